Source: an optimization exercise on an open RTL-to-GDS flow (aim: small area). Production flows keep margins and buffers that such runs may drop. The RTL was checked by simulation tests, not by an equivalence proof against the original design. Order is by start time. A run may have started before the one above it ended, and the first run may already hold edits. Some runs may be left out. An edit can pass the tests and still lose a function that they never use. No driver is modelled on the clock port, so clocking that relies on it looks cheaper here than on a real chip. Power is estimated from default activity; no workload was simulated.

$ cat flow/config.mk
export PLATFORM = sky130hd
export DESIGN_NAME = ecc_hamming_secded_faulty_memory
export DESIGN_NICKNAME = ecc_hamming_secded_faulty_memory
export VERILOG_FILES = /design/flow/design.v
export SDC_FILE = /design/flow/constraint.sdc
export NUM_CORES = 4
export LEC_CHECK = 0
export CAP_MARGIN = 20
export CORE_MARGIN = 2
export CORE_UTILIZATION = 40
export SLEW_MARGIN = 20
$ cat flow/constraint.sdc
create_clock -name core_clock -period 8.0 [get_ports {clk}]
set_input_delay 1.6000 -clock core_clock [delete_from_list [all_inputs] [get_ports {clk}]]
set_output_delay 1.6000 -clock core_clock [all_outputs]
set_load 0.01 [all_outputs]
$ cat flow/design.v
module hamming_secded_encoder;
endmodule
module mem_secded (
    input        clk,
    input        rst,
    input        wr_en,
    input  [3:0] addr,
    input  [7:0] data_in,
    output [7:0] data_out
);
    reg [7:0]  mem [0:15];
    reg [15:0] valid;
    wire [3:0] lo = 4'd1 << addr[1:0];
    wire [3:0] hi = 4'd1 << addr[3:2];
    integer i;
    reg [7:0] rd;
    reg [15:0] wsel;
    always @(*) begin
        rd = 8'd0;
        for (i = 0; i < 16; i = i + 1) begin
            wsel[i] = wr_en & hi[i/4] & lo[i%4];
            rd = rd | ({8{valid[i] & hi[i/4] & lo[i%4]}} & mem[i]);
        end
    end
    always @(posedge clk) begin
        for (i = 0; i < 16; i = i + 1)
            if (wsel[i])
                mem[i] <= data_in;
    end
    always @(posedge clk or posedge rst) begin
        if (rst)
            valid <= 16'd0;
        else
            valid <= valid | wsel;
    end
    assign data_out = rd;
endmodule
module two_bit_fault_injector
(
    input  [3:0] fault_bit_addr1,
    input  [3:0] fault_bit_addr2,
    input        fault_en,
    input        is_two_bit_fault,
    output [7:0] data_flip,
    output       single_error_corrected,
    output       double_error_detected
);
    wire v1 = fault_en && (fault_bit_addr1 <= 4'd12);
    wire v2 = fault_en && is_two_bit_fault && (fault_bit_addr2 <= 4'd12);
    wire two = v1 && v2 && (fault_bit_addr1 != fault_bit_addr2);
    assign double_error_detected  = two;
    assign single_error_corrected = (v1 || v2) && !two;
    wire [15:0] sel1 = 16'd1 << fault_bit_addr1;
    wire [15:0] sel2 = 16'd1 << fault_bit_addr2;
    wire [15:0] hit  = (sel1 | sel2) & {16{two}};
    assign data_flip = {hit[12], hit[11], hit[10], hit[9],
                        hit[7],  hit[6],  hit[5],  hit[3]};
endmodule
module hamming_secded_decoder(
    input  [7:0] in_data,
    input  [7:0] data_flip,
    output [7:0] out_data
);
    assign out_data = in_data ^ data_flip;
endmodule
module ecc_hamming_secded_faulty_memory(
    input clk,
    input rst,
    input [7:0] input_data,
    input [3:0] input_addr,
    input wr_en,
    input [3:0] fault_addr1,
    input [3:0] fault_addr2,
    input fault_enable,
    input two_bit_fault_enable,
    output [7:0] output_data,
    output single_bit_error_corrected,
    output double_bit_error_detected
);
    wire [7:0] word;
    wire [7:0] flip;
    mem_secded memory(
        .clk(clk),
        .rst(rst),
        .wr_en(wr_en),
        .addr(input_addr),
        .data_in(input_data),
        .data_out(word)
    );
    two_bit_fault_injector injector (
        .fault_bit_addr1(fault_addr1),
        .fault_bit_addr2(fault_addr2),
        .fault_en(fault_enable),
        .is_two_bit_fault(two_bit_fault_enable),
        .data_flip(flip),
        .single_error_corrected(single_bit_error_corrected),
        .double_error_detected(double_bit_error_detected)
    );
    hamming_secded_decoder decoder (
        .in_data(word),
        .data_flip(flip),
        .out_data(output_data)
    );
endmodule
$ cat flow/run.sh
#!/bin/bash
# synth_recipe.tcl (not shown) runs the flow's synth.tcl, then flattens the netlist and writes it again
# the make line also repeats each setting of config.mk as NAME=value (left out here)
make -C /OpenROAD-flow-scripts/flow DESIGN_CONFIG=/design/flow/config.mk WORK_HOME=/design/flow/orfs CLKGATE_MAP_FILE= SYNTH_SCRIPT=/design/flow/synth_recipe.tcl finish
==> impl_metrics.tcl, run 1 <==
set metrics [dict create \
    status "timing/DRC/antenna clean" \
    finalCriticalPeriod_ns 5.827 \
    utilization 0.4936 \
    dr.pass1.iters 5 \
    synth_warnings 2 \
    setup-violations-final 0 \
    ys_types 34 \
    numPortBuffers 34 \
    ir_drop_uv 152.6 \
    hp-start "memory.valid[0]" \
    synth_area_leaders "edfxtp_1 (67%), dfrtp_1 (7.0%), a22o_1 (3.8%)" \
    pwr-share-seq 0.453 \
    die_h_microns 124.0 \
    wirelength_met1_mm 5.572 \
    skew_ns 0 \
    syn_avg_cell_area_sq_um 16.00 \
    io_pins 35 \
    grt_pass1_vias 3372 \
    pwr-share-comb 0.067 \
    syn_nets 385 \
    slew_headroom 0.2573 \
    start_kind "input port" \
    synth_top_family_by_area "compound AO/OA/AOI/OAI gates" \
    hold_path_end "memory.valid[0]" \
    core_sq_um 13990 \
    gr-total-overflow 0 \
    end_kind "output port" \
    synth-simple-area-share 0.1073 \
    synth_cells 360 \
    required_ns 6.40 \
    p_per_area_nw_per_um2 274.7 \
    ctsHoldBuffers 0 \
    r2r_cells 1 \
    dieArea_sq_um 15380 \
    cts_made_buffers 17 \
    drt-total-wl_mm 13.26 \
    fillers 1174 \
    htree_levels 4 \
    criticalPathCategory "in -> out" \
    routed_via_density 5.576 \
    finalCritPeriodShare 0.7284 \
    cts_root_buf "clkbuf_16" \
    r2r_end "memory.valid[1]" \
    multi_input_area_sq_um 1403 \
    postCtsSetupBuffers 0 \
    p_leak_nw 2.285 \
    cts_tree "yes" \
    power_frac_clock 0.481 \
    nNetsFinal 422 \
    p_sw_frac 0.1976 \
    post_cts_resized 0 \
    met2_wirelength_mm 6.601 \
    yosysTopAreaCell "edfxtp_1" \
    routabilityCongestion 0.8605 \
    clock.fmax_mhz 171.6 \
    power.switching_w 0.0003749 \
    synth_fa_ha_area_frac 0 \
    holdPathStages 1 \
    syn-cell-area_sq_um 5761 \
    synth_compound_area_frac 0.1179 \
    maxUsedRoutingLayer "met4" \
    cp_max_fo 8 \
    synth.top_cell.area_share 0.6672 \
    drcViolationCount 0 \
    drt_first_iter_violations 239 \
    finalSetupTns_ns 0 \
    core.rowCount 43 \
    seqCellArea_sq_um 4244 \
    reg2reg_from "memory.valid[1]" \
    vias 3290 \
    hold_viol_final 0 \
    drive_gt1_frac 0.1659 \
    hp-class "reg -> reg" \
    initial_core_util 0.4118 \
    ys_seq_elements 144 \
    antenna_left 0 \
    worstSkewPairLatency_ns 0.41 \
    worst_slew_pin_slew_ns 1.110 \
    grt_pass1_wl_mm 19.84 \
    drv_cap 0 \
    holdWs_ns 0.4582 \
    antenna_found_initial 0 \
    rsz0062_at_grt "no" \
    wire_per_inst_microns 22.47 \
    arrival_ns 4.23 \
    met3WireLength_microns 813 \
    hpwl_mm 9.155 \
    n_antenna_cell 0 \
    ys_seq_area_frac 0.7368 \
    cts_buffer_depth 2 \
    finalMaxSlewViolations 0 \
    area_growth_syn_to_layout_pct 19.87 \
    track_usage 0.1854 \
    internal_power_w 0.001522 \
    reg2reg_slack_ns 7.20 \
    path_clk_slew_ns 0.06 \
    synth_xor_area_frac 0.01825 \
    cts.sink_count 144 \
    synthMuxAreaShare 0 \
    die_x_microns 124.0 \
    grt_max_degree 17 \
]
worst max-delay path, cell delays in order:
cell and delay (ns):
clkdlybuf4s50_1 0.53, nor2b_1 0.22, and3_1 0.34, a22oi_1 0.35
nand4_1 0.14, nor2_1 0.32, xor2_1 0.17, clkdlybuf4s50_1 0.55
cells in the final DEF (no fill, tap or decap), drive strengths merged:
| cell | instances |
|---|---|
| a21oi | 1 |
| clkbuf | 18 |
| dfrtp | 16 |
| nor2b | 4 |
| o22ai | 6 |
| nor4 | 2 |
| clkinv | 3 |
| a22o | 25 |
| clkinvlp | 2 |
| nand2b | 9 |
| edfxtp | 128 |
| a22oi | 24 |
| nand2 | 19 |
| nor2 | 28 |
| xnor2 | 5 |
| nand4 | 9 |
| and3 | 16 |
| bufinv | 7 |
| and2 | 2 |
| clkdlybuf4s50 | 34 |
| xor2 | 7 |
| a221oi | 15 |
| or2 | 17 |
| o21ai | 3 |
| or2b | 1 |
| nor3 | 5 |
| inv | 3 |
| o211ai | 1 |
cell families (layout without fill, tap and decap cells):
| logic type | after synthesis | after routing |
|---|---|---|
| buf+inv | 17 | 67 |
| simple gates | 112 | 112 |
| flops | 144 | 144 |
| compound gates | 75 | 75 |
| xor+xnor | 12 | 12 |
worst max path at each step:
stage                  startpoint        endpoint  slack (ns)  cells after the start
floorplan           input_addr[2]  output_data[2]        3.57                      7
global placement    input_addr[0]  output_data[3]        2.25                      8
detailed placement  input_addr[0]  output_data[3]        2.19                      8
CTS                 input_addr[0]  output_data[3]        2.18                      8
global route        input_addr[0]  output_data[0]        2.11                      8
finish              input_addr[0]  output_data[7]        2.17                      8
synth_stat cells:
| cell type | n |
|---|---|
| a221oi_1 | 4 |
| and3_1 | 13 |
| or2_2 | 17 |
| o21ai_0 | 3 |
| buf_6 | 5 |
| a221oi_2 | 11 |
| nor3_1 | 4 |
| nand2_2 | 1 |
| inv_1 | 1 |
| and2_1 | 1 |
| and2_4 | 1 |
| xnor2_1 | 5 |
| edfxtp_1 | 128 |
| nand2b_1 | 9 |
| nor4_4 | 1 |
| or2b_1 | 1 |
| dfrtp_1 | 16 |
| a22oi_2 | 3 |
| clkbuf_1 | 3 |
| a22oi_1 | 21 |
| o211ai_1 | 1 |
| nand4_1 | 9 |
| buf_4 | 1 |
| o22ai_1 | 6 |
| nor2_1 | 28 |
| buf_2 | 7 |
| nor4_1 | 1 |
| a22o_1 | 25 |
| nor3_2 | 1 |
| nand2_1 | 18 |
| a21oi_1 | 1 |
| xor2_1 | 7 |
| nor2b_1 | 4 |
| and3_4 | 3 |
sequential cells by signal, summed over array words and instances (netlist names):
signal / count
memory.valid: 16
memory.mem: 128
metal layers:
layer  track usage  vias up
li1              -     1493
met1        0.2380     1646
met2        0.3098      127
met3       0.04533       24
met4       0.06180        0
met5             0        -
power groups by stage:
stage	registers [W]	clock network [W]	logic (W)
after global routing	0.000862	0.000954	0.000136
after floorplan	0.000869	0	0.0000676
after global placement	0.000875	0	0.000125
after CTS	0.000859	0.000919	0.000127
after detailed placement	0.000875	0	0.000127
final	0.000859	0.000912	0.000126
area by class of cell:
class	count	share of cell area
Clock buffer	18	0.06215
Clock inverter	14	0.03769
Inverter	1	0.0005436
Multi-Input combinational cell	199	0.2031
Sequential cell	144	0.6146
Tap cell	180	0.03261
Timing Repair Buffer	34	0.04928
per-stage QoR:
| stage | total power, W | cell area (sq um) | worst slack [ns] | instances |
|---|---|---|---|---|
| floorplan | 0.0009369 | 5761 | 3.567 | 360 |
| global placement | 0.001000 | 6216 | 2.247 | 558 |
| detailed placement | 0.001001 | 6216 | 2.189 | 558 |
| CTS | 0.001906 | 6905 | 2.177 | 590 |
| global route | 0.001952 | 6905 | 2.109 | 590 |
| finish | 0.001897 | 6905 | 2.173 | 590 |
==> inputs of run 2 (changes only) <==
==> flow/flow/run.sh (new file) <==
#!/bin/bash
# Standard ORFS layout (standard.sh, standard synthesis) with:
#  - port buffers of the smallest buffer cell,
#  - a clock tree of small clock buffers and no dummy loads.
set -euo pipefail
cd "$(dirname "$0")/.."
bash standard.sh \
  "BUFFER_PORTS_ARGS=-buffer_cell sky130_fd_sc_hd__buf_1" \
  "CTS_ARGS=-sink_clustering_enable -repair_clock_nets -dont_use_dummy_load -buf_list {sky130_fd_sc_hd__clkbuf_2 sky130_fd_sc_hd__clkbuf_4 sky130_fd_sc_hd__clkbuf_8}" \
  finish > make_finish.log 2>&1
==> flow/standard.sh (new file) <==
#!/bin/bash
# synth_recipe.tcl (not shown) runs the flow's synth.tcl, then flattens the netlist and writes it again
# the make line also repeats each setting of config.mk as NAME=value (left out here)
make -C /OpenROAD-flow-scripts/flow DESIGN_CONFIG=/design/flow/config.mk WORK_HOME=/design/flow/orfs CLKGATE_MAP_FILE= SYNTH_SCRIPT=/design/flow/synth_recipe.tcl "${@:-finish}"
removed: flow/run.sh
==> run 2 against run 1 <==
Still clean. Maximum frequency increased by 17%. Area after synthesis unchanged. Combinational power decreased by 15%. Flip-flop and latch count unchanged. Cell area decreased by 9.7%. Critical path type unchanged. Critical endpoint unchanged. Largest cell class unchanged. Largest power group is now sequential cells. Highest routed layer unchanged.
==> impl_metrics.tcl, run 2 <==
set metrics [dict create \
    status "timing/DRC/antenna clean" \
    pwr-share-comb 0.078 \
    p_leak_nw 1.988 \
    drive_gt1_frac 0.1392 \
    cts_root_buf "clkbuf_8" \
    yosysTopAreaCell "edfxtp_1" \
    area_growth_syn_to_layout_pct 8.275 \
    hpwl_mm 9.232 \
    async_flop_share 0.1111 \
    cts.sink_count 144 \
    pre_cts_ws_ns 2.937 \
    core_sq_um 13990 \
    cts_made_buffers 17 \
    synth_xor_area_frac 0.01825 \
    hp-class "reg -> reg" \
    fillers 1268 \
    yosysMostFrequentCell "edfxtp_1" \
    synth_top_family_by_area "compound AO/OA/AOI/OAI gates" \
    ys_seq_area_frac 0.7368 \
    synth-simple-area-share 0.1073 \
    die_x_microns 124.0 \
    die_h_microns 124.0 \
    arrival_ns 3.40 \
    synth_compound_area_frac 0.1179 \
    syn_nets 385 \
    track_usage 0.1847 \
    dieArea_sq_um 15380 \
    use_met3 0.03755 \
    antenna_left 0 \
    power_frac_clock 0.295 \
    layout_commonest_cell "edfxtp_1" \
    n_antenna_cell 0 \
    utilization 0.4459 \
    ys_seq_elements 144 \
    largest_register_ffs 128 \
    criticalPathCategory "in -> out" \
    synth_area_leaders "edfxtp_1 (67%), dfrtp_1 (7.0%), a22o_1 (3.8%)" \
    finalMaxSlewViolations 0 \
    grt_use_met1 0.2393 \
    start_kind "input port" \
    gr-max-usage-layer "met2" \
    fin_cells 575 \
    finalCriticalPeriod_ns 5.000 \
    skew_ns 0 \
    cp_max_fo 8 \
    drcViolationCount 0 \
    p_sw_frac 0.2167 \
    cts_tree "yes" \
    cts_buffer_depth 2 \
    ir_drop_uv 101.2 \
    ys_types 34 \
    hold_viol_final 0 \
    io_pins 35 \
    drt-total-wl_mm 13.07 \
    finalSetupTns_ns 0 \
    dr.pass1.iters 5 \
    synth-edff-count 128 \
    synth_warnings 2 \
    synth_cells 360 \
    worst_slew_pin_slew_ns 1.075 \
    routed_via_density 5.656 \
    met2_usage 0.3049 \
    grt_pass1_wl_mm 19.55 \
    synth_fa_ha_area_frac 0 \
    routabilityCongestion 0.8145 \
    worstSkewPairLatency_ns 0.43 \
    initial_core_util 0.4118 \
    dp.cells 558 \
    pwr-share-seq 0.626 \
    vias 3252 \
    end_kind "output port" \
    wire_per_inst_microns 22.74 \
    rsz0062_at_grt "no" \
    regMostFlops "memory.mem" \
    synth.top_cell.area_share 0.6672 \
    final_cell_mix "edfxtp_1 (128), buf_1 (34), nor2_1 (28)" \
    ys.flop_type "edfxtp_1" \
    postCtsSetupBuffers 0 \
    core.rowCount 43 \
    gr-total-overflow 0 \
    p_per_area_nw_per_um2 219.7 \
    synthMuxAreaShare 0 \
    path_clk_slew_ns 0.06 \
    worst_slack_ns 3.000 \
    largestRegisters "memory.mem x128, memory.valid x16" \
    grt_pass1_vias 3267 \
    drt_first_iter_violations 297 \
    internal_power_w 0.001074 \
    drv_cap 0 \
    required_ns 6.40 \
    antenna_found_initial 0 \
    slew_headroom 0.2809 \
    clock.fmax_mhz 200.0 \
    synthTopCellsByCount "edfxtp_1 (128), nor2_1 (28), a22o_1 (25)" \
    syn_avg_cell_area_sq_um 16.00 \
    grt_max_degree 17 \
    setup-violations-final 0 \
    htree_levels 4 \
    post_cts_resized 0 \
    holdWs_ns 0.4588 \
    syn-cell-area_sq_um 5761 \
    finalCritPeriodShare 0.6250 \
    numPortBuffers 34 \
    reg2reg_slack_ns 7.19 \
    power.switching_w 0.0002969 \
    ctsHoldBuffers 0 \
    nNetsFinal 422 \
]
==> run 2: logic make-up (layout without fill, tap and decap cells) <==
logic type	Yosys count	after routing
and+or+nand+nor	112	112
xor gates and xnor gates	12	12
AOI/OAI and AO/OA	75	75
DFF	144	144
buffers and inverters	17	52
==> run 2: path summary, 6_finish.rpt <==
| kind | startpoint | endpoint | depth (start not counted) |
|---|---|---|---|
| worst min register to register | memory.valid[0] | memory.valid[0] | 1 |
| max in group asynchronous | rst | memory.valid[5] | 2 |
| worst max register to register | memory.valid[14] | memory.valid[14] | 1 |
| worst min-delay path | memory.valid[0] | memory.valid[0] | 1 |
| worst max-delay path | input_addr[0] | output_data[7] | 8 |
| min in group asynchronous | rst | memory.valid[2] | 2 |
==> run 2: area by class of cell <==
type                       instances  area (sq um)  share of cell area
multi-input combinational        199          1403              0.2249
timing repair buffer              34         127.6             0.02046
tap                              180         225.2             0.03611
clock buffer                      17         234.0             0.03751
sequential                       144          4244              0.6804
inverter                           1         3.754           0.0006018
==> run 2: power groups by stage <==
stage | clock network (W) | logic, W | registers (W)
floorplan | 0 | 0.0000676 | 0.000869
global placement | 0 | 0.000106 | 0.000875
detailed placement | 0 | 0.000109 | 0.000875
CTS | 0.000416 | 0.000109 | 0.000859
global route | 0.000440 | 0.000119 | 0.000861
finish | 0.000404 | 0.000107 | 0.000859
==> run 2: layer usage <==
layer,up-vias,share of wire
met1,1636,0.43
met5,-,0
li1,1479,-
met2,115,0.50
met4,0,0.017
met3,22,0.050
==> run 2: worst max-delay path: stages <==
cell	delay, ns
buf_1	0.21
nor2_1	0.13
and3_1	0.35
a22oi_1	0.31
nand4_1	0.13
nor2_1	0.32
xor2_1	0.17
buf_1	0.16
==> run 2: metrics by stage <==
step,instance area (sq um),total power (W)
floorplan,5761,0.0009369
global placement,6003,0.0009808
detailed placement,6003,0.0009833
CTS,6237,0.001384
global route,6237,0.001421
finish,6237,0.001371
==> inputs of run 3 (changes only) <==
==> flow/flow/run.sh (replaced) <==
#!/bin/bash
# Standard ORFS layout (standard.sh, standard synthesis) with:
#  - every logic cell swapped for its smallest variant after floorplan
#    (timing repair upsizes again where needed),
#  - port buffers of the smallest buffer cell,
#  - a clock tree of small clock buffers and no dummy loads.
set -euo pipefail
W="$(cd "$(dirname "$0")/.." && pwd)"
cd "$W"
bash standard.sh \
  "POST_FLOORPLAN_TCL=$W/flow/downsize.tcl" \
  "BUFFER_PORTS_ARGS=-buffer_cell sky130_fd_sc_hd__buf_1" \
  "CTS_ARGS=-sink_clustering_enable -repair_clock_nets -dont_use_dummy_load -buf_list {sky130_fd_sc_hd__clkbuf_4 sky130_fd_sc_hd__clkbuf_8} " \
  finish > make_finish.log 2>&1
==> flow/flow/downsize.tcl (new file) <==
# Swap every combinational cell and buffer for the smallest-area cell of the
# same function (the _0/_1 variant of its family). Timing repair later in the
# flow upsizes again wherever timing, slew or capacitance needs it.
set db [ord::get_db]
set n 0
foreach inst [[ord::get_db_block] getInsts] {
  set m [[$inst getMaster] getName]
  if {![regexp {^(sky130_fd_sc_hd__[a-z0-9]+)_([0-9]+)$} $m -> base drv]} { continue }
  if {[regexp {df|dl|edf|sdf|tap|fill|decap|conb|clk} $base]} { continue }
  set best ""
  set best_area 1e9
  foreach d {0 1 2} {
    set mm [$db findMaster ${base}_$d]
    if {$mm eq "NULL"} { continue }
    set a [expr {[$mm getWidth] * [$mm getHeight]}]
    if {$a < $best_area} { set best_area $a; set best ${base}_$d }
  }
  set cur [$inst getMaster]
  if {$best ne "" && $best ne $m && $best_area < [$cur getWidth] * [$cur getHeight]} {
    replace_cell [$inst getName] $best
    incr n
  }
}
puts "downsize: replaced $n cells"
==> run 3 against run 2 <==
Still clean on timing, DRC and antenna. Cell area fell by 1.6%. Maximum frequency fell by 3.9%. Worst hold slack got worse by 0.0019 ns. Combinational power barely moved. Power fell by 0.15%. Sequential share of layout area rose by 1.1 points. Largest cell class unchanged.
==> impl_metrics.tcl, run 3 <==
set metrics [dict create \
    criticalPathCategory "in -> out" \
    synth.top_cell.area_share 0.6672 \
    grt_pass1_wl_mm 20.07 \
    yosysMostFrequentCell "edfxtp_1" \
    clock.fmax_mhz 192.2 \
    numPortBuffers 34 \
    met3WireLength_microns 886 \
    finish.instance_area_sq_um 6138 \
    largest_register_ffs 128 \
    internal_power_w 0.001071 \
    hp-class "reg -> reg" \
    synth_cells 360 \
    area_growth_syn_to_layout_pct 6.560 \
    finalMaxSlewViolations 0 \
    slew_headroom 0.3090 \
    initial_core_util 0.4118 \
    io_pins 35 \
    maxUsedRoutingLayer "met4" \
    postCtsSetupBuffers 0 \
    finalCritPeriodShare 0.6503 \
    power.switching_w 0.0002974 \
    core.rowCount 43 \
    start_kind "input port" \
    cts_made_buffers 17 \
    post_cts_resized 0 \
    drt_first_iter_violations 294 \
    n_antenna_cell 0 \
    layout_commonest_cell "edfxtp_1" \
    antenna_found_initial 0 \
    htree_levels 4 \
    grt_max_degree 17 \
    ctsHoldBuffers 0 \
    ys_seq_area_frac 0.7368 \
    setup-violations-final 0 \
    synthTopCellsByCount "edfxtp_1 (128), nor2_1 (28), a22o_1 (25)" \
    regMostFlops "memory.mem" \
    holdWs_ns 0.4568 \
    hpwl_mm 9.199 \
    end_kind "output port" \
    hold_viol_final 0 \
    ys_seq_elements 144 \
    ys.flop_type "edfxtp_1" \
    largestRegisters "memory.mem x128, memory.valid x16" \
    p_leak_nw 1.967 \
    skew_ns 0 \
    rsz0062_at_grt "no" \
    p_sw_frac 0.2173 \
    synth-edff-count 128 \
    grt_pass1_vias 3447 \
    cp_max_fo 8 \
    synth_area_leaders "edfxtp_1 (67%), dfrtp_1 (7.0%), a22o_1 (3.8%)" \
    syn-cell-area_sq_um 5761 \
    ir_drop_uv 111.4 \
    finalCriticalPeriod_ns 5.202 \
    arrival_ns 3.60 \
    nNetsFinal 424 \
    wirelength_met1_mm 5.911 \
    track_usage 0.1869 \
    power_frac_clock 0.296 \
    routed_via_density 5.804 \
    dr.pass1.iters 6 \
    async_flop_share 0.1111 \
    antenna_left 0 \
    placed_cell_area_sq_um 5879 \
    status "timing/DRC/antenna clean" \
    finalSetupTns_ns 0 \
    ys_types 34 \
    drcViolationCount 0 \
    pre_cts_ws_ns 2.802 \
    core_sq_um 13990 \
    wire_per_inst_microns 23.50 \
    drt-total-wl_mm 13.56 \
    drv_cap 0 \
    pwr-share-seq 0.627 \
    utilization 0.4388 \
    worst_slew_pin_slew_ns 1.033 \
    dieArea_sq_um 15380 \
    cts_buffer_depth 2 \
    die_x_microns 124.0 \
    pwr-share-comb 0.076 \
    worstSkewPairLatency_ns 0.42 \
    routabilityCongestion 0.8694 \
    cts_tree "yes" \
    syn_avg_cell_area_sq_um 16.00 \
    final_cell_mix "edfxtp_1 (128), buf_1 (34), nor2_1 (27)" \
    drive_gt1_frac 0.09320 \
    cts_root_buf "clkbuf_8" \
    p_per_area_nw_per_um2 222.9 \
    path_clk_slew_ns 0.05 \
    yosysTopAreaCell "edfxtp_1" \
    syn_nets 385 \
    synth_warnings 2 \
    met2_wirelength_mm 6.480 \
    gr-total-overflow 0 \
    worst_slack_ns 2.798 \
    vias 3349 \
    cts.sink_count 144 \
    die_h_microns 124.0 \
    required_ns 6.40 \
]
run 3: power groups by stage:
| stage | sequential (W) | combinational, W | clock [W] |
|---|---|---|---|
| after floorplan | 0.000869 | 0.0000676 | 0 |
| after global placement | 0.000874 | 0.000102 | 0 |
| after detailed placement | 0.000874 | 0.000104 | 0 |
| after CTS | 0.000858 | 0.000105 | 0.000413 |
| after global routing | 0.000861 | 0.000115 | 0.000435 |
| final | 0.000859 | 0.000105 | 0.000405 |
run 3: cell families (layout without fill, tap and decap cells):
family | Yosys count | after routing | share of synthesized area
compound gates | 75 | 75 | 0.1179
xor+xnor | 12 | 12 | 0.01824
buf+inv | 17 | 54 | 0.01976
flops | 144 | 144 | 0.7368
simple gates | 112 | 112 | 0.1073
run 3: final cells by class:
| class | instances | area, sq um |
|---|---|---|
| clock buffers | 17 | 234.0 |
| fillers | 1287 | 7850 |
| inverters | 1 | 3.754 |
| multi-input cells | 199 | 1281 |
| flip-flops and latches | 144 | 4244 |
| well taps | 180 | 225.2 |
| repair buffers | 36 | 150.1 |
run 3: path summary, 6_finish.rpt:
path                                 start               end  cells past startpoint  slack, ns
hold / removal             memory.valid[4]   memory.valid[4]                      1       0.46
setup / recovery             input_addr[0]    output_data[1]                      8       2.80
min in group asynchronous              rst  memory.valid[15]                      2       1.22
hold reg to reg            memory.valid[4]   memory.valid[4]                      1       0.46
setup reg to reg           memory.valid[5]   memory.valid[5]                      1       7.19
max in group asynchronous              rst  memory.valid[14]                      2       6.35
run 3: per-layer routing:
| metal | vias up | GRT usage |
|---|---|---|
| li1 | 1478 | - |
| met5 | - | 0 |
| met4 | 0 | 0.07444 |
| met2 | 155 | 0.3032 |
| met1 | 1688 | 0.2414 |
| met3 | 28 | 0.04808 |
run 3: through the flow:
stage | total power, W | cells
after floorplan | 0.0009369 | 360
after global placement | 0.0009765 | 558
after detailed placement | 0.0009787 | 558
after CTS | 0.001376 | 575
after global routing | 0.001411 | 577
final | 0.001368 | 577
run 3: critical path, stage by stage:
cell and delay [ns]:
buf_1 0.22, nor2_1 0.15, and3_1 0.34, a22o_1 0.28, a221oi_1 0.36, nand4_1 0.24
xnor2_1 0.23, buf_1 0.18
==> inputs of run 4 (changes only) <==
==> flow/flow/run.sh (replaced) <==
#!/bin/bash
# Layout flow:
#  1. the standard synthesis (standard.sh synth);
#  2. the combinational cells of that netlist re-mapped for area by Yosys/ABC
#     (flow/remap.tcl); the flip-flops are left exactly as synthesis made them;
#  3. the standard ORFS steps from floorplan on (standard.sh finish), with
#     - every logic cell swapped for its smallest variant after floorplan
#       (timing repair upsizes again where needed),
#     - port buffers of the smallest buffer cell,
#     - a clock tree of small clock buffers and no dummy loads, its leaf
#       buffers then sized to the smallest that keeps clock-pin slew in limits.
# Each tool's output goes to a log file in this folder.
set -euo pipefail
W="$(cd "$(dirname "$0")/.." && pwd)"
cd "$W"
RES="$W/orfs/results/sky130hd/ecc_hamming_secded_faulty_memory/base"
PLAT="$FLOW_HOME/platforms/sky130hd"

bash standard.sh synth > make_synth.log 2>&1

cp "$RES/1_2_yosys.v" "$W/standard_synth.v"
YOSYS="$FLOW_HOME/../tools/install/yosys/bin/yosys"
[[ -x "$YOSYS" ]] || YOSYS=yosys
export REMAP_LIB="$PLAT/lib/sky130_fd_sc_hd__tt_025C_1v80.lib"
export REMAP_NETLIST="$RES/1_2_yosys.v"
export DESIGN_NAME="$FLOW_TOP"
export DONT_USE_CELLS="$(sed -n '/^export DONT_USE_CELLS += \\/,/[^\\]$/p' "$PLAT/config.mk" | sed 's/export DONT_USE_CELLS += //; s/\\//g' | tr -s ' \n' ' ')"
export REMAP_FLOPS="$(grep -oE '^\s*sky130_fd_sc_hd__(df|edf|sdf|dl)\w*' "$REMAP_NETLIST" | tr -d ' ' | sort -u | tr '\n' ' ')"
"$YOSYS" -c "$W/flow/remap.tcl" > remap.log 2>&1

bash standard.sh \
  "POST_FLOORPLAN_TCL=$W/flow/downsize.tcl" \
  "POST_CTS_TCL=$W/flow/cts_fix.tcl" \
  "BUFFER_PORTS_ARGS=-buffer_cell sky130_fd_sc_hd__buf_1" \
  "CTS_ARGS=-sink_clustering_enable -repair_clock_nets -dont_use_dummy_load -buf_list {sky130_fd_sc_hd__clkbuf_4}" \
  finish > make_finish.log 2>&1
==> flow/flow/cts_fix.tcl (new file) <==
# Resize the clock tree's leaf buffers: the smallest clock buffer whose
# flip-flop clock pins all see a slew below the target.
proc clk_leaf_slew { inst } {
  set on [[$inst findITerm X] getNet]
  set s 0
  foreach it [$on getITerms] {
    if {[$it getInst] eq $inst} { continue }
    set pn "[[$it getInst] getName]/[[$it getMTerm] getName]"
    set sl [get_property [get_pins $pn] slew_max]
    if {$sl > $s} { set s $sl }
  }
  return $s
}
set target 0.105
set sizes {sky130_fd_sc_hd__clkbuf_2 sky130_fd_sc_hd__clkbuf_4 sky130_fd_sc_hd__clkbuf_8 sky130_fd_sc_hd__clkbuf_16}
estimate_parasitics -placement
foreach inst [[ord::get_db_block] getInsts] {
  set m [[$inst getMaster] getName]
  if {![string match sky130_fd_sc_hd__clkbuf_* $m]} { continue }
  # leaf buffers only: those driving flip-flop clock pins
  set leaf 0
  foreach it [[[$inst findITerm X] getNet] getITerms] {
    if {[[$it getMTerm] getName] eq "CLK"} { set leaf 1 }
  }
  if {!$leaf} { continue }
  foreach c $sizes {
    replace_cell [$inst getName] $c
    estimate_parasitics -placement
    if {[clk_leaf_slew $inst] < $target} { break }
  }
  puts "cts_fix: [$inst getName] $m -> [[$inst getMaster] getName] slew [clk_leaf_slew $inst]"
}
detailed_placement
check_placement -verbose
estimate_parasitics -placement
==> flow/flow/remap.tcl (new file) <==
# Re-map the combinational logic of the standard synthesis netlist for area.
# The flip-flops are kept as they are (same instances, names and cell types);
# every other cell is expanded to its logic function and mapped again by ABC
# with an area-oriented script.
yosys -import
set lib $::env(REMAP_LIB)
set netlist $::env(REMAP_NETLIST)
read_liberty -ignore_miss_func $lib
# flip-flop cells stay black boxes so that flatten keeps them
foreach ff [split $::env(REMAP_FLOPS) " "] {
  if {$ff ne ""} { setattr -mod -set blackbox 1 $ff }
}
read_verilog $netlist
hierarchy -top $::env(DESIGN_NAME)
flatten
hierarchy -top $::env(DESIGN_NAME)
delete t:\$scopeinfo
yosys rename -hide w:_*_.*
opt_clean
set du {}
foreach c $::env(DONT_USE_CELLS) { lappend du -dont_use $c }
abc -liberty $lib {*}$du -script "+&get,-n;&st;&dch,-f;&nf,-R,1000;&put;topo"
read_liberty -lib -overwrite $lib
setundef -zero
splitnets
opt_clean -purge
hilomap -singleton -hicell sky130_fd_sc_hd__conb_1 HI -locell sky130_fd_sc_hd__conb_1 LO
insbuf -buf sky130_fd_sc_hd__buf_4 A X
check -assert -mapped
stat -liberty $lib
write_verilog -noattr -nohex -nodec $netlist
==> run 4 against run 3 <==
Critical path type unchanged. Combinational power shrank 5%. Utilization grew 1.1 points. Via count grew 1.4%. Highest routed layer unchanged. Routed wire length grew 2.8%. Largest power group unchanged. Die area shrank 5.1%.
==> impl_metrics.tcl, run 4 <==
set metrics [dict create \
    arrival_ns 3.71 \
    hp-class "reg -> reg" \
    die_x_microns 120.8 \
    path_clk_slew_ns 0.07 \
    drt-total-wl_mm 13.93 \
    hold_path_end "memory.valid[5]" \
    cp_common_cell "buf_1" \
    initial_core_util 0.4104 \
    finalCriticalPeriod_ns 5.314 \
    reg2reg_slack_ns 7.25 \
    p_per_area_nw_per_um2 213.1 \
    reg2reg_from "memory.valid[14]" \
    slowest_stage "a222oi_1" \
    syn_avg_cell_area_sq_um 16.39 \
    pre_cts_ws_ns 2.747 \
    cp_cell_sequence "buf_1 > nor2b_1 > and3_1 > a222oi_1 > nand4_1 > a211oi_1 > xor2_1 > buf_1" \
    finish.instance_area_sq_um 5986 \
    cts.sink_count 144 \
    cts_tree "yes" \
    holdPathStages 1 \
    crit_buf_inv 2 \
    n_antenna_cell 0 \
    placed_cell_area_sq_um 5827 \
    max_stage_delay_ns 0.43 \
    hpwl_mm 9.072 \
    cp_max_fo 8 \
    drcViolationCount 0 \
    finalMaxSlewViolations 0 \
    utilization 0.4502 \
    layout_commonest_cell "edfxtp_1" \
    area_growth_syn_to_layout_pct 9.700 \
    vias 3395 \
    largest_register_ffs 128 \
    rsz0062_at_grt "no" \
    synth_cells 333 \
    gr-total-overflow 0 \
    clock.fmax_mhz 188.2 \
    syn_nets 358 \
    nNetsFinal 415 \
    dieArea_sq_um 14590 \
    regMostFlops "memory.mem" \
    hold_viol_final 0 \
    drt_first_iter_violations 514 \
    setup-violations-final 0 \
    wire_per_inst_microns 24.70 \
    core.rowCount 42 \
    status "timing/DRC/antenna clean" \
    end_kind "output port" \
    worst_slack_ns 2.686 \
    grt_pass1_vias 3413 \
    worst_slew_pin_slew_ns 1.143 \
    routabilityCongestion 0.9572 \
    routed_via_density 6.020 \
    antenna_left 0 \
    required_ns 6.40 \
    antenna_found_initial 1 \
    die_h_microns 120.8 \
    finalPower_w 0.001275 \
    core_sq_um 13300 \
    io_pins 35 \
    crit_family "compound AO/OA/AOI/OAI gates" \
    finalCritPeriodShare 0.6643 \
    r2r_end "memory.valid[14]" \
    start_kind "input port" \
    grt_max_degree 17 \
    drive_gt1_frac 0.05928 \
    hp-start "memory.valid[5]" \
    fillers 1181 \
    worstSkewPairLatency_ns 0.50 \
    p_leak_nw 1.869 \
    criticalPathCategory "in -> out" \
    finalSetupTns_ns 0 \
    numPortBuffers 34 \
    largestRegisters "memory.mem x128, memory.valid x16" \
    dr.pass1.iters 8 \
    drv_cap 0 \
    final_cell_mix "edfxtp_1 (128), buf_1 (34), nand2_1 (23), a22oi_1 (23), a222oi_1 (22)" \
    track_usage 0.2022 \
    ir_drop_uv 122.4 \
    r2r_cells 1 \
    grt_pass1_wl_mm 20.58 \
    syn-cell-area_sq_um 5456 \
    skew_ns 0 \
    synth_warnings 2 \
    slew_headroom 0.2350 \
]
==> run 4: layer usage <==
metal	global-route usage	vias up	routed length, microns
met5	0	-	0
met4	0.08794	0	335
met1	0.2719	1699	5530
met3	0.05991	25	1532
li1	-	1465	-
met2	0.3061	206	6534
==> run 4: how the worst max path moves through the flow <==
stage	to	start	cells past startpoint	slack [ns]
2_1_floorplan	output_data[0]	fault_addr2[0]	5	3.35
3_3_place_gp	output_data[6]	input_addr[0]	8	2.76
5_1_grt	output_data[0]	input_addr[1]	9	2.53
6_report	output_data[5]	input_addr[1]	8	2.69
3_5_place_dp	output_data[0]	input_addr[1]	9	2.75
==> run 4: power breakdown <==
group | leakage (nW) | internal (W) | total [W] | switching (W)
combinational | 0.464 | 0.0000319 | 0.0000994 | 0.0000675
clock | 0.0860 | 0.000113 | 0.000318 | 0.000206
sequential | 1.32 | 0.000846 | 0.000858 | 0.0000114
==> run 4: per-stage QoR <==
| step | instances | hold slack (ns) |
|---|---|---|
| global placement | 545 | 0.4574 |
| finish | 564 | 0.4784 |
| global route | 564 | 0.5014 |
| detailed placement | 546 | 0.4606 |
| floorplan | 333 | 0.4345 |
==> run 4: layout make-up <==
type                       count  area, sq um  area share
clock buffer                  17        146.4     0.02446
multi-input combinational    188         1214      0.2028
timing repair buffer          38        157.7     0.02634
tap                          176        220.2     0.03679
inverter                       1        3.754   0.0006271
sequential                   144         4244      0.7090
==> inputs of run 5 (changes only) <==
==> flow/flow/run.sh (replaced) <==
#!/bin/bash
# Standard ORFS layout (standard.sh, standard synthesis) with:
#  - every logic cell swapped for its smallest variant after floorplan
#    (timing repair upsizes again where needed),
#  - port buffers of the smallest buffer cell,
#  - a clock tree of small clock buffers and no dummy loads, its leaf
#    buffers then sized to the smallest that keeps clock-pin slew in limits.
set -euo pipefail
W="$(cd "$(dirname "$0")/.." && pwd)"
cd "$W"
bash standard.sh \
  "POST_FLOORPLAN_TCL=$W/flow/downsize.tcl" \
  "POST_CTS_TCL=$W/flow/cts_fix.tcl" \
  "BUFFER_PORTS_ARGS=-buffer_cell sky130_fd_sc_hd__buf_1" \
  "CTS_ARGS=-sink_clustering_enable -repair_clock_nets -dont_use_dummy_load -buf_list {sky130_fd_sc_hd__clkbuf_4} " \
  finish > make_finish.log 2>&1
removed: flow/flow/remap.tcl
==> run 5 against run 4 <==
Largest power group unchanged. Clock skew did not move. Non-clock buffer count fell by 2. Cell area rose by 1.2%. Setup slack improved by 0.062 ns. Still clean on timing, DRC and antenna. Highest routed layer unchanged. Sequential share of layout area fell by 0.83 points. Worst hold slack got worse by 0.015 ns.
==> impl_metrics.tcl, run 5 <==
set metrics [dict create \
    clock.fmax_mhz 190.4 \
    fillers 1294 \
    hold_viol_final 0 \
    core.rowCount 43 \
    syn_nets 385 \
    criticalPathCategory "in -> out" \
    initial_core_util 0.4118 \
    slew_headroom 0.2909 \
    drcViolationCount 0 \
    grt_max_degree 17 \
    synthMuxAreaShare 0 \
    antenna_found_initial 0 \
    finalCriticalPeriod_ns 5.252 \
    dr.pass1.iters 5 \
    worst_slew_pin_slew_ns 1.060 \
    fin_cells 577 \
    ys_types 34 \
    cts.sink_count 144 \
    die_x_microns 124.0 \
    antenna_left 0 \
    ir_drop_uv 99.57 \
    drive_gt1_frac 0.09320 \
    status "timing/DRC/antenna clean" \
    cp_cell_sequence "buf_1 > nor2_1 > and3_1 > a22o_1 > a221oi_1 > nand4_1 > xnor2_1 > buf_1" \
    synth_xor_area_frac 0.01825 \
    synth_fa_ha_area_frac 0 \
    vias 3312 \
    start_kind "input port" \
    power.switching_w 0.0002855 \
    syn-cell-area_sq_um 5761 \
    setup-violations-final 0 \
    die_h_microns 124.0 \
    arrival_ns 3.65 \
    nNetsFinal 424 \
    routabilityCongestion 0.8694 \
    slowest_stage "a221oi_1" \
    synth-simple-area-share 0.1073 \
    synth_area_leaders "edfxtp_1 (67%), dfrtp_1 (7.0%), a22o_1 (3.8%)" \
    drv_cap 0 \
    required_ns 6.40 \
    crit_buf_inv 2 \
    dieArea_sq_um 15380 \
    rsz0062_at_grt "no" \
    track_usage 0.1871 \
    p_sw_frac 0.2220 \
    yosysMostFrequentCell "edfxtp_1" \
    ys.flop_type "edfxtp_1" \
    largestRegisters "memory.mem x128, memory.valid x16" \
    core_sq_um 13990 \
    dp.cells 558 \
    synthTopCellsByCount "edfxtp_1 (128), nor2_1 (28), a22o_1 (25)" \
    synth.top_cell.area_share 0.6672 \
    hp-class "reg -> reg" \
    cp_common_cell "buf_1" \
    skew_ns 0 \
    layout_commonest_cell "edfxtp_1" \
    pwr-share-comb 0.081 \
    finalMaxSlewViolations 0 \
    synth_compound_area_frac 0.1179 \
    routed_via_density 5.740 \
    wire_per_inst_microns 23.36 \
    numPortBuffers 34 \
    async_flop_share 0.1111 \
    drt_first_iter_violations 260 \
    gr-total-overflow 0 \
    ys_seq_elements 144 \
    finalSetupTns_ns 0 \
    syn_avg_cell_area_sq_um 16.00 \
    end_kind "output port" \
    finalCritPeriodShare 0.6565 \
    crit_family "simple AND/OR/NAND/NOR gates" \
    cts_tree "yes" \
    n_antenna_cell 0 \
    synth_top_family_by_area "compound AO/OA/AOI/OAI gates" \
    regMostFlops "memory.mem" \
    path_clk_slew_ns 0.07 \
    power_frac_clock 0.252 \
    synth_warnings 2 \
    io_pins 35 \
    grt_pass1_wl_mm 20.07 \
    drt-total-wl_mm 13.48 \
    worstSkewPairLatency_ns 0.48 \
    pwr-share-seq 0.667 \
    grt_pass1_vias 3439 \
    final_cell_mix "edfxtp_1 (128), buf_1 (34), nor2_1 (27)" \
    max_stage_delay_ns 0.42 \
    internal_power_w 0.001001 \
    largest_register_ffs 128 \
    synth_cells 360 \
    hpwl_mm 9.199 \
    p_leak_nw 1.933 \
    yosysTopAreaCell "edfxtp_1" \
    p_per_area_nw_per_um2 212.4 \
    ys_seq_area_frac 0.7368 \
    area_growth_syn_to_layout_pct 5.148 \
    cp_max_fo 8 \
    synth-edff-count 128 \
]
[run 5: cell count changes in the layout (fill, tap and decap cells not counted), moves of 7 or more]
cell | before | now
a221oi_1 | 3 | 15
a222oi_1 | 22 | 0
a22o_1 | 1 | 25
nor2_1 | 20 | 27
or2_0 | 17 | 0
or2_2 | 0 | 17
[run 5: final cells by class]
class	count	area [sq um]	share of cell area
Tap cell	180	225.2	0.03718
Clock buffer	17	152.6	0.02520
Timing Repair Buffer	36	150.1	0.02479
Sequential cell	144	4244	0.7007
Multi-Input combinational cell	199	1281	0.2115
Inverter	1	3.754	0.0006197
[run 5: metrics by stage]
step                      setup slack (ns)  utilization  area, sq um  power (W)  hold slack (ns)
after floorplan                      3.567            -         5761  0.0009369           0.4302
after global placement               2.843       0.4203         5879  0.0009765           0.4491
after detailed placement             2.802       0.4203         5879  0.0009787           0.4465
after global routing                 2.692       0.4330         6057   0.001331           0.4756
final                                2.748       0.4330         6057   0.001286           0.4632
[run 5: path summary, 6_finish.rpt]
check | cells past startpoint | slack, ns | start | endpoint
hold reg to reg | 1 | 0.46 | memory.valid[4] | memory.valid[4]
max in group asynchronous | 2 | 6.43 | rst | memory.valid[8]
hold / removal | 1 | 0.46 | memory.valid[4] | memory.valid[4]
min in group asynchronous | 2 | 1.13 | rst | memory.valid[9]
setup reg to reg | 1 | 7.18 | memory.valid[5] | memory.valid[5]
setup / recovery | 8 | 2.75 | input_addr[0] | output_data[1]
[run 5: logic make-up after synthesis]
logic type | after synthesis
xor+xnor | 12
simple gates | 112
compound gates | 75
buf+inv | 17
flops | 144
[run 5: power by group through the flow]
stage                     combinational (W)  sequential (W)  clock, W
after global placement             0.000102        0.000874         0
after detailed placement           0.000104        0.000874         0
after global routing               0.000115        0.000860  0.000356
after floorplan                   0.0000676        0.000869         0
final                              0.000105        0.000857  0.000324
[run 5: layer usage]
layer / global-route usage / routed length, microns / vias to the layer above
met4: 0.06390 / 215 / 0
met1: 0.2423 / 5783 / 1667
met5: 0 / 0 / -
met2: 0.3053 / 6574 / 149
li1: - / - / 1479
met3: 0.05174 / 902 / 17
==> inputs of run 6 (changes only) <==
==> flow/flow/run.sh (replaced) <==
#!/bin/bash
# Layout flow:
#  1. the standard synthesis (standard.sh synth);
#  2. the combinational cells of that netlist re-mapped for area by Yosys/ABC
#     (flow/remap.tcl); the flip-flops are left exactly as synthesis made them;
#  3. the standard ORFS steps from floorplan on (standard.sh finish), with
#     - every logic cell swapped for its smallest variant after floorplan
#       (timing repair upsizes again where needed),
#     - port buffers of the smallest buffer cell,
#     - a clock tree of small clock buffers and no dummy loads, its leaf
#       buffers then sized to the smallest that keeps clock-pin slew in limits.
# Each tool's output goes to a log file in this folder.
set -euo pipefail
W="$(cd "$(dirname "$0")/.." && pwd)"
cd "$W"
RES="$W/orfs/results/sky130hd/ecc_hamming_secded_faulty_memory/base"
PLAT="$FLOW_HOME/platforms/sky130hd"

bash standard.sh synth > make_synth.log 2>&1

cp "$RES/1_2_yosys.v" "$W/standard_synth.v"
YOSYS="$FLOW_HOME/../tools/install/yosys/bin/yosys"
[[ -x "$YOSYS" ]] || YOSYS=yosys
export REMAP_LIB="$PLAT/lib/sky130_fd_sc_hd__tt_025C_1v80.lib"
export REMAP_NETLIST="$RES/1_2_yosys.v"
export DESIGN_NAME="$FLOW_TOP"
export DONT_USE_CELLS="$(sed -n '/^export DONT_USE_CELLS += \\/,/[^\\]$/p' "$PLAT/config.mk" | sed 's/export DONT_USE_CELLS += //; s/\\//g' | tr -s ' \n' ' ')"
export REMAP_FLOPS="$(grep -oE '^\s*sky130_fd_sc_hd__(df|edf|sdf|dl)\w*' "$REMAP_NETLIST" | tr -d ' ' | sort -u | tr '\n' ' ')"
"$YOSYS" -c "$W/flow/remap.tcl" > remap.log 2>&1

bash standard.sh \
  "POST_FLOORPLAN_TCL=$W/flow/downsize.tcl" \
  "POST_CTS_TCL=$W/flow/cts_fix.tcl" \
  "BUFFER_PORTS_ARGS=-buffer_cell sky130_fd_sc_hd__buf_1" \
  "CTS_ARGS=-sink_clustering_enable -repair_clock_nets -dont_use_dummy_load -buf_list {sky130_fd_sc_hd__clkbuf_4}" \
  finish > make_finish.log 2>&1
==> flow/flow/remap.tcl (new file) <==
# Re-map the combinational logic of the standard synthesis netlist for area.
# The flip-flops are kept as they are (same instances, names and cell types);
# every other cell is expanded to its logic function and mapped again by ABC
# with an area-oriented script.
yosys -import
set lib $::env(REMAP_LIB)
set netlist $::env(REMAP_NETLIST)
read_liberty -ignore_miss_func $lib
# flip-flop cells stay black boxes so that flatten keeps them
foreach ff [split $::env(REMAP_FLOPS) " "] {
  if {$ff ne ""} { setattr -mod -set blackbox 1 $ff }
}
read_verilog $netlist
hierarchy -top $::env(DESIGN_NAME)
flatten
hierarchy -top $::env(DESIGN_NAME)
delete t:\$scopeinfo
yosys rename -hide w:_*_.*
opt_clean
set du {}
foreach c $::env(DONT_USE_CELLS) { lappend du -dont_use $c }
abc -liberty $lib {*}$du -script "+&get,-n;&st;&dch,-f;&nf,-R,1000;&put;topo"
read_liberty -lib -overwrite $lib
setundef -zero
splitnets
opt_clean -purge
hilomap -singleton -hicell sky130_fd_sc_hd__conb_1 HI -locell sky130_fd_sc_hd__conb_1 LO
insbuf -buf sky130_fd_sc_hd__buf_4 A X
check -assert -mapped
stat -liberty $lib
write_verilog -noattr -nohex -nodec $netlist
--- a/flow/config.mk
+++ b/flow/config.mk
@@ -6,6 +6,6 @@
 export NUM_CORES = 4
 export LEC_CHECK = 0
-export CAP_MARGIN = 20
+export CAP_MARGIN = 0
 export CORE_MARGIN = 2
 export CORE_UTILIZATION = 40
-export SLEW_MARGIN = 20
+export SLEW_MARGIN = 0
==> run 6 against run 5 <==
Still clean. Register-to-register slack better by 0.07 ns. Clock skew unchanged. Utilization up 1.7 points. Synthesized cell count down 7.5%. Critical path type unchanged.
==> impl_metrics.tcl, run 6 <==
set metrics [dict create \
    grt_max_degree 17 \
    cp_cell_sequence "buf_1 > nor2_1 > and3_1 > a222oi_1 > nand3_1 > a221oi_1 > nand4_1 > xnor2_1 > buf_1" \
    finalSetupTns_ns 0 \
    die_x_microns 120.8 \
    routabilityCongestion 0.9572 \
    cp_common_cell "buf_1" \
    regMostFlops "memory.mem" \
    slew_headroom 0.1709 \
    area_growth_syn_to_layout_pct 9.562 \
    cts.sink_count 144 \
    drt_first_iter_violations 456 \
    p_leak_nw 1.864 \
    worstSkewPairLatency_ns 0.52 \
    antenna_found_initial 0 \
    reg2reg_from "memory.valid[7]" \
    worst_slew_pin_slew_ns 1.239 \
    r2r_end "memory.valid[7]" \
    holdWs_ns 0.4808 \
    ir_drop_uv 120.8 \
    track_usage 0.2037 \
    hp-class "reg -> reg" \
    cp_max_fo 8 \
    pre_cts_ws_ns 2.731 \
    setup-violations-final 0 \
    maxUsedRoutingLayer "met4" \
    gr-total-overflow 0 \
    worst_slack_ns 2.693 \
    status "timing/DRC/antenna clean" \
    skew_ns 0 \
    final_cell_mix "edfxtp_1 (128), buf_1 (34), nand2_1 (23), a22oi_1 (23)" \
    grt_pass1_wl_mm 20.80 \
    required_ns 6.40 \
    finalMaxSlewViolations 0 \
    largest_register_ffs 128 \
    holdPathStages 1 \
    syn-cell-area_sq_um 5456 \
    slowest_stage "a222oi_1" \
    dieArea_sq_um 14590 \
    met2_wirelength_mm 6.492 \
    synth_cells 333 \
    met3WireLength_mm 1.154 \
    grt_pass1_vias 3425 \
    wire_per_inst_microns 24.78 \
    synth_warnings 2 \
    hp-start "memory.valid[5]" \
    path_clk_slew_ns 0.08 \
    nNetsFinal 413 \
    syn_avg_cell_area_sq_um 16.39 \
    dr.pass1.iters 5 \
    core.rowCount 42 \
    hold_path_end "memory.valid[5]" \
    syn_nets 358 \
    drt-total-wl_mm 13.93 \
    arrival_ns 3.71 \
    crit_family "simple AND/OR/NAND/NOR gates" \
    crit_buf_inv 2 \
    vias 3325 \
    initial_core_util 0.4104 \
    core_sq_um 13300 \
    p_per_area_nw_per_um2 215.1 \
    routed_via_density 5.916 \
    drv_cap 0 \
    numPortBuffers 34 \
    clock.fmax_mhz 188.4 \
    finalCritPeriodShare 0.6634 \
    io_pins 35 \
    criticalPathCategory "in -> out" \
    hpwl_mm 9.089 \
    finalCriticalPeriod_ns 5.307 \
    hold_viol_final 0 \
    drcViolationCount 0 \
    die_h_microns 120.8 \
    max_stage_delay_ns 0.43 \
    antenna_left 0 \
    drive_gt1_frac 0.04922 \
    rsz0062_at_grt "no" \
    reg2reg_slack_ns 7.25 \
    start_kind "input port" \
    largestRegisters "memory.mem x128, memory.valid x16" \
    n_antenna_cell 0 \
    r2r_cells 1 \
    cts_tree "yes" \
    layout_commonest_cell "edfxtp_1" \
    end_kind "output port" \
    wirelength_met1_mm 5.960 \
]
==> run 6: worst max-delay path by stage <==
| stage | cells past startpoint | startpoint | slack (ns) | endpoint |
|---|---|---|---|---|
| after floorplan | 5 | fault_addr2[0] | 3.35 | output_data[0] |
| after global placement | 8 | input_addr[0] | 2.76 | output_data[6] |
| after detailed placement | 9 | input_addr[1] | 2.73 | output_data[0] |
| after global routing | 7 | fault_addr2[1] | 2.55 | output_data[7] |
| final | 9 | input_addr[1] | 2.69 | output_data[0] |
==> run 6: stage by stage <==
| step | instance area (sq um) | total power, W | utilization | std cells |
|---|---|---|---|---|
| 2_1_floorplan | 5456 | 0.0009230 | - | 333 |
| 6_report | 5978 | 0.001286 | 0.4497 | 562 |
| 3_5_place_dp | 5819 | 0.0009729 | 0.4377 | 545 |
| 3_3_place_gp | 5819 | 0.0009706 | 0.4377 | 545 |
| 5_1_grt | 5978 | 0.001339 | 0.4497 | 562 |
==> run 6: layout make-up <==
cell class | count | area, sq um
Timing Repair Buffer | 36 | 142.6
Inverter | 1 | 3.754
Fill cell | 1156 | 7317
Tap cell | 176 | 220.2
Sequential cell | 144 | 4244
Multi-Input combinational cell | 188 | 1209
Clock buffer | 17 | 158.9
==> run 6: layer usage <==
layer	up-vias	GRT usage
met5	-	0
met4	0	0.07558
met3	28	0.06038
met2	158	0.3111
met1	1675	0.2771
li1	1464	-
==> run 6: power by group <==
group	leakage, nW	total, W	internal, W	switching [W]
registers	1.32	0.000858	0.000846	0.0000116
clock network	0.0912	0.000330	0.000123	0.000207
logic	0.453	0.0000980	0.0000317	0.0000664
==> inputs of run 7 (changes only) <==
--- a/flow/config.mk
+++ b/flow/config.mk
@@ -8,4 +8,4 @@
 export CAP_MARGIN = 0
 export CORE_MARGIN = 2
-export CORE_UTILIZATION = 40
+export CORE_UTILIZATION = 60
 export SLEW_MARGIN = 0
==> run 7 against run 6 <==
Still clean. Routed wire length decreased by 6.2%. First-iteration DRC count decreased by 7.0%. Utilization increased by 22 points. Clock-buffer cell count unchanged. Critical path type unchanged. Largest power group unchanged.
==> impl_metrics.tcl, run 7 <==
set metrics [dict create \
    syn_nets 358 \
    routabilityCongestion 0.8811 \
    initial_core_util 0.6226 \
    antenna_found_initial 0 \
    start_kind "input port" \
    grt_max_degree 17 \
    rsz0062_at_grt "no" \
    dieArea_sq_um 9873 \
    syn-cell-area_sq_um 5456 \
    cp_cell_sequence "buf_1 > and2_0 > and3_1 > a222oi_1 > nand3_1 > a221oi_1 > nand4_1 > xnor2_1 > buf_1" \
    gr-total-overflow 0 \
    die_x_microns 99.37 \
    finalCritPeriodShare 0.6694 \
    wire_per_inst_microns 26.55 \
    p_per_area_nw_per_um2 215.5 \
    drive_gt1_frac 0.04427 \
    largest_register_ffs 128 \
    path_clk_slew_ns 0.10 \
    routed_via_density 6.817 \
    finalSetupTns_ns 0 \
    end_kind "output port" \
    largestRegisters "memory.mem x128, memory.valid x16" \
    arrival_ns 3.76 \
    fillers 635 \
    holdWs_ns 0.4846 \
    area_growth_syn_to_layout_pct 7.384 \
    final_cell_mix "edfxtp_1 (128), buf_1 (34), nand2_1 (23), a22oi_1 (23)" \
    finalCriticalPeriod_ns 5.355 \
    vias 3354 \
    ir_drop_uv 140.1 \
    criticalPathCategory "in -> out" \
    clock.fmax_mhz 186.7 \
    skew_ns 0 \
    n_antenna_cell 0 \
    cts.sink_count 144 \
    hp-class "reg -> reg" \
    drcViolationCount 0 \
    crit_buf_inv 2 \
    hold_viol_final 0 \
    p_leak_nw 1.845 \
    setup-violations-final 0 \
    r2r_cells 1 \
    finalPower_w 0.001263 \
    worstSkewPairLatency_ns 0.50 \
    drt-total-wl_mm 13.06 \
    grt_pass1_wl_mm 19.48 \
    core_sq_um 8763 \
    drt_first_iter_violations 424 \
    status "timing/DRC/antenna clean" \
    numPortBuffers 34 \
    slowest_stage "and3_1" \
    worst_slew_pin_slew_ns 1.351 \
    syn_avg_cell_area_sq_um 16.39 \
    slew_headroom 0.09603 \
    cp_max_fo 8 \
    antenna_left 0 \
    hpwl_mm 8.357 \
    holdPathStages 1 \
    required_ns 6.40 \
    nNetsFinal 411 \
    crit_family "simple AND/OR/NAND/NOR gates" \
    track_usage 0.2860 \
    cts_tree "yes" \
    regMostFlops "memory.mem" \
    synth_cells 333 \
    cp_common_cell "buf_1" \
    drv_cap 0 \
    io_pins 35 \
    dr.pass1.iters 6 \
    max_stage_delay_ns 0.40 \
    die_h_microns 99.37 \
    finalMaxSlewViolations 0 \
    core.rowCount 34 \
    grt_pass1_vias 3242 \
    synth_warnings 2 \
    cp.depth 9 \
    layout_commonest_cell "edfxtp_1" \
]
-- run 7: power breakdown --
| group | switching, W | total [W] | internal (W) | leakage, nW |
|---|---|---|---|---|
| clock | 0.000203 | 0.000311 | 0.000108 | 0.0834 |
| sequential | 0.0000107 | 0.000857 | 0.000846 | 1.32 |
| combinational | 0.0000641 | 0.0000956 | 0.0000315 | 0.442 |
-- run 7: metrics by stage --
stage / setup slack (ns) / instance area (sq um) / utilization / cells
floorplan: 3.345 / 5456 / - / 333
detailed placement: 2.704 / 5719 / 0.6526 / 475
global placement: 2.738 / 5719 / 0.6526 / 475
global route: 2.476 / 5859 / 0.6686 / 492
finish: 2.645 / 5859 / 0.6686 / 492
-- run 7: cell type report --
type                       count  area, sq um  share of cell area
timing repair buffer          34        127.6             0.02178
inverter                       1        3.754           0.0006406
multi-input combinational    188         1209              0.2063
sequential                   144         4244              0.7243
tap                          108        135.1             0.02306
clock buffer                  17        140.1             0.02392
-- run 7: path summary, 6_finish.rpt --
check                            startpoint  slack (ns)               end
max                           input_addr[0]        2.64    output_data[0]
min                        memory.valid[11]        0.48  memory.valid[11]
max reg2reg                 memory.valid[4]        7.26   memory.valid[4]
min reg2reg                memory.valid[11]        0.48  memory.valid[11]
max in group asynchronous               rst        6.64  memory.valid[14]
min in group asynchronous               rst        1.04   memory.valid[9]
-- run 7: metal layers --
layer  share of wire  global-route usage
met2            0.49              0.4371
met1            0.38              0.4138
met4           0.018             0.08957
met3            0.11             0.07309
met5               0                   0
==> inputs of run 8 (changes only) <==
--- a/flow/flow/cts_fix.tcl
+++ b/flow/flow/cts_fix.tcl
@@ -12,5 +12,5 @@
   return $s
 }
-set target 0.105
+set target 0.115
 set sizes {sky130_fd_sc_hd__clkbuf_2 sky130_fd_sc_hd__clkbuf_4 sky130_fd_sc_hd__clkbuf_8 sky130_fd_sc_hd__clkbuf_16}
 estimate_parasitics -placement
--- a/flow/config.mk
+++ b/flow/config.mk
@@ -8,4 +8,5 @@
 export CAP_MARGIN = 0
 export CORE_MARGIN = 2
-export CORE_UTILIZATION = 60
+export CORE_UTILIZATION = 75
+export PLACE_DENSITY = 0.85
 export SLEW_MARGIN = 0
==> run 8 against run 7 <==
Still clean. Register-to-register slack is essentially flat. Utilization grew 15 points. Die area shrank 19%. Clock skew is the same. Setup slack gained 0.089 ns. Flip-flop and latch count is the same. Clock power shrank 4%. Sequential power is essentially flat. First-iteration DRC count grew 53%. Via count grew 2.4%. Area after synthesis is the same. Non-clock buffer count is the same. Highest routed layer unchanged.
==> impl_metrics.tcl, run 8 <==
set metrics [dict create \
    largest_register_ffs 128 \
    area_growth_syn_to_layout_pct 6.994 \
    io_pins 35 \
    core_sq_um 7137 \
    hpwl_mm 8.374 \
    start_kind "input port" \
    r2r_end "memory.valid[6]" \
    grt_pass1_wl_mm 18.02 \
    hp-start "memory.valid[4]" \
    cp_max_fo 8 \
    finalSetupTns_ns 0 \
    final_cell_mix "edfxtp_1 (128), buf_1 (34), nand2_1 (23), a22oi_1 (23)" \
    n_antenna_cell 0 \
    syn_avg_cell_area_sq_um 16.39 \
    arrival_ns 3.67 \
    antenna_left 0 \
    die_h_microns 89.30 \
    pwr-share-seq 0.684 \
    synth_warnings 2 \
    dieArea_sq_um 7974 \
    p_per_area_nw_per_um2 214.7 \
    worst_slew_pin_slew_ns 1.216 \
    largestRegisters "memory.mem x128, memory.valid x16" \
    reg2reg_slack_ns 7.25 \
    finalMaxSlewViolations 0 \
    die_x_microns 89.30 \
    grt_max_degree 17 \
    clock.fmax_mhz 189.9 \
    p_sw_frac 0.2217 \
    cts.sink_count 144 \
    hp-class "reg -> reg" \
    reg2reg_from "memory.valid[6]" \
    track_usage 0.3397 \
    holdPathStages 1 \
    nNetsFinal 411 \
    ir_drop_uv 206.0 \
    drt-total-wl_mm 12.59 \
    pwr-share-comb 0.077 \
    finish.instance_area_sq_um 5838 \
    syn_nets 358 \
    p_leak_nw 1.844 \
    cts_tree "yes" \
    grt_pass1_vias 3200 \
    regMostFlops "memory.mem" \
    worstSkewPairLatency_ns 0.52 \
    status "timing/DRC/antenna clean" \
    max_stage_delay_ns 0.44 \
    routabilityCongestion 0.9743 \
    drive_gt1_frac 0.04427 \
    drv_cap 0 \
    placed_cell_area_sq_um 5708 \
    initial_core_util 0.7646 \
    rsz0062_at_grt "no" \
    end_kind "output port" \
    routed_via_density 7.108 \
    syn-cell-area_sq_um 5456 \
    drcViolationCount 0 \
    path_clk_slew_ns 0.10 \
    numPortBuffers 34 \
    slew_headroom 0.1861 \
    dp.cells 466 \
    antenna_found_initial 0 \
    core.rowCount 31 \
    hold_viol_final 0 \
    r2r_cells 1 \
    cp_cell_sequence "buf_1 > nor2_1 > and3_1 > a222oi_1 > nand3_1 > a221oi_1 > nand4_1 > xnor2_1 > buf_1" \
    setup-violations-final 0 \
    vias 3433 \
    skew_ns 0 \
    fin_cells 483 \
    holdWs_ns 0.4858 \
    power_frac_clock 0.239 \
    utilization 0.8180 \
    synth_cells 333 \
    finalCriticalPeriod_ns 5.266 \
    dr.pass1.iters 6 \
    finalCritPeriodShare 0.6583 \
    cp_common_cell "buf_1" \
    required_ns 6.40 \
    power.switching_w 0.0002779 \
    hold_path_end "memory.valid[4]" \
    drt_first_iter_violations 650 \
    gr-total-overflow 0 \
    slowest_stage "a222oi_1" \
    criticalPathCategory "in -> out" \
    internal_power_w 0.0009756 \
    layout_commonest_cell "edfxtp_1" \
    wire_per_inst_microns 26.07 \
]
==> run 8: worst max-delay path by stage <==
stage | to | start | depth (start not counted) | slack, ns
floorplan | output_data[0] | fault_addr2[0] | 5 | 3.35
global placement | output_data[0] | input_addr[1] | 9 | 2.80
detailed placement | output_data[0] | input_addr[1] | 9 | 2.77
global route | output_data[0] | input_addr[1] | 9 | 2.54
finish | output_data[0] | input_addr[1] | 9 | 2.73
==> run 8: layer usage <==
metal,GRT usage,share of wire,up-vias
met3,0.08957,0.14,37
met1,0.4750,0.35,1655
met2,0.5138,0.48,283
met5,0,0,-
li1,-,-,1458
met4,0.1560,0.034,0
==> run 8: critical path, delay by kind of cell <==
kind,cells,cell delay [ns]
compound gates,2,0.78
xor+xnor,1,0.16
buf+inv,2,0.38
simple gates,4,0.75
==> run 8: cell type report <==
cell class                      count  area, sq um
Fill cell                         404         1299
Multi-Input combinational cell    188         1209
Clock buffer                       17        130.1
Sequential cell                   144         4244
Timing Repair Buffer               34        127.6
Tap cell                           99        123.9
Inverter                            1        3.754
==> run 8: metrics by stage <==
stage / setup slack, ns / power [W]
floorplan: 3.345 / 0.0009230
global placement: 2.801 / 0.0009648
detailed placement: 2.772 / 0.0009689
global route: 2.540 / 0.001293
finish: 2.734 / 0.001253
==> run 8: power groups by stage <==
| stage | clock (W) | combinational [W] | sequential (W) |
|---|---|---|---|
| 5_1_grt | 0.000328 | 0.000105 | 0.000859 |
| 2_1_floorplan | 0 | 0.0000545 | 0.000869 |
| 3_3_place_gp | 0 | 0.0000918 | 0.000873 |
| 3_5_place_dp | 0 | 0.0000951 | 0.000874 |
| 6_report | 0.000300 | 0.0000966 | 0.000857 |
==> inputs of run 9 (changes only) <==
--- a/flow/config.mk
+++ b/flow/config.mk
@@ -8,5 +8,4 @@
 export CAP_MARGIN = 0
 export CORE_MARGIN = 2
-export CORE_UTILIZATION = 75
-export PLACE_DENSITY = 0.85
+export CORE_UTILIZATION = 60
 export SLEW_MARGIN = 0
==> run 9 against run 8 <==
Largest cell class unchanged. Critical path depth is the same. Flip-flop and latch count stayed put. Critical endpoint unchanged. Utilization down 15 points.
==> impl_metrics.tcl, run 9 <==
set metrics [dict create \
    p_per_area_nw_per_um2 215.0 \
    pwr-share-comb 0.076 \
    track_usage 0.2860 \
    final_cell_mix "edfxtp_1 (128), buf_1 (34), nand2_1 (23), a22oi_1 (23)" \
    cts.sink_count 144 \
    grt_pass1_wl_mm 19.48 \
    utilization 0.6678 \
    cp_max_fo 8 \
    routabilityCongestion 0.8811 \
    gr-total-overflow 0 \
    routed_via_density 6.801 \
    hp-class "reg -> reg" \
    internal_power_w 0.0009780 \
    startpoint "input_addr[0]" \
    start_kind "input port" \
    p_sw_frac 0.2227 \
    status "timing/DRC/antenna clean" \
    synth_cells 333 \
    required_ns 6.40 \
    antenna_left 0 \
    ir_drop_uv 139.4 \
    reg2reg_from "memory.valid[7]" \
    cp_common_cell "buf_1" \
    antenna_found_initial 0 \
    reg2reg_slack_ns 7.27 \
    placed_cell_area_sq_um 5719 \
    syn_avg_cell_area_sq_um 16.39 \
    setup-violations-final 0 \
    dr.pass1.iters 5 \
    cp_cell_sequence "buf_1 > and2_0 > and3_1 > a222oi_1 > nand3_1 > a221oi_1 > nand4_1 > xnor2_1 > buf_1" \
    grt_pass1_vias 3242 \
    hp-start "memory.valid[3]" \
    io_pins 35 \
    layout_commonest_cell "edfxtp_1" \
    drive_gt1_frac 0.04427 \
    end_kind "output port" \
    n_antenna_cell 0 \
    finalCritPeriodShare 0.6685 \
    pwr-share-seq 0.681 \
    fillers 637 \
    holdPathStages 1 \
    drv_cap 0 \
    synth_warnings 2 \
    initial_core_util 0.6226 \
    p_leak_nw 1.844 \
    core_sq_um 8763 \
    rsz0062_at_grt "no" \
    max_stage_delay_ns 0.40 \
    area_growth_syn_to_layout_pct 7.246 \
    finalSetupTns_ns 0 \
    regMostFlops "memory.mem" \
    finalMaxSlewViolations 0 \
    finish.instance_area_sq_um 5852 \
    worstSkewPairLatency_ns 0.51 \
    clock.fmax_mhz 187.0 \
    largest_register_ffs 128 \
    power_frac_clock 0.243 \
    path_clk_slew_ns 0.11 \
    syn_nets 358 \
    power.switching_w 0.0002802 \
    slew_headroom 0.1382 \
    criticalPathCategory "in -> out" \
    slowest_stage "and3_1" \
    die_x_microns 99.37 \
    nNetsFinal 411 \
    r2r_end "memory.valid[7]" \
    grt_max_degree 17 \
    cts_tree "yes" \
    wire_per_inst_microns 26.54 \
    core.rowCount 34 \
    syn-cell-area_sq_um 5456 \
    drt_first_iter_violations 424 \
    r2r_cells 1 \
    vias 3346 \
    largestRegisters "memory.mem x128, memory.valid x16" \
    worst_slack_ns 2.652 \
    worst_slew_pin_slew_ns 1.288 \
    finalCriticalPeriod_ns 5.348 \
    drcViolationCount 0 \
    hold_path_end "memory.valid[3]" \
    numPortBuffers 34 \
    arrival_ns 3.75 \
    pre_cts_ws_ns 2.704 \
    dieArea_sq_um 9873 \
    holdWs_ns 0.4854 \
    skew_ns 0 \
    hpwl_mm 8.357 \
    drt-total-wl_mm 13.06 \
    hold_viol_final 0 \
    die_h_microns 99.37 \
]
-- run 9: area by class of cell --
cell class                 count  area (sq um)  area share
clock buffer                  17         132.6     0.02266
inverter                       1         3.754   0.0006414
multi-input combinational    188          1209      0.2065
sequential                   144          4244      0.7253
tap                          108         135.1     0.02309
timing repair buffer          34         127.6     0.02181
-- run 9: per-layer routing --
metal / up-vias / GRT usage / share of wire
li1: 1454 / - / -
met1: 1649 / 0.4138 / 0.39
met2: 218 / 0.4371 / 0.48
met3: 25 / 0.07309 / 0.10
met4: 0 / 0.08957 / 0.020
met5: - / 0 / 0
-- run 9: critical path, delay by kind of cell --
family	cells	cell delay (ns)
buffers and inverters	2	0.30
AND/OR/NAND/NOR	4	0.94
XOR/XNOR	1	0.17
AO/OA/AOI/OAI	2	0.72
-- run 9: worst max-delay path by stage --
stage | to | slack (ns) | depth (start not counted)
2_1_floorplan | output_data[0] | 3.35 | 5
5_1_grt | output_data[0] | 2.48 | 9
6_report | output_data[0] | 2.65 | 9
3_5_place_dp | output_data[0] | 2.70 | 9
3_3_place_gp | output_data[0] | 2.74 | 9
-- run 9: power by group through the flow --
stage / Clock [W] / Combinational, W / Sequential (W)
finish: 0.000306 / 0.0000954 / 0.000856
global placement: 0 / 0.0000933 / 0.000873
detailed placement: 0 / 0.0000949 / 0.000874
global route: 0.000337 / 0.000105 / 0.000859
floorplan: 0 / 0.0000545 / 0.000869
-- run 9: per-stage QoR --
step / std cells / power (W)
floorplan: 333 / 0.0009230
global placement: 475 / 0.0009667
detailed placement: 475 / 0.0009686
global route: 492 / 0.001302
finish: 492 / 0.001258
==> inputs of run 10 (changes only) <==
--- a/flow/design.v
+++ b/flow/design.v
@@ -9,16 +9,18 @@
     output [7:0] data_out
 );
-    reg [7:0]  mem [0:15];
-    reg [15:0] valid;
+    reg [7:0] mem [0:15];
+    reg [3:0] valid;
     wire [3:0] lo = 4'd1 << addr[1:0];
     wire [3:0] hi = 4'd1 << addr[3:2];
+    wire [3:0] wq = hi & {4{wr_en}};
+    wire [3:0] hv = hi & valid;
     integer i;
-    reg [7:0] rd;
+    reg [7:0]  rd;
     reg [15:0] wsel;
     always @(*) begin
         rd = 8'd0;
         for (i = 0; i < 16; i = i + 1) begin
-            wsel[i] = wr_en & hi[i/4] & lo[i%4];
-            rd = rd | ({8{valid[i] & hi[i/4] & lo[i%4]}} & mem[i]);
+            wsel[i] = wq[i/4] & (lo[i%4] | ~valid[i/4]);
+            rd = rd | ({8{hv[i/4] & lo[i%4]}} & mem[i]);
         end
     end
@@ -26,11 +28,11 @@
         for (i = 0; i < 16; i = i + 1)
             if (wsel[i])
-                mem[i] <= data_in;
+                mem[i] <= data_in & {8{lo[i%4]}};
     end
     always @(posedge clk or posedge rst) begin
         if (rst)
-            valid <= 16'd0;
+            valid <= 4'd0;
         else
-            valid <= valid | wsel;
+            valid <= valid | wq;
     end
     assign data_out = rd;
--- a/flow/flow/run.sh
+++ b/flow/flow/run.sh
@@ -3,5 +3,6 @@
 #  1. the standard synthesis (standard.sh synth);
 #  2. the combinational cells of that netlist re-mapped for area by Yosys/ABC
-#     (flow/remap.tcl); the flip-flops are left exactly as synthesis made them;
+#     (flow/remap.tcl) with a few ABC scripts, keeping the smallest result;
+#     the flip-flops are left exactly as synthesis made them;
 #  3. the standard ORFS steps from floorplan on (standard.sh finish), with
 #     - every logic cell swapped for its smallest variant after floorplan
@@ -23,9 +24,34 @@
 [[ -x "$YOSYS" ]] || YOSYS=yosys
 export REMAP_LIB="$PLAT/lib/sky130_fd_sc_hd__tt_025C_1v80.lib"
-export REMAP_NETLIST="$RES/1_2_yosys.v"
 export DESIGN_NAME="$FLOW_TOP"
 export DONT_USE_CELLS="$(sed -n '/^export DONT_USE_CELLS += \\/,/[^\\]$/p' "$PLAT/config.mk" | sed 's/export DONT_USE_CELLS += //; s/\\//g' | tr -s ' \n' ' ')"
-export REMAP_FLOPS="$(grep -oE '^\s*sky130_fd_sc_hd__(df|edf|sdf|dl)\w*' "$REMAP_NETLIST" | tr -d ' ' | sort -u | tr '\n' ' ')"
-"$YOSYS" -c "$W/flow/remap.tcl" > remap.log 2>&1
+export REMAP_FLOPS="$(grep -oE '^\s*sky130_fd_sc_hd__(df|edf|sdf|dl)\w*' "$W/standard_synth.v" | tr -d ' ' | sort -u | tr '\n' ' ')"
+# ABC scripts tried; the netlist with the smallest cell area is kept.
+SCRIPTS=(
+  '+&get,-n;&st;&dch,-f;&nf,-R,1000;&put;topo'
+  '+strash;dch,-f;amap;topo'
+  '+strash;&get,-n;&deepsyn,-J,20,-T,100;&put;dch,-f;&get,-n;&nf,-R,1000;&put;topo'
+  '+strash;&get,-n;&deepsyn,-J,50,-T,100,-S,3;&put;&get,-n;&dch,-f;&nf,-R,1000;&put;topo'
+)
+best=""
+best_area=""
+for i in "${!SCRIPTS[@]}"; do
+  cp "$W/standard_synth.v" "$W/remap_$i.v"
+  if REMAP_NETLIST="$W/remap_$i.v" REMAP_SCRIPT="${SCRIPTS[$i]}" \
+       "$YOSYS" -c "$W/flow/remap.tcl" > "remap_$i.log" 2>&1; then
+    a="$(grep 'Chip area' "remap_$i.log" | tail -1 | awk '{print $NF}')"
+    echo "remap $i: area $a script ${SCRIPTS[$i]}" >> remap_choice.log
+    if [[ -n "$a" ]] && { [[ -z "$best_area" ]] || awk -v a="$a" -v b="$best_area" 'BEGIN{exit !(a < b)}'; }; then
+      best=$i
+      best_area=$a
+    fi
+  else
+    echo "remap $i: failed" >> remap_choice.log
+  fi
+done
+if [[ -n "$best" ]]; then
+  echo "chosen: $best ($best_area)" >> remap_choice.log
+  cp "$W/remap_$best.v" "$RES/1_2_yosys.v"
+fi
 
 bash standard.sh \
--- a/flow/flow/remap.tcl
+++ b/flow/flow/remap.tcl
@@ -20,5 +20,5 @@
 set du {}
 foreach c $::env(DONT_USE_CELLS) { lappend du -dont_use $c }
-abc -liberty $lib {*}$du -script "+&get,-n;&st;&dch,-f;&nf,-R,1000;&put;topo"
+abc -liberty $lib {*}$du -script $::env(REMAP_SCRIPT)
 read_liberty -lib -overwrite $lib
 setundef -zero
==> run 10 against run 9 <==
Die area decreased by 3.3%. Combinational power down 8.0%. Largest power group unchanged. Highest routed layer unchanged. Critical endpoint is now output_data[1]. Cell count is 2.2% higher. Cell area shrank 2.8%. Utilization is 0.90 points lower. Still clean on timing, DRC and antenna. Setup slack worse by 0.30 ns.
==> impl_metrics.tcl, run 10 <==
set metrics [dict create \
    drv_cap 0 \
    dr.pass1.iters 5 \
    nNetsFinal 422 \
    drt-total-wl_mm 13.66 \
    required_ns 6.40 \
    wire_per_inst_microns 27.16 \
    crit_buf_inv 2 \
    n_antenna_cell 0 \
    finalCriticalPeriod_ns 5.647 \
    grt_max_degree 17 \
    utilization 0.6588 \
    numPortBuffers 34 \
    die_x_microns 97.71 \
    reg2reg_slack_ns 6.12 \
    finalCritPeriodShare 0.7059 \
    slowest_stage "a222oi_1" \
    crit_family "simple AND/OR/NAND/NOR gates" \
    syn-cell-area_sq_um 5269 \
    synth_warnings 2 \
    core.rowCount 34 \
    syn_nets 365 \
    path_clk_slew_ns 0.11 \
    dieArea_sq_um 9547 \
    antenna_found_initial 0 \
    rsz0062_at_grt "no" \
    worst_slew_pin_slew_ns 1.335 \
    worst_slack_ns 2.353 \
    max_stage_delay_ns 0.52 \
    drcViolationCount 0 \
    cts_tree "yes" \
    status "timing/DRC/antenna clean" \
    skew_ns 0.04546 \
    area_growth_syn_to_layout_pct 7.979 \
    clock.fmax_mhz 177.1 \
    grt_pass1_wl_mm 20.30 \
    finalSetupTns_ns 0 \
    cp_common_cell "buf_1" \
    dp.cells 486 \
    final_cell_mix "edfxtp_1 (128), buf_1 (34), nor2_1 (27)" \
    largest_register_ffs 128 \
    layout_commonest_cell "edfxtp_1" \
    grt_pass1_vias 3294 \
    die_h_microns 97.71 \
    hp-start "memory.valid[2]" \
    vias 3446 \
    io_pins 35 \
    startpoint "input_addr[1]" \
    drt_first_iter_violations 520 \
    hp-class "reg -> reg" \
    synth_cells 340 \
    syn_avg_cell_area_sq_um 15.50 \
    antenna_left 0 \
    drive_gt1_frac 0.05316 \
    cp_cell_sequence "buf_1 > or2_0 > nor2_1 > a222oi_1 > and4_1 > nand3_1 > xnor2_1 > buf_1" \
    routed_via_density 6.851 \
    setup-violations-final 0 \
    initial_core_util 0.6101 \
    core_sq_um 8636 \
    fillers 641 \
    ir_drop_uv 108.3 \
    routabilityCongestion 0.9151 \
    criticalPathCategory "in -> out" \
    track_usage 0.2986 \
    cp_max_fo 15 \
    pre_cts_ws_ns 2.435 \
    start_kind "input port" \
    largestRegisters "memory.mem x128, memory.valid x4" \
    hold_viol_final 0 \
    worstSkewPairLatency_ns 0.50 \
    gr-total-overflow 0 \
    hpwl_mm 9.543 \
    slew_headroom 0.1101 \
    finalMaxSlewViolations 0 \
    end_kind "output port" \
    reg2reg_from "memory.valid[2]" \
    cts.sink_count 132 \
    arrival_ns 4.05 \
    fin_cells 503 \
    regMostFlops "memory.mem" \
    p_per_area_nw_per_um2 201.4 \
    p_leak_nw 1.780 \
    finalPower_w 0.001146 \
]
-- run 10: final timing paths --
path,endpoint,cells past startpoint
max,output_data[1],8
min,memory.valid[2],1
max reg2reg,memory.mem[9][0],1
min reg2reg,memory.valid[2],1
max in group asynchronous,memory.valid[3],2
min in group asynchronous,memory.valid[1],2
-- run 10: area by class of cell --
cell class	count	area, sq um	area share
flip-flops and latches	132	3944	0.6932
inverters	1	3.754	0.0006598
well taps	108	135.1	0.02375
multi-input cells	207	1321	0.2322
clock buffers	17	127.6	0.02243
repair buffers	38	157.7	0.02771
-- run 10: power breakdown --
| part | switching [W] | internal, W |
|---|---|---|
| sequential | 0.00000257 | 0.000764 |
| clock | 0.000196 | 0.0000957 |
| combinational | 0.0000600 | 0.0000278 |
| total | 0.000259 | 0.000887 |
-- run 10: per-layer routing --
layer  up-vias  GRT usage  wire [microns]
li1       1489          -               -
met1      1635     0.4655            5662
met2       292     0.4260            5926
met3        30    0.06331            1816
met4         0     0.1026             258
met5         -          0               0
-- run 10: stage by stage --
| step | cell area, sq um | hold WS (ns) |
|---|---|---|
| 3_5_place_dp | 5562 | 0.5640 |
| 6_report | 5689 | 0.5953 |
| 5_1_grt | 5689 | 0.6129 |
| 2_1_floorplan | 5269 | 0.5209 |
| 3_3_place_gp | 5562 | 0.5785 |
==> inputs of run 11 (changes only) <==
--- a/flow/config.mk
+++ b/flow/config.mk
@@ -9,3 +9,4 @@
 export CORE_MARGIN = 2
 export CORE_UTILIZATION = 60
+export GPL_TIMING_DRIVEN = 0
 export SLEW_MARGIN = 0
==> run 11 against run 10 <==
Still clean. Routed wire length is 0.20% higher. Die area unchanged. Maximum frequency down 3.1%. Worst hold slack worse by 0.0017 ns. Global-route usage barely moved. Utilization decreased by 0.36 points.
==> impl_metrics.tcl, run 11 <==
set metrics [dict create \
    drv_cap 0 \
    syn-cell-area_sq_um 5269 \
    initial_core_util 0.6101 \
    required_ns 6.40 \
    finish.instance_area_sq_um 5658 \
    die_h_microns 97.71 \
    p_leak_nw 1.757 \
    finalPower_w 0.001138 \
    cts.sink_count 132 \
    cp_cell_sequence "buf_1 > nand2_1 > nor2_1 > a22o_1 > a221oi_1 > and4_1 > nand3_1 > xnor2_1 > buf_1" \
    synth_warnings 2 \
    syn_nets 365 \
    core_sq_um 8636 \
    drt_first_iter_violations 572 \
    ir_drop_uv 113.2 \
    dieArea_sq_um 9547 \
    layout_commonest_cell "edfxtp_1" \
    multi_input_area_sq_um 1321 \
    reg2reg_slack_ns 6.09 \
    hpwl_mm 9.361 \
    finalSetupTns_ns 0 \
    vias 3543 \
    holdWs_ns 0.5936 \
    die_x_microns 97.71 \
    worst_slew_pin_slew_ns 1.365 \
    seqCellArea_sq_um 3944 \
    rsz0062_at_grt "no" \
    io_pins 35 \
    status "timing/DRC/antenna clean" \
    finalCritPeriodShare 0.7288 \
    placed_cell_area_sq_um 5532 \
    grt_max_degree 17 \
    routabilityCongestion 0.8753 \
    hp-class "reg -> reg" \
    area_growth_syn_to_layout_pct 7.385 \
    n_antenna_cell 0 \
    drt-total-wl_mm 13.69 \
    final_cell_mix "edfxtp_1 (128), buf_1 (34), nor2_1 (27)" \
    grt_pass1_wl_mm 20.36 \
    skew_ns 0.03934 \
    core.rowCount 34 \
    grt_pass1_vias 3407 \
    antenna_found_initial 0 \
    largest_register_ffs 128 \
    syn_avg_cell_area_sq_um 15.50 \
    finalMaxSlewViolations 0 \
    fillers 644 \
    slew_headroom 0.09027 \
    clock.fmax_mhz 171.5 \
    track_usage 0.2981 \
    routed_via_density 7.100 \
    max_stage_delay_ns 0.81 \
    arrival_ns 4.23 \
    pre_cts_ws_ns 2.303 \
    crit_family "simple AND/OR/NAND/NOR gates" \
    finalCriticalPeriod_ns 5.831 \
    end_kind "output port" \
    slowest_stage "nor2_1" \
    cp_common_cell "buf_1" \
    start_kind "input port" \
    cts_tree "yes" \
    dr.pass1.iters 5 \
    nNetsFinal 418 \
    cp_max_fo 15 \
    p_per_area_nw_per_um2 201.2 \
    regMostFlops "memory.mem" \
    gr-total-overflow 0 \
    criticalPathCategory "in -> out" \
    setup-violations-final 0 \
    worst_slack_ns 2.169 \
    synth_cells 340 \
    path_clk_slew_ns 0.08 \
    drive_gt1_frac 0.04348 \
    antenna_left 0 \
    numPortBuffers 34 \
    hold_viol_final 0 \
    worstSkewPairLatency_ns 0.50 \
    largestRegisters "memory.mem x128, memory.valid x4" \
    crit_buf_inv 2 \
    wire_per_inst_microns 27.43 \
    drcViolationCount 0 \
]
[run 11: cell count changes in the layout (fill, tap and decap cells not counted)]
cell,before,now
buf_4,4,0
clkbuf_2,5,3
clkbuf_8,2,1
clkbuf_4,10,13
[run 11: worst paths after layout]
check / start / end / cells past startpoint
min reg2reg: memory.valid[1] / memory.valid[1] / 1
max: input_addr[1] / output_data[1] / 9
max reg2reg: memory.valid[3] / memory.mem[13][6] / 1
min in group asynchronous: rst / memory.valid[0] / 2
min: memory.valid[1] / memory.valid[1] / 1
max in group asynchronous: rst / memory.valid[1] / 2
[run 11: routing by layer]
layer / wire (microns) / vias up / GRT usage
li1: - / 1482 / -
met5: 0 / - / 0
met4: 415 / 0 / 0.1047
met1: 5485 / 1705 / 0.4381
met2: 5994 / 312 / 0.4286
met3: 1794 / 44 / 0.09496
[run 11: area by class of cell]
cell class / count / area share
flip-flops and latches: 132 / 0.6970
multi-input cells: 207 / 0.2335
well taps: 108 / 0.02388
repair buffers: 34 / 0.02256
inverters: 1 / 0.0006634
clock buffers: 17 / 0.02234
[run 11: through the flow]
stage | util | std cells
floorplan | - | 340
global placement | 0.6405 | 482
detailed placement | 0.6405 | 482
global route | 0.6552 | 499
finish | 0.6552 | 499
[run 11: report_power, final]
part	internal, W	switching [W]
Clock	0.0000952	0.000189
Combinational	0.0000273	0.0000608
Sequential	0.000764	0.00000237
Total	0.000886	0.000252
==> inputs of run 12 (changes only) <==
--- a/flow/flow/cts_fix.tcl
+++ b/flow/flow/cts_fix.tcl
@@ -12,5 +12,5 @@
   return $s
 }
-set target 0.115
+set target 0.105
 set sizes {sky130_fd_sc_hd__clkbuf_2 sky130_fd_sc_hd__clkbuf_4 sky130_fd_sc_hd__clkbuf_8 sky130_fd_sc_hd__clkbuf_16}
 estimate_parasitics -placement
==> run 12 against run 11 <==
Flip-flop and latch count did not move. Cell area increased by 0.20%. Clock skew rose by 0.00050 ns. Highest routed layer unchanged. Power grew 0.93%. Critical path type unchanged. Non-clock buffer count did not move. Worst hold slack better by 0.0072 ns. Sequential share of layout area fell by 0.14 points. Routed wire length shrank 0.47%. Die area unchanged. First-iteration DRC count down 0.52%. Setup slack worse by 0.012 ns. Register-to-register slack improved by 0.02 ns.
==> impl_metrics.tcl, run 12 <==
set metrics [dict create \
    drv_cap 0 \
    cp_common_cell "buf_1" \
    drt_first_iter_violations 569 \
    synth_cells 340 \
    vias 3515 \
    cts.sink_count 132 \
    finalSetupTns_ns 0 \
    area_growth_syn_to_layout_pct 7.599 \
    largestRegisters "memory.mem x128, memory.valid x4" \
    gr-total-overflow 0 \
    cp_max_fo 15 \
    hp-class "reg -> reg" \
    dr.pass1.iters 6 \
    finalCritPeriodShare 0.7304 \
    finalMaxSlewViolations 0 \
    multi_input_area_sq_um 1321 \
    die_x_microns 97.71 \
    fillers 642 \
    worst_slew_pin_slew_ns 1.349 \
    hold_viol_final 0 \
    utilization 0.6565 \
    grt_pass1_vias 3408 \
    largest_register_ffs 128 \
    slew_headroom 0.1007 \
    p_per_area_nw_per_um2 202.7 \
    holdWs_ns 0.6008 \
    dieArea_sq_um 9547 \
    io_pins 35 \
    hpwl_mm 9.361 \
    p_leak_nw 1.760 \
    dp.cells 482 \
    syn_avg_cell_area_sq_um 15.50 \
    skew_ns 0.03984 \
    slowest_stage "nor2_1" \
    clock.fmax_mhz 171.1 \
    antenna_left 0 \
    crit_buf_inv 2 \
    worstSkewPairLatency_ns 0.49 \
    die_h_microns 97.71 \
    wirelength_met1_mm 5.331 \
    start_kind "input port" \
    drt-total-wl_mm 13.63 \
    finalCriticalPeriod_ns 5.843 \
    max_stage_delay_ns 0.81 \
    core_sq_um 8636 \
    routabilityCongestion 0.8753 \
    regMostFlops "memory.mem" \
    criticalPathCategory "in -> out" \
    path_clk_slew_ns 0.08 \
    syn_nets 365 \
    synth_warnings 2 \
    drcViolationCount 0 \
    met3WireLength_mm 1.908 \
    setup-violations-final 0 \
    numPortBuffers 34 \
    met2_wirelength_mm 6.088 \
    status "timing/DRC/antenna clean" \
    rsz0062_at_grt "no" \
    crit_family "simple AND/OR/NAND/NOR gates" \
    n_antenna_cell 0 \
    cp_cell_sequence "buf_1 > nand2_1 > nor2_1 > a22o_1 > a221oi_1 > and4_1 > nand3_1 > xnor2_1 > buf_1" \
    fin_cells 499 \
    cts_tree "yes" \
    initial_core_util 0.6101 \
    end_kind "output port" \
    drive_gt1_frac 0.04348 \
    finish.instance_area_sq_um 5669 \
    nNetsFinal 418 \
    arrival_ns 4.24 \
    track_usage 0.2983 \
    seqCellArea_sq_um 3944 \
    final_cell_mix "edfxtp_1 (128), buf_1 (34), nor2_1 (27)" \
    maxUsedRoutingLayer "met4" \
    core.rowCount 34 \
    syn-cell-area_sq_um 5269 \
    grt_pass1_wl_mm 20.38 \
    ir_drop_uv 112.8 \
    layout_commonest_cell "edfxtp_1" \
    placed_cell_area_sq_um 5532 \
    required_ns 6.40 \
    antenna_found_initial 0 \
    grt_max_degree 17 \
    wire_per_inst_microns 27.30 \
    routed_via_density 7.044 \
]
-- run 12: report_power, final --
group	internal [W]	total [W]	switching [W]
registers	0.000764	0.000766	0.00000234
clock network	0.000105	0.000295	0.000189
logic	0.0000273	0.0000882	0.0000609
-- run 12: worst paths after layout --
path	from	end	slack, ns	cells after the start
max	input_addr[1]	output_data[1]	2.16	9
min	memory.valid[3]	memory.valid[3]	0.60	1
max reg2reg	memory.valid[3]	memory.mem[13][6]	6.11	1
min reg2reg	memory.valid[3]	memory.valid[3]	0.60	1
max in group asynchronous	rst	memory.valid[1]	6.94	2
min in group asynchronous	rst	memory.valid[0]	0.92	2
-- run 12: layout make-up --
type,instances,area share
tap,108,0.02384
inverter,1,0.0006621
multi-input combinational,207,0.2331
clock buffer,17,0.02428
sequential,132,0.6957
timing repair buffer,34,0.02251
-- run 12: routing by layer --
layer | GRT usage | vias to the layer above
met5 | 0 | -
met4 | 0.1047 | 0
met3 | 0.09496 | 36
met2 | 0.4286 | 310
met1 | 0.4386 | 1687
li1 | - | 1482
-- run 12: per-stage QoR --
step	power [W]	setup WS [ns]
global route	0.001188	2.077
finish	0.001149	2.157
global placement	0.0008661	2.297
floorplan	0.0008308	3.298
detailed placement	0.0008681	2.303
==> inputs of run 13 (changes only) <==
--- a/flow/design.v
+++ b/flow/design.v
@@ -15,12 +15,17 @@
     wire [3:0] wq = hi & {4{wr_en}};
     wire [3:0] hv = hi & valid;
-    integer i;
+    integer i, b, c;
+    reg [7:0]  qd;
     reg [7:0]  rd;
     reg [15:0] wsel;
     always @(*) begin
         rd = 8'd0;
-        for (i = 0; i < 16; i = i + 1) begin
+        for (i = 0; i < 16; i = i + 1)
             wsel[i] = wq[i/4] & (lo[i%4] | ~valid[i/4]);
-            rd = rd | ({8{hv[i/4] & lo[i%4]}} & mem[i]);
+        for (b = 0; b < 4; b = b + 1) begin
+            qd = 8'd0;
+            for (c = 0; c < 4; c = c + 1)
+                qd = qd | ({8{lo[c]}} & mem[4*b+c]);
+            rd = rd | ({8{hv[b]}} & qd);
         end
     end
--- a/flow/config.mk
+++ b/flow/config.mk
@@ -6,7 +6,7 @@
 export NUM_CORES = 4
 export LEC_CHECK = 0
-export CAP_MARGIN = 0
+export CAP_MARGIN = 10
 export CORE_MARGIN = 2
 export CORE_UTILIZATION = 60
 export GPL_TIMING_DRIVEN = 0
-export SLEW_MARGIN = 0
+export SLEW_MARGIN = 10
==> run 13 against run 12 <==
Area after synthesis down 0.57%. Maximum frequency down 3.3%. Sequential share of layout area up 0.20 points. Critical path depth down 1. Highest routed layer unchanged.
==> impl_metrics.tcl, run 13 <==
set metrics [dict create \
    criticalPathCategory "in -> out" \
    largestRegisters "memory.mem x128, memory.valid x4" \
    path_clk_slew_ns 0.09 \
    largest_register_ffs 128 \
    n_antenna_cell 0 \
    regMostFlops "memory.mem" \
    internal_power_w 0.0008914 \
    nNetsFinal 411 \
    io_pins 35 \
    clock.fmax_mhz 165.5 \
    finalCriticalPeriod_ns 6.042 \
    ir_drop_uv 122.0 \
    grt_pass1_vias 3385 \
    final_cell_mix "edfxtp_1 (128), buf_1 (34), a222oi_1 (27)" \
    cts_tree "yes" \
    reg2reg_slack_ns 6.05 \
    start_kind "input port" \
    cp_max_fo 15 \
    reg2reg_from "memory.valid[0]" \
    dieArea_sq_um 9495 \
    hp-class "reg -> reg" \
    use_met3 0.08777 \
    fillers 653 \
    layout_commonest_cell "edfxtp_1" \
    required_ns 6.40 \
    dr.pass1.iters 5 \
    initial_core_util 0.6096 \
    power.switching_w 0.0002597 \
    syn_avg_cell_area_sq_um 15.78 \
    worstSkewPairLatency_ns 0.52 \
    endpoint "output_data[6]" \
    finalMaxSlewViolations 0 \
    drt_first_iter_violations 560 \
    track_usage 0.3157 \
    worst_slew_pin_slew_ns 1.389 \
    status "timing/DRC/antenna clean" \
    placed_cell_area_sq_um 5509 \
    arrival_ns 4.44 \
    antenna_left 0 \
    power_frac_clock 0.256 \
    die_x_microns 97.44 \
    drv_cap 0 \
    wire_per_inst_microns 29.42 \
    core.rowCount 34 \
    p_leak_nw 1.739 \
    cts.sink_count 132 \
    synth_warnings 2 \
    grt_max_degree 17 \
    met2_usage 0.4997 \
    r2r_end "memory.mem[3][2]" \
    setup-violations-final 0 \
    hpwl_mm 9.153 \
    gr-total-overflow 0 \
    skew_ns 0.04124 \
    numPortBuffers 34 \
    finalCritPeriodShare 0.7552 \
    antenna_found_initial 0 \
    syn-cell-area_sq_um 5239 \
    syn_nets 357 \
    pwr-share-seq 0.665 \
    routabilityCongestion 0.8776 \
    hold_viol_final 0 \
    grt_pass1_wl_mm 21.02 \
    finish.instance_area_sq_um 5653 \
    routed_via_density 7.091 \
    drt-total-wl_mm 14.48 \
    grt_use_met1 0.4297 \
    drcViolationCount 0 \
    pwr-share-comb 0.079 \
    area_growth_syn_to_layout_pct 7.905 \
    synth_cells 332 \
    p_sw_frac 0.2256 \
    finalSetupTns_ns 0 \
    r2r_cells 1 \
    core_sq_um 8593 \
    vias 3489 \
    drive_gt1_frac 0.05469 \
    end_kind "output port" \
    die_h_microns 97.44 \
    rsz0062_at_grt "no" \
    gr-max-usage-layer "met2" \
    startpoint "input_addr[1]" \
    p_per_area_nw_per_um2 203.6 \
    slew_headroom 0.07401 \
]
run 13: changes by cell type in the layout (fill, tap and decap cells not counted), sizes merged, moves of 2 or more:
cell and delta:
nand3 +4, a222oi +15, nand2 +2, a221oi -8
and3 -2, nor2 -2, nand4 -5, a22o -9
and4 +5, a22oi -4
run 13: how the worst min path moves through the flow:
stage                     from         endpoint  slack (ns)  depth (start not counted)
2_1_floorplan  memory.valid[0]  memory.valid[0]        0.52                          1
3_3_place_gp   memory.valid[1]  memory.valid[1]        0.56                          1
3_5_place_dp   memory.valid[1]  memory.valid[1]        0.55                          1
5_1_grt        memory.valid[1]  memory.valid[1]        0.61                          1
6_report       memory.valid[1]  memory.valid[1]        0.59                          1
run 13: routing by layer:
metal,vias up,wire (microns),share of wire
li1,1469,-,-
met1,1696,5195,0.36
met2,274,6919,0.48
met3,50,1851,0.13
met4,0,508,0.035
met5,-,0,0
run 13: critical path: stages:
cell,delay [ns]
buf_1,0.53
nand2b_1,0.34
nor2_1,0.93
a222oi_1,0.33
and4_1,0.27
nand3_1,0.13
xnor2_1,0.13
buf_1,0.17
run 13: power by group through the flow:
stage / Sequential, W / Clock [W] / Combinational, W
floorplan: 0.000780 / 0 / 0.0000501
finish: 0.000766 / 0.000295 / 0.0000904
detailed placement: 0.000781 / 0 / 0.0000884
global route: 0.000766 / 0.000325 / 0.0000966
global placement: 0.000781 / 0 / 0.0000867
run 13: final cells by class:
| cell class | instances | area [sq um] | share of cell area |
|---|---|---|---|
| flip-flops and latches | 132 | 3944 | 0.6977 |
| well taps | 108 | 135.1 | 0.02390 |
| inverters | 1 | 3.754 | 0.0006640 |
| repair buffers | 35 | 135.1 | 0.02390 |
| multi-input cells | 199 | 1303 | 0.2304 |
| clock buffers | 17 | 132.6 | 0.02346 |
run 13: stage by stage:
stage	std cells	power (W)	hold WS [ns]	util	setup slack, ns
6_report	492	0.001151	0.5877	0.6578	1.958
2_1_floorplan	332	0.0008305	0.5209	-	3.298
5_1_grt	492	0.001188	0.6070	0.6578	1.920
3_5_place_dp	475	0.0008699	0.5539	0.6411	2.137
3_3_place_gp	474	0.0008679	0.5581	0.6402	2.018
==> inputs of run 14 (changes only) <==
--- a/flow/config.mk
+++ b/flow/config.mk
@@ -8,5 +8,6 @@
 export CAP_MARGIN = 10
 export CORE_MARGIN = 2
-export CORE_UTILIZATION = 60
+export CORE_UTILIZATION = 70
 export GPL_TIMING_DRIVEN = 0
+export PLACE_DENSITY = 0.8
 export SLEW_MARGIN = 10
==> run 14 against run 13 <==
Cell area fell by 0.20%. Largest cell class unchanged. Synthesized cell count unchanged. Critical path type unchanged. Die area down 14%. Power grew 0.31%. Highest routed layer unchanged. Non-clock buffer count unchanged.
==> impl_metrics.tcl, run 14 <==
set metrics [dict create \
    slowest_stage "nor2_1" \
    slew_headroom 0.06362 \
    io_pins 35 \
    cp.depth 8 \
    worstSkewPairLatency_ns 0.54 \
    p_leak_nw 1.739 \
    max_stage_delay_ns 0.91 \
    drive_gt1_frac 0.05469 \
    finalSetupTns_ns 0 \
    antenna_left 0 \
    largest_register_ffs 128 \
    pwr-share-comb 0.079 \
    hold_viol_final 0 \
    finish.instance_area_sq_um 5642 \
    vias 3537 \
    wire_per_inst_microns 29.66 \
    n_antenna_cell 0 \
    placed_cell_area_sq_um 5490 \
    crit_family "simple AND/OR/NAND/NOR gates" \
    drcViolationCount 0 \
    ir_drop_uv 137.4 \
    cts.sink_count 132 \
    cp_cell_sequence "buf_1 > nand2b_1 > nor2_1 > a22oi_1 > and3_1 > nand4_1 > xnor2_1 > buf_1" \
    r2r_end "memory.mem[4][5]" \
    status "timing/DRC/antenna clean" \
    fillers 437 \
    arrival_ns 4.41 \
    nNetsFinal 411 \
    core_sq_um 7253 \
    criticalPathCategory "in -> out" \
    initial_core_util 0.7223 \
    startpoint "input_addr[1]" \
    syn-cell-area_sq_um 5239 \
    required_ns 6.40 \
    end_kind "output port" \
    p_per_area_nw_per_um2 204.7 \
    area_growth_syn_to_layout_pct 7.690 \
    cp_max_fo 15 \
    syn_avg_cell_area_sq_um 15.78 \
    finalMaxSlewViolations 0 \
    hp-class "reg -> reg" \
    path_clk_slew_ns 0.09 \
    drt-total-wl_mm 14.32 \
    core.rowCount 31 \
    routabilityCongestion 0.8528 \
    internal_power_w 0.0008912 \
    rsz0062_at_grt "no" \
    cts_tree "yes" \
    power_frac_clock 0.258 \
    pwr-share-seq 0.663 \
    r2r_cells 1 \
    dieArea_sq_um 8192 \
    synth_cells 332 \
    final_cell_mix "edfxtp_1 (128), buf_1 (34), a222oi_1 (27)" \
    holdPathStages 1 \
    gr-total-overflow 0 \
    grt_pass1_wl_mm 20.38 \
    layout_commonest_cell "edfxtp_1" \
    finalCriticalPeriod_ns 6.006 \
    grt_pass1_vias 3478 \
    routed_via_density 7.323 \
    largestRegisters "memory.mem x128, memory.valid x4" \
    p_sw_frac 0.2282 \
    cp_common_cell "buf_1" \
    drv_cap 0 \
    die_x_microns 90.51 \
    reg2reg_slack_ns 6.07 \
    reg2reg_from "memory.valid[1]" \
    regMostFlops "memory.mem" \
    antenna_found_initial 0 \
    syn_nets 357 \
    endpoint "output_data[5]" \
    worst_slew_pin_slew_ns 1.405 \
    synth_warnings 2 \
    setup-violations-final 0 \
    die_h_microns 90.51 \
    track_usage 0.3636 \
    crit_buf_inv 2 \
    finalCritPeriodShare 0.7508 \
    drt_first_iter_violations 796 \
    grt_max_degree 17 \
    power.switching_w 0.0002635 \
    start_kind "input port" \
    numPortBuffers 34 \
    dr.pass1.iters 11 \
    clock.fmax_mhz 166.5 \
    hpwl_mm 8.882 \
    skew_ns 0.03785 \
]
## run 14: cell counts in the layout (fill, tap and decap cells not counted)
Identical to the previous run, type by type.
## run 14: how the worst min path moves through the flow
stage | startpoint | to | slack, ns
5_1_grt | memory.valid[2] | memory.valid[2] | 0.62
6_report | memory.valid[2] | memory.valid[2] | 0.58
3_3_place_gp | memory.valid[3] | memory.valid[3] | 0.54
3_5_place_dp | memory.valid[0] | memory.valid[0] | 0.55
2_1_floorplan | memory.valid[0] | memory.valid[0] | 0.52
## run 14: metrics by stage
stage | cells | setup slack, ns | power [W] | utilization | hold slack, ns
after floorplan | 332 | 3.298 | 0.0008305 | - | 0.5209
after global routing | 483 | 2.031 | 0.001185 | 0.7778 | 0.6247
after global placement | 465 | 2.290 | 0.0008662 | 0.7569 | 0.5396
after detailed placement | 465 | 2.186 | 0.0008696 | 0.7569 | 0.5527
final | 483 | 1.994 | 0.001155 | 0.7778 | 0.5770
## run 14: area by class of cell
class / count / area, sq um / area share
clock buffer: 17 / 132.6 / 0.02351
inverter: 1 / 3.754 / 0.0006653
multi-input combinational: 199 / 1303 / 0.2309
sequential: 132 / 3944 / 0.6990
tap: 99 / 123.9 / 0.02196
timing repair buffer: 35 / 135.1 / 0.02395
## run 14: power by group through the flow
| stage | Combinational [W] | Clock (W) | Sequential [W] |
|---|---|---|---|
| 3_5_place_dp | 0.0000881 | 0 | 0.000782 |
| 3_3_place_gp | 0.0000850 | 0 | 0.000781 |
| 6_report | 0.0000911 | 0.000298 | 0.000766 |
| 5_1_grt | 0.0000966 | 0.000322 | 0.000766 |
| 2_1_floorplan | 0.0000501 | 0 | 0.000780 |
## run 14: routing by layer
metal / wire length, microns / global-route usage / up-vias
met5: 0 / 0 / -
met4: 672 / 0.1974 / 0
met3: 2069 / 0.1327 / 63
met2: 6899 / 0.5603 / 297
met1: 4683 / 0.4530 / 1702
li1: - / - / 1475
==> inputs of run 15 (changes only) <==
--- a/flow/flow/cts_fix.tcl
+++ b/flow/flow/cts_fix.tcl
@@ -12,5 +12,5 @@
   return $s
 }
-set target 0.105
+set target 0.110
 set sizes {sky130_fd_sc_hd__clkbuf_2 sky130_fd_sc_hd__clkbuf_4 sky130_fd_sc_hd__clkbuf_8 sky130_fd_sc_hd__clkbuf_16}
 estimate_parasitics -placement
--- a/flow/config.mk
+++ b/flow/config.mk
@@ -8,6 +8,5 @@
 export CAP_MARGIN = 10
 export CORE_MARGIN = 2
-export CORE_UTILIZATION = 70
+export CORE_UTILIZATION = 60
 export GPL_TIMING_DRIVEN = 0
-export PLACE_DENSITY = 0.8
 export SLEW_MARGIN = 10
==> run 15 against run 14 <==
Critical path type unchanged. Routed wire length is 1.1% higher. Die area is 16% higher. Power is 0.31% lower.
==> impl_metrics.tcl, run 15 <==
set metrics [dict create \
    p_sw_frac 0.2256 \
    core.rowCount 34 \
    ir_drop_uv 122.0 \
    dp.cells 475 \
    hp-start "memory.valid[1]" \
    cts_tree "yes" \
    holdPathStages 1 \
    r2r_end "memory.mem[3][2]" \
    die_h_microns 97.44 \
    hold_path_end "memory.valid[1]" \
    vias 3489 \
    syn-cell-area_sq_um 5239 \
    use_met3 0.08777 \
    internal_power_w 0.0008914 \
    routed_via_density 7.091 \
    path_clk_slew_ns 0.09 \
    drv_cap 0 \
    end_kind "output port" \
    finalCriticalPeriod_ns 6.042 \
    reg2reg_slack_ns 6.05 \
    hp-class "reg -> reg" \
    cts.sink_count 132 \
    nNetsFinal 411 \
    synth_cells 332 \
    dr.pass1.iters 5 \
    setup-violations-final 0 \
    antenna_found_initial 0 \
    largestRegisters "memory.mem x128, memory.valid x4" \
    r2r_cells 1 \
    slew_headroom 0.07401 \
    finalMaxSlewViolations 0 \
    drive_gt1_frac 0.05469 \
    gr-total-overflow 0 \
    worst_slack_ns 1.958 \
    multi_input_area_sq_um 1303 \
    pwr-share-comb 0.079 \
    worst_slew_pin_slew_ns 1.389 \
    synth_warnings 2 \
    final_cell_mix "edfxtp_1 (128), buf_1 (34), a222oi_1 (27)" \
    required_ns 6.40 \
    reg2reg_from "memory.valid[0]" \
    worstSkewPairLatency_ns 0.52 \
    pre_cts_ws_ns 2.137 \
    drt-total-wl_mm 14.48 \
    fillers 653 \
    drt_first_iter_violations 560 \
    p_leak_nw 1.739 \
    antenna_left 0 \
    syn_avg_cell_area_sq_um 15.78 \
    area_growth_syn_to_layout_pct 7.905 \
    gr-max-usage-layer "met2" \
    drcViolationCount 0 \
    hpwl_mm 9.153 \
    seqCellArea_sq_um 3944 \
    pwr-share-seq 0.665 \
    syn_nets 357 \
    hold_viol_final 0 \
    rsz0062_at_grt "no" \
    finalSetupTns_ns 0 \
    initial_core_util 0.6096 \
    power.switching_w 0.0002597 \
    fin_cells 492 \
    arrival_ns 4.44 \
    start_kind "input port" \
    criticalPathCategory "in -> out" \
    power_frac_clock 0.256 \
    finalCritPeriodShare 0.7552 \
    largest_register_ffs 128 \
    routabilityCongestion 0.8776 \
    die_x_microns 97.44 \
    grt_max_degree 17 \
    io_pins 35 \
    layout_commonest_cell "edfxtp_1" \
    status "timing/DRC/antenna clean" \
    p_per_area_nw_per_um2 203.6 \
    grt_pass1_vias 3385 \
    numPortBuffers 34 \
    grt_pass1_wl_mm 21.02 \
    clock.fmax_mhz 165.5 \
    wire_per_inst_microns 29.42 \
    track_usage 0.3157 \
    finalPower_w 0.001151 \
    core_sq_um 8593 \
    met2_usage 0.4997 \
    skew_ns 0.04124 \
    n_antenna_cell 0 \
    regMostFlops "memory.mem" \
    cp_max_fo 15 \
    dieArea_sq_um 9495 \
    grt_use_met1 0.4297 \
]
## run 15: worst max-delay path, stage by stage
cell and delay [ns]:
buf_1 0.53, nand2b_1 0.34, nor2_1 0.93, a222oi_1 0.33, and4_1 0.27, nand3_1 0.13, xnor2_1 0.13, buf_1 0.17
## run 15: final cells by class
type | count | area share
Inverter | 1 | 0.0006640
Tap cell | 108 | 0.02390
Timing Repair Buffer | 35 | 0.02390
Clock buffer | 17 | 0.02346
Sequential cell | 132 | 0.6977
Multi-Input combinational cell | 199 | 0.2304
## run 15: power by group through the flow
stage / logic (W) / registers [W] / clock network [W]
floorplan: 0.0000501 / 0.000780 / 0
global placement: 0.0000867 / 0.000781 / 0
detailed placement: 0.0000884 / 0.000781 / 0
global route: 0.0000966 / 0.000766 / 0.000325
finish: 0.0000904 / 0.000766 / 0.000295
## run 15: worst max path at each step
stage                        start        endpoint
finish               input_addr[1]  output_data[6]
detailed placement   input_addr[1]  output_data[6]
global route         input_addr[1]  output_data[6]
global placement     input_addr[1]  output_data[6]
floorplan           fault_addr2[2]  output_data[3]
## run 15: per-stage QoR
stage	hold WS (ns)	area, sq um	utilization
final	0.5877	5653	0.6578
after floorplan	0.5209	5239	-
after global placement	0.5581	5502	0.6402
after detailed placement	0.5539	5509	0.6411
after global routing	0.6070	5653	0.6578
## run 15: layer usage
layer / wire (microns) / up-vias
met1: 5195 / 1696
met5: 0 / -
met3: 1851 / 50
met2: 6919 / 274
met4: 508 / 0
li1: - / 1469

-- port drivers added, routing unchanged --
Ports are ideal in the flow. The routed layouts listed here were re-timed in OpenROAD. Step 1, drivers: a clkbuf_16 drives clk and a buf_2 each remaining input, both assumed. Step 2 times the ports against the registers' clock, not the clock port: input delays grow and output delays shrink by t, the midpoint of the rising clock arrivals with the driver on. a / b / c = ideal / step 1 / step 2; a / b = the first two.
run	t (ns)	slack for setup (ns)	worst setup path after step 2	slew at the worst register clock pin (ns)	cell pins on the clock port's net
run 1	0.447	2.173 / 2.151 / 2.151	input to output	0.06 / 0.06	1
run 2	0.463	3.000 / 2.977 / 2.977	input to output	0.08 / 0.08	1
run 3	0.448	2.798 / 2.775 / 2.775	input to output	0.08 / 0.08	1
run 4	0.534	2.686 / 2.664 / 2.664	input to output	0.11 / 0.11	1
run 5	0.533	2.748 / 2.725 / 2.725	input to output	0.11 / 0.11	1
run 6	0.548	2.693 / 2.667 / 2.667	input to output	0.10 / 0.10	1
run 7	0.524	2.645 / 2.624 / 2.624	input to output	0.10 / 0.10	1
run 8	0.528	2.734 / 2.711 / 2.711	input to output	0.12 / 0.12	1
run 9	0.530	2.652 / 2.631 / 2.631	input to output	0.11 / 0.11	1
run 10	0.508	2.353 / 2.331 / 2.331	input to output	0.12 / 0.12	1
run 11	0.510	2.169 / 2.144 / 2.144	input to output	0.12 / 0.12	1
run 12	0.504	2.157 / 2.131 / 2.131	input to output	0.10 / 0.10	1
run 13	0.534	1.958 / 1.929 / 1.929	input to output	0.11 / 0.11	1
run 14	0.557	1.994 / 1.970 / 1.970	input to output	0.11 / 0.11	1
run 15	0.534	1.958 / 1.929 / 1.929	input to output	0.11 / 0.11	1
After both steps every run listed still meets setup and hold.
